Source: an optimization exercise on an open RTL-to-GDS flow (aim: small area). Production flows keep margins and buffers that such runs may drop.
Function was checked by simulation only, so behaviour that the tests miss may differ from the original.
Runs are listed by start time; runs that overlapped did not see each other's results, and the first one shown may already differ from the original design.
The series may have gaps, and a smaller design here may also do less where the tests do not look.
Power figures rest on the tool's default switching activity, not on a simulated workload.

`config.mk`:
```
export PLATFORM = sky130hd
export DESIGN_NAME = pipeline_datapath_core
export DESIGN_NICKNAME = pipeline_datapath_core
export VERILOG_FILES = /design/flow/design.v
export SDC_FILE = /design/flow/constraint.sdc
export NUM_CORES = 4
export LEC_CHECK = 0
export CAP_MARGIN = 20
export CORE_MARGIN = 2
export CORE_UTILIZATION = 40
export SLEW_MARGIN = 20
```
`constraint.sdc`:
```
create_clock -name core_clock -period 8.0 [get_ports {clk}]
set_input_delay 1.6000 -clock core_clock [delete_from_list [all_inputs] [get_ports {clk}]]
set_output_delay 1.6000 -clock core_clock [all_outputs]
set_load 0.01 [all_outputs]
```
`design.v`:
```
`timescale 1ns / 1ps
module regfile #(
    parameter REGISTERED_OUTPUT = 1,
    parameter ADDRESS_WIDTH     = 5,
    parameter DATA_WIDTH        = 64
)(
    input                          clk,
    input  [ADDRESS_WIDTH-1:0]     r0addr, r1addr,
    input  [ADDRESS_WIDTH-1:0]     waddr,
    input  [DATA_WIDTH-1:0]        wdata,
    input                          wena,
    input                          rst,
    output [DATA_WIDTH-1:0]        r0data,
    output [DATA_WIDTH-1:0]        r1data
);
    reg [DATA_WIDTH-1:0] register [0:2**ADDRESS_WIDTH-1];
    integer i;
    always @(negedge clk) begin
        if(rst) begin
            for (i = 0; i < 2**ADDRESS_WIDTH; i = i + 1) begin
                register[i] <= {DATA_WIDTH{1'b0}};
            end
        end
        else if (wena && waddr != 0)
            register[waddr] <= wdata;
    end
    generate
        if (REGISTERED_OUTPUT) begin
            reg [DATA_WIDTH-1:0] data_reg0;
            reg [DATA_WIDTH-1:0] data_reg1;
            always @(posedge clk) begin
                data_reg0 <= (r0addr != 0) ? register[r0addr] : {DATA_WIDTH{1'b0}};
                data_reg1 <= (r1addr != 0) ? register[r1addr] : {DATA_WIDTH{1'b0}};
            end
            assign r0data = data_reg0;
            assign r1data = data_reg1;
        end
        else begin
            assign r0data = (r0addr != 0) ? register[r0addr] : {DATA_WIDTH{1'b0}};
            assign r1data = (r1addr != 0) ? register[r1addr] : {DATA_WIDTH{1'b0}};
        end
    endgenerate
endmodule
`timescale 1ns / 1ps
module pipeline_datapath_core #(
    parameter DATA_WIDTH              = 64,
    parameter INSTR_WIDTH             = 32,
    parameter IMEM_ADDR_WIDTH         = 9,    
    parameter DMEM_ADDR_WIDTH         = 8,    
    parameter REGFILE_ADDRESS_WIDTH   = 5
)(
    input  wire                         clk,
    input  wire                         reset,
    input  wire                         enable,
    output reg  [IMEM_ADDR_WIDTH-1:0]    imem_addr,
    input  wire [INSTR_WIDTH-1:0]        imem_dout,
    output wire                         dmem_wea,
    output wire [DMEM_ADDR_WIDTH-1:0]   dmem_addra,
    output wire [DMEM_ADDR_WIDTH-1:0]   dmem_addrb,
    output wire [DATA_WIDTH-1:0]        dmem_dina,
    input  wire [DATA_WIDTH-1:0]        dmem_doutb
);
    reg [IMEM_ADDR_WIDTH-1:0] PC;
    reg [INSTR_WIDTH-1:0]              if_id_instr;
    reg                               id_ex_wmem_en;
    reg                               id_ex_wreg_en;
    reg [DATA_WIDTH-1:0]              id_ex_r1out;
    reg [DATA_WIDTH-1:0]              id_ex_r2out;
    reg [REGFILE_ADDRESS_WIDTH-1:0]   id_ex_wreg;
    reg                               ex_mem_wmem_en;
    reg                               ex_mem_wreg_en;
    reg [DATA_WIDTH-1:0]              ex_mem_r1out;
    reg [DATA_WIDTH-1:0]              ex_mem_r2out;
    reg [REGFILE_ADDRESS_WIDTH-1:0]   ex_mem_wreg;
    reg                               mem_wb_wreg_en;
    reg [DATA_WIDTH-1:0]              mem_wb_wdata;
    reg [REGFILE_ADDRESS_WIDTH-1:0]   mem_wb_wreg;
    wire [DATA_WIDTH-1:0] r0data;
    wire [DATA_WIDTH-1:0] r1data;
    regfile #(
        .REGISTERED_OUTPUT(0),
        .ADDRESS_WIDTH(REGFILE_ADDRESS_WIDTH),
        .DATA_WIDTH(DATA_WIDTH)
    ) u_regfile (
        .clk   (clk),
        .r0addr(if_id_instr[29:25]),
        .r1addr(if_id_instr[24:20]),
        .wdata (mem_wb_wdata),
        .wena  (mem_wb_wreg_en),
        .waddr (mem_wb_wreg),
        .rst   (reset),
        .r0data(r0data),
        .r1data(r1data)
    );
    assign dmem_wea   = ex_mem_wmem_en;
    assign dmem_addra = ex_mem_r1out[DMEM_ADDR_WIDTH-1:0];
    assign dmem_addrb = ex_mem_r1out[DMEM_ADDR_WIDTH-1:0];
    assign dmem_dina  = ex_mem_r2out;
    always @(posedge clk) begin
        if (reset) begin
            PC         <= {IMEM_ADDR_WIDTH{1'b0}};
            imem_addr  <= {IMEM_ADDR_WIDTH{1'b0}};
            if_id_instr <= {INSTR_WIDTH{1'b0}};
            id_ex_wmem_en <= 1'b0;
            id_ex_wreg_en <= 1'b0;
            id_ex_r1out   <= {DATA_WIDTH{1'b0}};
            id_ex_r2out   <= {DATA_WIDTH{1'b0}};
            id_ex_wreg    <= {REGFILE_ADDRESS_WIDTH{1'b0}};
            ex_mem_wmem_en <= 1'b0;
            ex_mem_wreg_en <= 1'b0;
            ex_mem_r1out   <= {DATA_WIDTH{1'b0}};
            ex_mem_r2out   <= {DATA_WIDTH{1'b0}};
            ex_mem_wreg    <= {REGFILE_ADDRESS_WIDTH{1'b0}};
            mem_wb_wreg_en <= 1'b0;
            mem_wb_wdata   <= {DATA_WIDTH{1'b0}};
            mem_wb_wreg    <= {REGFILE_ADDRESS_WIDTH{1'b0}};
        end else if (enable) begin
            imem_addr <= PC;
            PC <= PC + 1'b1;
            if_id_instr <= imem_dout;
            id_ex_wmem_en <= if_id_instr[31];
            id_ex_wreg_en <= if_id_instr[30];
            id_ex_r1out   <= r0data;
            id_ex_r2out   <= r1data;
            id_ex_wreg    <= if_id_instr[19:15];
            ex_mem_wmem_en <= id_ex_wmem_en;
            ex_mem_wreg_en <= id_ex_wreg_en;
            ex_mem_r1out   <= id_ex_r1out;
            ex_mem_r2out   <= id_ex_r2out;
            ex_mem_wreg    <= id_ex_wreg;
            mem_wb_wdata   <= dmem_doutb;
            mem_wb_wreg_en <= ex_mem_wreg_en;
            mem_wb_wreg    <= ex_mem_wreg;
        end
    end
endmodule
```
`run.sh`:
```
#!/bin/bash
# synth_recipe.tcl (not shown) runs the flow's synth.tcl, then flattens the netlist and writes it again
# the make line also repeats each setting of config.mk as NAME=value (left out here)
make -C /OpenROAD-flow-scripts/flow DESIGN_CONFIG=/design/flow/config.mk WORK_HOME=/design/flow/orfs CLKGATE_MAP_FILE= SYNTH_SCRIPT=/design/flow/synth_recipe.tcl finish
```
==> results of run 1 <==
==> worst paths after layout <==
path                                              endpoint  cells after the start
worst min-delay path                       id_ex_r2out[51]                      1
worst max register to register  u_regfile.register[23][21]                      4
worst max-delay path            u_regfile.register[23][21]                      4
worst min register to register             id_ex_r2out[51]                      1
==> final cells by class <==
cell class	instances	area (um^2)
fill	22200	130000
multi-input combinational	3816	33600
clock inverter	2206	9280
sequential	2311	66800
tap	3384	4230
inverter	3	12.5
timing repair buffer	368	4320
clock buffer	326	7580
antenna	12	30.0
==> worst max-delay path: cells and delay by family (launching register included) <==
kind                   cells  cell delay (ns)
AND/OR/NAND/NOR            3             0.91
flip-flops                 1             0.69
buffers and inverters      1             0.84
==> state kept, by name (all words and copies together) (netlist names), 8 cells and up <==
| register | flops |
|---|---|
| imem_addr | 9 |
| mem_wb_wdata | 64 |
| if_id_instr | 17 |
| PC | 9 |
| ex_mem_r1out | 8 |
| u_regfile.register | 2048 |
| id_ex_r1out | 8 |
| id_ex_r2out | 64 |
| ex_mem_r2out | 64 |
==> routing by layer <==
metal / track usage / wire length (um) / share of wire / up-vias
li1: - / - / - / 29100
met1: 0.323 / 130000 / 0.39 / 34700
met2: 0.400 / 157000 / 0.47 / 3664
met3: 0.0686 / 34000 / 0.10 / 678
met4: 0.103 / 9960 / 0.030 / 16
met5: 0 / 95 / 0.00029 / -
==> logic make-up after synthesis <==
group	share of synthesized area
AO/OA/AOI/OAI	0.0343
multiplexers	0.146
other	0.0000365
adder cells (fa/ha/maj)	0.000122
flip-flops	0.650
buffers and inverters	0.0288
XOR/XNOR	0.000426
AND/OR/NAND/NOR	0.140
==> cell usage after synthesis (all sizes together) (32+ instances only) <==
| cell type | count |
|---|---|
| and2 | 1986 |
| mux2i | 406 |
| buf | 155 |
| o221ai | 57 |
| clkbuf | 546 |
| nor2 | 229 |
| a32o | 60 |
| mux4 | 470 |
| a211o | 53 |
| nand2 | 69 |
| dfxtp | 263 |
| a22o | 67 |
| a22oi | 89 |
| edfxtp | 2048 |
| mux2 | 32 |
| or2 | 32 |
| nand4 | 36 |
==> where the power goes <==
| part | total [mW] | switching [mW] | internal [mW] |
|---|---|---|---|
| clock | 16.8 | 7.63 | 9.13 |
| sequential | 14.0 | 0.327 | 13.6 |
| combinational | 1.85 | 1.12 | 0.726 |
| total | 32.5 | 9.07 | 23.5 |
==> stage by stage <==
stage | worst slack (ns) | std cells
2_1_floorplan | 0.219 | 6832
3_3_place_gp | 0.473 | 9883
3_5_place_dp | 0.472 | 9883
4_1_cts | 1.36 | 12400
5_1_grt | 1.21 | 12400
6_report | 1.26 | 12400
==> summary.md, run 1 <==
| Metric | Value |
|---|---|
| Post-synthesis cell type count | 56 |
| DRC violation count after routing | 0 |
| Synth Warn # | 2 |
| DP HPWL | 173,000 um |
| Syn Inst Count | 6,769 |
| Ranking of synthesized cells by area | edfxtp_1 (60%), and2_1 (12%), mux4_2 (10%), dfxtp_1 (5.1%), mux2i_1 (4.0%) |
| Sequential fraction of the synthesis area | 0.650 |
| Nets | approximately 8,900 |
| Hold_sp | id_ex_r2out[51] |
| Design area | about 130,000 um^2 |
| Root Buffer | clkbuf_16 |
| Grt ovf | 0 |
| Slowest cell on crit path | buf_4 |
| CP max FO | 64 |
| FF+latch count, synth | approximately 2,300 |
| Leakage | 52.9 nW |
| Post-CTS sizing | 0 |
| Cell area after synthesis | 103,000 um^2 |
| Cell taking the most area after synthesis | edfxtp_1 |
| Initial core utilization | 0.401 |
| Critical Path RT | 4.76 ns |
| CP cell instances | nand3b_1, nor2_4, buf_4, and2_1 |
| Number of buffers created by CTS | about 290 |
| Commonest non-fill, non-tap cell in the layout | inv_1 |
| GRT Total Usage | 0.251 |
| First-pass GRT wire length | around 470,000 um |
| Mapped Avg Cell Area | 15.2 um^2 |
| Most frequent cells in the layout | inv_1 (2,083), edfxtp_1 (2,048), and2_1 (1,985) |
| Drt total wl | 331,000 um |
| RSZ-0062 raised after global routing | no |
| Hold-fix buffers, CTS | 0 |
| Placement Cell Area | 109,000 um^2 |
| Maximum vdd ir drop | 0.275 mV |
| Commonest register cell after synthesis | edfxtp_1 |
| Antenna Violating Nets Remaining | 0 |
| Clk slew on worst S/H paths | 0.06 ns |
| Iteration count of the initial detailed-routing pass | 8 |
| Post-Route Skew | 0.0773 ns |
| Synth top area share | 0.599 |
| CP peak stage delay | 0.84 ns |
| Site row count | 186 |
| Pwr Density | 259 nW/um^2 |
| Antenna violations before repair | 34 |
| Chip Width | 511 um |
| Avg WL per Cell | 26.6 um |
| Design Power | 32.6 mW |
| CP startpoint kind | register |
| Area growth, synth to finish | 22.6% |
| Die area | approximately 260,000 um^2 |
| Slew HR | 0.239 |
| Critical path arrival | 3.50 ns |
| Post-synth EDFFs | 2,048 |
| Max Buffers Root-to-Sink | 4 |
| CTS tree | yes |
| Vias in the first global route | 71,600 |
| CP Launch Point | mem_wb_wreg[4] |
| Final core occ | 0.491 |
| Final hold slack | 0.471 ns |
| Endpoint class of the critical path | register |
| Post-CTS setup buffer count | 0 |
| Outcome | finished clean |
| Vias per std cell | between 5 and 6 |
| Hold Crit Class | reg -> reg |
| CORE AREA | 256,000 um^2 |
| Reg-to-reg slack, setup | ~1.3 ns |
| Measured slew at the worst slew-check pin | 1.14 ns |
| Final Max Tran Viols | 0 |
| Largest net degree at the start of global routing | 110 |
| Share of cells above drive strength 1 | 0.134 |
| Clock Sinks | 2,311 |
| GPL Wtd Cong | 0.800 |
| Setup TNS | 0 ns |
| Async SR Flop Fraction | 0 |
| Final setup vio count | 0 |
| Worst r2r src | mem_wb_wreg[4] |
| Clk Latency, worst-skew pair | 0.97 ns |
| IO Port Bufs | around 170 |
| Number of DRC markers in iteration 0 | 8,404 |
| Via Count | about 68,000 |
| # H-tree levels | 5 |
| I/O pins | 189 |
| Max-cap viol count | 0 |
| Final Hold Viols | 0 |
| Die Ht | 511 um |
| Critical path class | reg -> reg |
==> run 2: changes to the inputs <==
==> design.v (replaced) <==
`timescale 1ns / 1ps
module rf_aoi222 (
    input  a0, b0, a1, b1, a2, b2,
    output y
);
    assign y = ~((a0 & b0) | (a1 & b1) | (a2 & b2));
endmodule
module rf_read_bit (
    input  [30:0] sel,
    input  [30:0] data,
    output        y
);
    wire [10:0] g;
    genvar k;
    generate
        for (k = 0; k < 10; k = k + 1) begin : grp
            rf_aoi222 u_aoi (
                .a0(sel[3*k]),   .b0(data[3*k]),
                .a1(sel[3*k+1]), .b1(data[3*k+1]),
                .a2(sel[3*k+2]), .b2(data[3*k+2]),
                .y (g[k])
            );
        end
    endgenerate
    assign g[10] = ~(sel[30] & data[30]);
    assign y = ~&g;
endmodule
`timescale 1ns / 1ps
module pipeline_datapath_core #(
    parameter DATA_WIDTH              = 64,
    parameter INSTR_WIDTH             = 32,
    parameter IMEM_ADDR_WIDTH         = 9,
    parameter DMEM_ADDR_WIDTH         = 8,
    parameter REGFILE_ADDRESS_WIDTH   = 5
)(
    input  wire                         clk,
    input  wire                         reset,
    input  wire                         enable,
    output reg  [IMEM_ADDR_WIDTH-1:0]    imem_addr,
    input  wire [INSTR_WIDTH-1:0]        imem_dout,
    output wire                         dmem_wea,
    output wire [DMEM_ADDR_WIDTH-1:0]   dmem_addra,
    output wire [DMEM_ADDR_WIDTH-1:0]   dmem_addrb,
    output wire [DATA_WIDTH-1:0]        dmem_dina,
    input  wire [DATA_WIDTH-1:0]        dmem_doutb
);
    reg                               pc_started;
    reg                               if_id_wmem_en;
    reg                               if_id_wreg_en;
    reg [4:0]                         if_id_rs1;
    reg [4:0]                         if_id_rs2;
    reg [4:0]                         if_id_rd;
    reg                               id_ex_wmem_en;
    reg                               id_ex_wreg_en;
    reg [DMEM_ADDR_WIDTH-1:0]         id_ex_r1out;
    reg [DATA_WIDTH-1:0]              id_ex_r2out;
    reg [4:0]                         id_ex_wreg;
    reg                               ex_mem_wmem_en;
    reg                               ex_mem_wreg_en;
    reg [DMEM_ADDR_WIDTH-1:0]         ex_mem_r1out;
    reg [DATA_WIDTH-1:0]              ex_mem_r2out;
    reg [4:0]                         ex_mem_wreg;
    reg [DATA_WIDTH-1:0] register [1:31];
    reg [31:1]           valid;
    wire rf_we = enable && !reset && ex_mem_wreg_en;
    integer i;
    always @(posedge clk) begin
        for (i = 1; i < 32; i = i + 1)
            if (rf_we && ex_mem_wreg == i)
                register[i] <= dmem_doutb;
    end
    always @(posedge clk) begin
        if (reset)
            valid <= 31'd0;
        else
            for (i = 1; i < 32; i = i + 1)
                if (rf_we && ex_mem_wreg == i)
                    valid[i] <= 1'b1;
    end
    reg [30:0] sel1, sel2;
    always @(*) begin
        for (i = 1; i < 32; i = i + 1) begin
            sel1[i-1] = !reset && valid[i] && if_id_rs1 == i;
            sel2[i-1] = !reset && valid[i] && if_id_rs2 == i;
        end
    end
    wire [DMEM_ADDR_WIDTH-1:0] r0data;
    wire [DATA_WIDTH-1:0]      r1data;
    genvar b;
    generate
        for (b = 0; b < DATA_WIDTH; b = b + 1) begin : rd2
            wire [30:0] col;
            genvar r;
            for (r = 1; r < 32; r = r + 1) begin : c
                assign col[r-1] = register[r][b];
            end
            rf_read_bit u_rd (.sel(sel2), .data(col), .y(r1data[b]));
        end
        for (b = 0; b < DMEM_ADDR_WIDTH; b = b + 1) begin : rd1
            wire [30:0] col;
            genvar r;
            for (r = 1; r < 32; r = r + 1) begin : c
                assign col[r-1] = register[r][b];
            end
            rf_read_bit u_rd (.sel(sel1), .data(col), .y(r0data[b]));
        end
    endgenerate
    assign dmem_wea   = ex_mem_wmem_en;
    assign dmem_addra = ex_mem_r1out;
    assign dmem_addrb = ex_mem_r1out;
    assign dmem_dina  = ex_mem_r2out;
    always @(posedge clk) begin
        if (reset) begin
            imem_addr      <= {IMEM_ADDR_WIDTH{1'b0}};
            pc_started     <= 1'b0;
            if_id_wmem_en  <= 1'b0;
            if_id_wreg_en  <= 1'b0;
            id_ex_wmem_en  <= 1'b0;
            id_ex_wreg_en  <= 1'b0;
            ex_mem_wmem_en <= 1'b0;
            ex_mem_wreg_en <= 1'b0;
            ex_mem_r1out   <= {DMEM_ADDR_WIDTH{1'b0}};
            ex_mem_r2out   <= {DATA_WIDTH{1'b0}};
        end else if (enable) begin
            imem_addr      <= imem_addr + pc_started;
            pc_started     <= 1'b1;
            if_id_wmem_en  <= imem_dout[31];
            if_id_wreg_en  <= imem_dout[30];
            id_ex_wmem_en  <= if_id_wmem_en;
            id_ex_wreg_en  <= if_id_wreg_en;
            ex_mem_wmem_en <= id_ex_wmem_en;
            ex_mem_wreg_en <= id_ex_wreg_en;
            ex_mem_r1out   <= id_ex_r1out;
            ex_mem_r2out   <= id_ex_r2out;
        end
    end
    always @(posedge clk) begin
        if (reset || enable) begin
            id_ex_r1out <= r0data;
            id_ex_r2out <= r1data;
        end
    end
    always @(posedge clk) begin
        if (enable) begin
            if_id_rs1   <= imem_dout[29:25];
            if_id_rs2   <= imem_dout[24:20];
            if_id_rd    <= imem_dout[19:15];
            id_ex_wreg  <= if_id_rd;
            ex_mem_wreg <= id_ex_wreg;
        end
    end
endmodule
--- a/config.mk
+++ b/config.mk
@@ -7,5 +7,7 @@
 export LEC_CHECK = 0
 export CAP_MARGIN = 20
 export CORE_MARGIN = 2
-export CORE_UTILIZATION = 40
+export CORE_UTILIZATION = 60
+export CTS_BUF_LIST = sky130_fd_sc_hd__clkbuf_8
 export SLEW_MARGIN = 20
+export SYNTH_HIERARCHICAL = 1
==> run 2 against run 1 <==
Global-route usage increased by 11 points. Sequential share of layout area grew 20 points. Setup slack improved by 2.6 ns. Die area fell by 50%. Routed wire length is 29% lower. Cell count decreased by 50%. Cell area shrank 30%. Via count fell by 32%. Power down 33%. Clock power shrank 48%. Count of clock-buffer cells in the layout rose by 55. Sequential power is 9% lower. Critical path type is now in -> reg. Critical endpoint is now id_ex_r2out[54].
==> summary.md, run 2 <==
| Metric | Value |
|---|---|
| Iteration count of the initial detailed-routing pass | 13 |
| CP top delay family | buffers and inverters |
| Min Tclk post-route | 4.09 ns |
| Max-cap viol count | 0 |
| I/O pins | about 190 |
| Critical path class | in -> reg |
| Critical Path RT | 8.70 ns |
| CP startpoint kind | input pin |
| Design area | 88,300 um^2 |
| RSZ-0062 raised after global routing | no |
| Most frequent cells in the layout | edfxtp_1 (2,081), a222oi_1 (720), clkbuf_8 (381) |
| Top-count cell post-synth | edfxtp_1 |
| Hold_sp | id_ex_wreg[3] |
| Maximum vdd ir drop | 0.227 mV |
| Number of DRC markers in iteration 0 | 10,300 |
| Layout Cells excl Fill | 6,202 |
| Slew HR | 0.214 |
| Hold Path Cell Cnt | 0 |
| First-pass GRT wire length | 326,000 um |
| Mapped Avg Cell Area | around 21 um^2 |
| Leakage | 29.0 nW |
| Chip Width | roughly 360 um |
| Root Buffer | clkbuf_8 |
| DP HPWL | 118,000 um |
| Final hold slack | 0.418 ns |
| Max Buffers Root-to-Sink | 4 |
| Vias in the first global route | about 45,000 |
| Synth top area share | 0.814 |
| CTS tree | yes |
| Placed cell count | 5,586 |
| Grt ovf | 0 |
| Placement Cell Area | 81,900 um^2 |
| CORE AREA | about 130,000 um^2 |
| Hold-fix buffers, CTS | 0 |
| Max reg flops | 1,984 |
| Outcome | finished clean |
| Worst Hold End | ex_mem_wreg[3] |
| Ranking of synthesized cells by area | edfxtp_1 (81%), a222oi_1 (9.4%), dfxtp_1 (3.1%), nand4_1 (1.2%), a2111o_1 (1.1%) |
| Largest regs | register x1984, ex_mem_r2out x64, id_ex_r2out x64 |
| Worst Path Buf+Inv | 3 |
| Most frequent CP cell | buf_4 |
| Synth Warn # | 8 |
| Via Count | 46,200 |
| Clock Sinks | about 2,200 |
| Post-Route Skew | 0.0478 ns |
| Slowest cell on crit path | a222oi_1 |
| R2R Path End | id_ex_r2out[54] |
| Fill cells | 8,042 |
| Antenna Violating Nets Remaining | 0 |
| Worst reg-to-reg path cell count | 7 |
| Pwr Density | 247 nW/um^2 |
| FF+latch count, synth | between 2,000 and 2,500 |
| Synth top cells by count | edfxtp_1 (2,081), a222oi_1 (720), nand4_1 (146), dfxtp_1 (119), nor2_1 (119) |
| Post-synth EDFFs | 2,081 |
| Critical path arrival | around 4.8 ns |
| Die area | 131,000 um^2 |
| Largest net degree at the start of global routing | 70 |
| Endpoint class of the critical path | register |
| Vias per std cell | approximately 7.5 |
| Avg WL per Cell | 38.1 um |
| Share of cells above drive strength 1 | 0.149 |
| Period utilization | 0.511 |
| Commonest register cell after synthesis | edfxtp_1 |
| Post-CTS setup buffer count | 0 |
| Final Hold Viols | 0 |
| Hold Crit Class | reg -> reg |
| Post-synthesis cell type count | 35 |
| Post-CTS sizing | 0 |
| Cell area after synthesis | 76,700 um^2 |
| Setup TNS | 0 ns |
| Reg-to-reg slack, setup | 4.36 ns |
| Final Max Tran Viols | 0 |
| Final setup vio count | 0 |
| Measured slew at the worst slew-check pin | around 1.2 ns |
| Sequential fraction of the synthesis area | 0.845 |
| Worst r2r src | if_id_rs2[0] |
| Clk Latency, worst-skew pair | between 1 and 1.5 ns |
| Die Ht | 362 um |
| DRC violation count after routing | 0 |
| CP peak stage delay | approximately 0.68 ns |
| GPL Wtd Cong | 0.881 |
| Cell taking the most area after synthesis | edfxtp_1 |
| Clk slew on worst S/H paths | approximately 0.060 ns |
| IO Port Bufs | 173 |
| CP max FO | 69 |
| CP cell instances | buf_4, nand2b_1, nor3_2, buf_4, buf_4, a222oi_1, nand4_1, a2111o_1 |
| Initial core utilization | 0.603 |
| GRT Total Usage | 0.357 |
| Commonest non-fill, non-tap cell in the layout | edfxtp_1 |
| Drt total wl | between 200,000 and 250,000 um |
| Syn Inst Count | 3,644 |
| Area growth, synth to finish | 15.1% |
| Site row count | 131 |
| Antenna violations before repair | 11 |
| Fmax | about 240 MHz |
| Async SR Flop Fraction | 0 |
| Nets | 4,376 |
| # H-tree levels | 5 |
| Most flops, register | register |
| Number of buffers created by CTS | 348 |
## run 2: power breakdown
group	switching, mW	leakage, nW	internal, mW	total, mW
clock network	4.18	3.72	4.61	8.79
registers	0.0325	19.8	12.6	12.7
logic	0.231	5.45	0.0865	0.317
total	4.44	29.0	17.3	21.8
## run 2: cells by family after synthesis
family / after synthesis / share of synthesized area
simple gates: 485 / 0.0335
mux: 80 / 0.0104
fa+ha+maj: 2 / 0.000326
xor+xnor: 3 / 0.000342
flops: 2200 / 0.845
buf+inv: 43 / 0.00313
compound gates: 831 / 0.107
## run 2: metrics by stage
stage	utilization	power, mW	setup WS (ns)
4_1_cts	0.694	21.9	4.05
3_5_place_dp	0.644	13.2	2.99
3_3_place_gp	0.643	13.2	3.01
5_1_grt	0.694	22.4	3.97
2_1_floorplan	-	13.0	0.111
6_report	0.694	21.8	3.91
## run 2: metal layers
metal  up-vias  routed length (um)  track usage  part of all wire
li1      18200                   -            -                 -
met1     23500               82100        0.468              0.35
met2      3866              113000        0.576              0.48
met3       681               31300       0.0873              0.13
met4         6                9830        0.154             0.042
met5         -                  42            0           0.00018
## run 2: cell type report
class / count / area (um^2) / share of cell area
diodes: 7 / 17.5 / 0.000198
clock buffers: 381 / 5240 / 0.0594
clock inverters: 227 / 1110 / 0.0126
inverters: 1 / 3.75 / 0.0000425
multi-input cells: 1401 / 12100 / 0.137
flip-flops and latches: 2200 / 64900 / 0.735
well taps: 1662 / 2080 / 0.0236
repair buffers: 323 / 2890 / 0.0328
## run 2: Yosys stat by module, one instance, submodules excluded
module | area (um^2) | cells | copies in the design | flops+latches
rf_aoi222 | 10.0 | 1 | 720 | 0
rf_read_bit | 27.5 | 4 | 72 | 0
pipeline_datapath_core | 67600 | 2636 | 1 | 2200
## run 2: worst max path at each step
stage                     startpoint         endpoint  slack, ns  cells after the start
after detailed placement       reset  id_ex_r2out[54]       2.99                      8
final                          reset  id_ex_r2out[54]       3.91                      8
after floorplan                reset   id_ex_r2out[0]       0.11                      7
after CTS                      reset  id_ex_r2out[54]       4.05                      8
after global routing           reset  id_ex_r2out[54]       3.97                      8
after global placement         reset  id_ex_r2out[54]       3.01                      8
==> run 3: changes to the inputs <==
==> flow/run.sh (new file) <==
#!/bin/bash
# The standard layout with two changes:
#  - port buffers are the smallest buffer cell (buf_1) instead of buffer_ports' default;
#  - clock tree: clkbuf_8 only, larger sink clusters, and no dummy loads.
set -euo pipefail
export BUFFER_PORTS_ARGS="-buffer_cell sky130_fd_sc_hd__buf_1"
export CTS_ARGS="-sink_clustering_enable -repair_clock_nets -dont_use_dummy_load -buf_list sky130_fd_sc_hd__clkbuf_8 -sink_clustering_size 15 -sink_clustering_max_diameter 50"
bash standard.sh > flow_make.log 2>&1
==> standard.sh (new file) <==
#!/bin/bash
# synth_recipe.tcl (not shown) runs the flow's synth.tcl, then flattens the netlist and writes it again
# the make line also repeats each setting of config.mk as NAME=value (left out here)
make -C /OpenROAD-flow-scripts/flow DESIGN_CONFIG=/design/flow/config.mk WORK_HOME=/design/flow/orfs CLKGATE_MAP_FILE= SYNTH_SCRIPT=/design/flow/synth_recipe.tcl "${@:-finish}"
--- a/config.mk
+++ b/config.mk
@@ -8,6 +8,5 @@
 export CAP_MARGIN = 20
 export CORE_MARGIN = 2
 export CORE_UTILIZATION = 60
-export CTS_BUF_LIST = sky130_fd_sc_hd__clkbuf_8
 export SLEW_MARGIN = 20
 export SYNTH_HIERARCHICAL = 1
removed: run.sh
==> run 3 against run 2 <==
Routed wire length down 1.8%. Critical path type unchanged. Sequential cell count unchanged. Area after synthesis unchanged. Register-to-register slack lost 0.03 ns. Power is 16% lower. Cell count decreased by 7.0%. Synthesized cell count unchanged. Maximum frequency is 6.0% lower. Die area did not move. Count of clock-buffer cells in the layout down 200. Largest cell class unchanged.
==> summary.md, run 3 <==
| Metric | Value |
|---|---|
| Outcome | finished clean |
| Sequential fraction of the synthesis area | 0.845 |
| Hold-fix buffers, CTS | 0 |
| Ranking of synthesized cells by area | edfxtp_1 (81%), a222oi_1 (9.4%), dfxtp_1 (3.1%), nand4_1 (1.2%), a2111o_1 (1.1%) |
| Synth top cells by count | edfxtp_1 (2,081), a222oi_1 (720), nand4_1 (146), dfxtp_1 (119), nor2_1 (119) |
| CP startpoint kind | input pin |
| Die Ht | 362 um |
| Root Buffer | clkbuf_8 |
| Clk slew on worst S/H paths | 0.07 ns |
| Post-Route Skew | around 0.058 ns |
| Most frequent cells in the layout | edfxtp_1 (2,081), a222oi_1 (720), clkbuf_8 (181) |
| Iteration count of the initial detailed-routing pass | 12 |
| Final Max Tran Viols | 0 |
| Design Power | 18.3 mW |
| Critical Path RT | 8.49 ns |
| Number of buffers created by CTS | 181 |
| DP HPWL | 114,000 um |
| # H-tree levels | 4 |
| Via Count | 44,600 |
| DP Worst Slack | 2.81 ns |
| Number of DRC markers in iteration 0 | 10,000 |
| Final core occ | 0.657 |
| Leakage | 26.3 nW |
| Antenna violations before repair | 9 |
| Setup TNS | 0 ns |
| Async SR Flop Fraction | 0 |
| Post-synth EDFFs | 2,081 |
| CORE AREA | 127,000 um^2 |
| Critical path class | in -> reg |
| Share of cells above drive strength 1 | 0.115 |
| Cell area after synthesis | between 70,000 and 80,000 um^2 |
| Final Hold Viols | 0 |
| Chip Width | 362 um |
| Commonest non-fill, non-tap cell in the layout | edfxtp_1 |
| Syn Inst Count | between 3,000 and 4,000 |
| Vias per std cell | 7.74 |
| Max-cap viol count | 0 |
| Post-CTS setup buffer count | 0 |
| Pwr Density | 219 nW/um^2 |
| Site row count | 131 |
| GRT Total Usage | 0.350 |
| Final setup margin | 3.65 ns |
| Slew HR | 0.195 |
| Grt ovf | 0 |
| Vias in the first global route | 43,000 |
| GPL Wtd Cong | 0.845 |
| Measured slew at the worst slew-check pin | 1.20 ns |
| Max Buffers Root-to-Sink | 3 |
| Top-count cell post-synth | edfxtp_1 |
| Clock Sinks | between 2,000 and 2,500 |
| Synth Warn # | 8 |
| Mapped Avg Cell Area | 21.1 um^2 |
| Most flops, register | register |
| Die area | 131,000 um^2 |
| Cell taking the most area after synthesis | edfxtp_1 |
| CTS tree | yes |
| Area growth, synth to finish | 8.89% |
| Clk Latency, worst-skew pair | between 0.9 and 1 ns |
| FF+latch count, synth | 2,200 |
| Drt total wl | 232,000 um |
| Synth top area share | 0.814 |
| First-pass GRT wire length | between 300,000 and 400,000 um |
| DRC violation count after routing | 0 |
| Fmax | between 200 and 250 MHz |
| RSZ-0062 raised after global routing | no |
| Antenna Violating Nets Remaining | 0 |
| Endpoint class of the critical path | register |
| Critical path arrival | 4.84 ns |
| Post-synthesis cell type count | 35 |
| Final setup vio count | 0 |
| Min Tclk post-route | approximately 4.3 ns |
| Avg WL per Cell | 40.2 um |
| Commonest register cell after synthesis | edfxtp_1 |
| I/O pins | 189 |
| Max reg flops | 1,984 |
| Largest regs | register x1984, ex_mem_r2out x64, id_ex_r2out x64 |
| Initial core utilization | 0.603 |
| IO Port Bufs | 173 |
| Period utilization | 0.544 |
| Maximum vdd ir drop | ~0.18 mV |
| Nets | about 4,200 |
| Hold Crit Class | reg -> reg |
| Post-CTS sizing | 0 |
| Largest net degree at the start of global routing | 76 |
| CP max FO | 75 |
## run 3: cell types whose count changed in the layout (fill, tap and decap cells not counted), moves of 8 or more
cell,before,now
buf_1,0,117
buf_12,2,12
clkdlybuf4s50_1,164,0
inv_1,117,0
bufinv_16,8,0
clkbuf_2,0,52
clkbuf_8,381,181
buf_4,146,123
clkinv_1,64,0
clkinv_2,36,0
## run 3: cells by family after synthesis
kind of cell,Yosys count,synth area share
and+or+nand+nor,485,0.0335
muxes,80,0.0104
buffers and inverters,43,0.00313
xor gates and xnor gates,3,0.000342
adders and majority gates,2,0.000326
DFF,2200,0.845
AOI/OAI and AO/OA,831,0.107
## run 3: critical path: stages
cell	delay (ns)
clkbuf_4	0.54
nor3b_1	0.46
nand2_1	0.43
nor2_4	0.76
buf_4	0.90
## run 3: metal layers
| layer | routed length, um | global-route usage | vias up |
|---|---|---|---|
| li1 | - | - | 17600 |
| met1 | 82500 | 0.480 | 22700 |
| met2 | 109000 | 0.552 | 3719 |
| met3 | 30600 | 0.0757 | 627 |
| met4 | 9920 | 0.145 | 10 |
| met5 | 63 | 0 | - |
## run 3: final timing paths
check	from	endpoint	slack, ns	depth (start not counted)
hold / removal	if_id_rd[1]	id_ex_wreg[1]	0.40	0
setup / recovery	reset	register[13][47]	3.65	5
setup reg to reg	if_id_rs2[0]	id_ex_r2out[51]	4.33	7
hold reg to reg	if_id_rd[1]	id_ex_wreg[1]	0.40	0
## run 3: cell type report
type                    instances  area [um^2]
diodes                          5         12.5
inverters                       1         3.75
clock buffers                 181         2490
fillers                      8433        43600
repair buffers                315         2040
multi-input cells            1401        12100
well taps                    1662         2080
flip-flops and latches       2200        64900
## run 3: metrics by stage
step                      area, um^2  hold slack [ns]  instances
after global routing           83600            0.399       5764
after detailed placement       80900            0.405       5575
after floorplan                76700            0.400       3644
after CTS                      83400            0.385       5756
after global placement         80800            0.402       5571
final                          83600            0.396       5765
## run 3: report_power, final
group	total (mW)	internal, mW	switching [mW]
logic	0.285	0.0513	0.234
clock network	5.35	2.01	3.34
registers	12.6	12.6	0.0320
total	18.3	14.7	3.60
## run 3: modules after synthesis, one instance, submodules excluded
module / copies in the design / area (um^2)
pipeline_datapath_core: 1 / 67600
rf_read_bit: 72 / 27.5
rf_aoi222: 720 / 10.0
==> run 4: changes to the inputs <==
==> flow/run.sh (replaced) <==
#!/bin/bash
# The standard layout with two changes:
#  - port buffers are the smallest buffer cell (buf_1) instead of buffer_ports' default;
#  - clock tree: clkbuf_8 only, sink clusters of at most 16 flip-flops, and no dummy loads.
set -euo pipefail
export BUFFER_PORTS_ARGS="-buffer_cell sky130_fd_sc_hd__buf_1"
export CTS_ARGS="-sink_clustering_enable -repair_clock_nets -dont_use_dummy_load -buf_list sky130_fd_sc_hd__clkbuf_8 -sink_clustering_size 16 -sink_clustering_max_diameter 60"
bash standard.sh > flow_make.log 2>&1
--- a/config.mk
+++ b/config.mk
@@ -7,6 +7,6 @@
 export LEC_CHECK = 0
 export CAP_MARGIN = 20
 export CORE_MARGIN = 2
-export CORE_UTILIZATION = 60
+export CORE_UTILIZATION = 70
 export SLEW_MARGIN = 20
 export SYNTH_HIERARCHICAL = 1
==> run 4 against run 3 <==
Synthesized cell count stayed put. Sequential share of layout area is 0.74 points higher. Highest routed layer unchanged. Critical endpoint is now id_ex_r2out[36]. Combinational power is 1% lower. Still clean on timing, DRC and antenna. Largest power group unchanged. Cell count is 4.8% lower. Maximum frequency is 0.90% higher.
==> summary.md, run 4 <==
| Metric | Value |
|---|---|
| Number of DRC markers in iteration 0 | between 10,000 and 15,000 |
| Syn Inst Count | 3,644 |
| Slew HR | 0.185 |
| # H-tree levels | 4 |
| Antenna violations before repair | 9 |
| Critical Path RT | 8.64 ns |
| Cell taking the most area after synthesis | edfxtp_1 |
| CTS tree | yes |
| Clk slew on worst S/H paths | 0.09 ns |
| Avg WL per Cell | 39.1 um |
| Post-CTS setup buffer count | 0 |
| Clk Latency, worst-skew pair | 0.91 ns |
| IO Port Bufs | between 150 and 200 |
| Multi-input logic area | 12,100 um^2 |
| Die area | 112,000 um^2 |
| Drt total wl | 215,000 um |
| First-pass GRT wire length | 300,000 um |
| Antenna Violating Nets Remaining | 0 |
| Die Ht | between 300 and 400 um |
| Reg-to-reg slack, setup | 4.26 ns |
| Post-synth EDFFs | 2,081 |
| Vias in the first global route | around 43,000 |
| GR Layer Usage met2 | 0.594 |
| CORE AREA | around 110,000 um^2 |
| Gr busiest metal | met2 |
| Outcome | finished clean |
| CP startpoint kind | input pin |
| Setup TNS | 0 ns |
| Maximum vdd ir drop | between 0.2 and 0.25 mV |
| DRC violation count after routing | 0 |
| Pwr Density | about 220 nW/um^2 |
| DP HPWL | around 110,000 um |
| Most flops, register | register |
| Share of cells above drive strength 1 | 0.111 |
| Final setup vio count | 0 |
| Final hold slack | 0.429 ns |
| Synth top area share | 0.814 |
| Root Buffer | clkbuf_8 |
| Mapped Avg Cell Area | between 20 and 25 um^2 |
| Synth Warn # | 8 |
| I/O pins | between 150 and 200 |
| Grt ovf | 0 |
| Final Max Tran Viols | 0 |
| Register area | 64,900 um^2 |
| Max Buffers Root-to-Sink | 3 |
| FF+latch count, synth | 2,200 |
| Nets | 4,173 |
| Commonest non-fill, non-tap cell in the layout | edfxtp_1 |
| Chip Width | 335 um |
| Hold Crit Class | reg -> reg |
| Met3 usage | 0.0911 |
| Critical path class | in -> reg |
| Initial core utilization | 0.705 |
| Measured slew at the worst slew-check pin | between 1 and 1.5 ns |
| Hold-fix buffers, CTS | 0 |
| Post-CTS sizing | 0 |
| GRT Total Usage | 0.381 |
| Layout Cells excl Fill | 5,490 |
| Vias per std cell | 8.12 |
| Synth top cells by count | edfxtp_1 (2,081), a222oi_1 (720), nand4_1 (146), dfxtp_1 (119), nor2_1 (119) |
| RSZ-0062 raised after global routing | no |
| Via Count | about 45,000 |
| Worst reg-to-reg path cell count | 6 |
| Ranking of synthesized cells by area | edfxtp_1 (81%), a222oi_1 (9.4%), dfxtp_1 (3.1%), nand4_1 (1.2%), a2111o_1 (1.1%) |
| Cell area after synthesis | 76,700 um^2 |
| Commonest register cell after synthesis | edfxtp_1 |
| Placed cell count | between 5,000 and 6,000 |
| Top-count cell post-synth | edfxtp_1 |
| Fmax | 232 MHz |
| Endpoint class of the critical path | register |
| Critical path arrival | 4.95 ns |
| Site row count | 121 |
| Fill cells | 5,949 |
| Most frequent cells in the layout | edfxtp_1 (2,081), a222oi_1 (720), clkbuf_8 (160) |
| Min Tclk post-route | about 4.3 ns |
| Leakage | about 26 nW |
| Hold Path Cell Cnt | 0 |
| CP max FO | 65 |
| Final Hold Viols | 0 |
| Largest regs | register x1984, ex_mem_r2out x64, id_ex_r2out x64 |
| GPL Wtd Cong | 0.895 |
| Global Route met1 Usage | 0.526 |
| Post-synthesis cell type count | 35 |
| Design Power | 17.9 mW |
| Post-Route Skew | 0.0846 ns |
| Number of buffers created by CTS | 160 |
| Max reg flops | 1,984 |
| Period utilization | 0.539 |
| Async SR Flop Fraction | 0 |
| Area growth, synth to finish | 7.86% |
| Sequential fraction of the synthesis area | 0.845 |
| Max-cap viol count | 0 |
| Clock Sinks | 2,200 |
| Iteration count of the initial detailed-routing pass | 20 |
| Largest net degree at the start of global routing | 66 |
[run 4: cell counts after synthesis]
Identical to the previous run, type by type.
[run 4: cells by family after synthesis]
| logic type | synth area share |
|---|---|
| AOI/OAI and AO/OA | 0.107 |
| xor gates and xnor gates | 0.000342 |
| adders and majority gates | 0.000326 |
| buffers and inverters | 0.00313 |
| DFF | 0.845 |
| muxes | 0.0104 |
| and+or+nand+nor | 0.0335 |
[run 4: per-stage QoR]
step | worst slack, ns | util | instance area (um^2)
3_3_place_gp | 2.96 | 0.739 | 80400
2_1_floorplan | 0.111 | - | 76700
4_1_cts | 3.85 | 0.759 | 82600
5_1_grt | 3.62 | 0.760 | 82800
3_5_place_dp | 2.90 | 0.739 | 80400
6_report | 3.69 | 0.760 | 82800
[run 4: final timing paths]
check / startpoint / end
min: if_id_rd[0] / id_ex_wreg[0]
max: reset / id_ex_r2out[36]
min reg2reg: if_id_rd[0] / id_ex_wreg[0]
max reg2reg: if_id_rs2[0] / id_ex_r2out[55]
[run 4: critical path: stages]
cell and delay, ns:
clkbuf_4 0.67, buf_4 0.75, nand2b_1 0.32, nor4_2 0.09, buf_4 0.42, a222oi_1 0.38, nand2_1 0.18, a2111o_1 0.46
[run 4: routing by layer]
layer	vias to the layer above	wire [um]
met1	22300	72400
met3	599	32600
met5	-	114
met4	10	9180
li1	17500	-
met2	4183	100000
[run 4: cell type report]
cell class | count | area share
Sequential cell | 2200 | 0.784
Multi-Input combinational cell | 1401 | 0.146
Clock buffer | 160 | 0.0266
Timing Repair Buffer | 308 | 0.0221
Tap cell | 1414 | 0.0214
Antenna cell | 6 | 0.000181
Inverter | 1 | 0.0000453
[run 4: power breakdown]
group	internal, mW	switching, mW	total [mW]
sequential	12.6	0.0300	12.6
clock	1.79	3.22	5.01
combinational	0.0500	0.231	0.281
total	14.4	3.48	17.9
[run 4: modules after synthesis, one instance, submodules excluded]
module                  cells inside  flops+latches  times used  cell area (um^2)
rf_read_bit                        4              0          72              27.5
rf_aoi222                          1              0         720              10.0
pipeline_datapath_core          2636           2200           1             67600
==> run 5: changes to the inputs <==
--- a/config.mk
+++ b/config.mk
@@ -7,6 +7,6 @@
 export LEC_CHECK = 0
 export CAP_MARGIN = 20
 export CORE_MARGIN = 2
-export CORE_UTILIZATION = 70
+export CORE_UTILIZATION = 60
 export SLEW_MARGIN = 20
 export SYNTH_HIERARCHICAL = 1
==> run 5 against run 4 <==
Still clean. Combinational power about the same. Power is 0.30% higher. Clock power rose by 1%. Critical path depth unchanged. Maximum frequency is 1.4% lower. Routed wire length increased by 7.9%. Critical path type unchanged. Critical endpoint is now id_ex_r2out[20]. Largest power group unchanged.
==> summary.md, run 5 <==
| Metric | Value |
|---|---|
| Outcome | finished clean |
| Grt ovf | 0 |
| Drt total wl | 232,000 um |
| Min Tclk post-route | 4.37 ns |
| Mux share of post-synthesis cell area | 0.0104 |
| Largest family of logic cells by synthesized area | compound AO/OA/AOI/OAI gates |
| Cell area after synthesis | about 77,000 um^2 |
| Setup TNS | 0 ns |
| CP cell instances | clkbuf_4, nand2b_1, nor3_2, buf_4, buf_4, a222oi_1, nand4_1, a2111o_1 |
| Clk slew on worst S/H paths | about 0.09 ns |
| Vias in the first global route | 42,900 |
| Top-count cell post-synth | edfxtp_1 |
| Via Count | 44,400 |
| Critical path class | in -> reg |
| CP peak stage delay | 0.79 ns |
| CTS tree | yes |
| Clk Latency, worst-skew pair | 0.93 ns |
| Maximum vdd ir drop | 0.186 mV |
| Antenna violations before repair | 9 |
| Fraction of the mapped netlist area in adder cells | 0.000326 |
| Sequential fraction of the synthesis area | 0.845 |
| Post-synthesis cell type count | 35 |
| Syn Inst Count | 3,644 |
| Commonest register cell after synthesis | edfxtp_1 |
| Final setup margin | 3.63 ns |
| Endpoint class of the critical path | register |
| I/O pins | 189 |
| Xor/xnor cell area share of the yosys netlist | 0.000342 |
| Synth Area in Compound Gates | 0.107 |
| Post-CTS setup buffer count | 0 |
| Iteration count of the initial detailed-routing pass | 15 |
| DP HPWL | roughly 110,000 um |
| Slew HR | 0.197 |
| Most frequent cells in the layout | edfxtp_1 (2,081), a222oi_1 (720), clkbuf_8 (160) |
| Die area | 131,000 um^2 |
| Root Buffer | clkbuf_8 |
| Initial core utilization | 0.603 |
| Most frequent CP cell | buf_4 |
| Ranking of synthesized cells by area | edfxtp_1 (81%), a222oi_1 (9.4%), dfxtp_1 (3.1%), nand4_1 (1.2%), a2111o_1 (1.1%) |
| Hold Path Cell Cnt | 0 |
| Final Max Tran Viols | 0 |
| FF+latch count, synth | 2,200 |
| Vias per std cell | 7.72 |
| CP max FO | 75 |
| CP startpoint kind | input pin |
| GRT Total Usage | 0.350 |
| GPL Wtd Cong | 0.845 |
| Most flops, register | register |
| Design area | 83,300 um^2 |
| Chip Width | 362 um |
| Hold_sp | id_ex_wreg[0] |
| Leakage | 26.2 nW |
| Synth top cells by count | edfxtp_1 (2,081), a222oi_1 (720), nand4_1 (146), dfxtp_1 (119), nor2_1 (119) |
| Synth Area in Simple Gates | 0.0335 |
| Max-cap viol count | 0 |
| Critical Path RT | around 8.7 ns |
| Hold-fix buffers, CTS | 0 |
| Period utilization | 0.546 |
| Largest regs | register x1984, ex_mem_r2out x64, id_ex_r2out x64 |
| Synth Warn # | 8 |
| Critical path arrival | 5.04 ns |
| Antenna Violating Nets Remaining | 0 |
| Post-Route Skew | 0.0659 ns |
| Commonest non-fill, non-tap cell in the layout | edfxtp_1 |
| First-pass GRT wire length | 318,000 um |
| Reg-to-reg slack, setup | ~4.4 ns |
| Share of cells above drive strength 1 | 0.111 |
| Async SR Flop Fraction | 0 |
| IO Port Bufs | 173 |
| Hold Crit Class | reg -> reg |
| DP Worst Slack | 2.81 ns |
| Synth top area share | 0.814 |
| Area growth, synth to finish | 8.52% |
| RSZ-0062 raised after global routing | no |
| DRC violation count after routing | 0 |
| Avg WL per Cell | between 40 and 50 um |
| Die Ht | 362 um |
| Number of buffers created by CTS | 160 |
| Site row count | 131 |
| R2R Path End | id_ex_r2out[51] |
| Final setup vio count | 0 |
| Measured slew at the worst slew-check pin | 1.20 ns |
| Fmax | about 230 MHz |
| Post-synth EDFFs | around 2,100 |
| Nets | between 4,000 and 5,000 |
| Worst Hold End | ex_mem_wreg[0] |
| Mapped Avg Cell Area | around 21 um^2 |
| Worst reg-to-reg path cell count | 7 |
| Pwr Density | 216 nW/um^2 |
| Number of DRC markers in iteration 0 | 10,000 |
| Post-CTS sizing | 0 |
| Placement Cell Area | 80,900 um^2 |
| # H-tree levels | 4 |
| Cell taking the most area after synthesis | edfxtp_1 |
| Max reg flops | 1,984 |
| CORE AREA | 127,000 um^2 |
| Largest net degree at the start of global routing | 76 |
| Clock Sinks | around 2,200 |
| Max Buffers Root-to-Sink | 3 |
| Final Hold Viols | 0 |
| Worst r2r src | if_id_rs2[0] |
| Slowest cell on crit path | clkbuf_4 |
-- run 5: cell types whose count changed in the layout (fill, tap and decap cells not counted), sizes merged --
cell,before,now
buf,247,261
diode,6,8
clkbuf,221,214
-- run 5: Yosys stat by module (local to each module, per instance) --
module,flip-flops and latches,cells,times used
pipeline_datapath_core,2200,2636,1
rf_read_bit,0,4,72
rf_aoi222,0,1,720
-- run 5: how the worst max path moves through the flow --
stage                     startpoint          endpoint  slack [ns]
after floorplan                reset    id_ex_r2out[0]        0.11
after global placement         reset   id_ex_r2out[51]        2.87
after detailed placement       reset  register[14][42]        2.81
after CTS                      reset   id_ex_r2out[51]        3.78
after global routing           reset  register[13][43]        3.57
final                          reset   id_ex_r2out[20]        3.63
-- run 5: critical path: cells and delay by family --
family,cells,cell delay [ns]
AND/OR/NAND/NOR,3,0.62
buffers and inverters,3,1.57
AO/OA/AOI/OAI,2,1.07
-- run 5: report_power, final --
| part | switching [mW] | internal (mW) |
|---|---|---|
| sequential | 0.0321 | 12.6 |
| clock | 3.27 | 1.79 |
| combinational | 0.233 | 0.0512 |
| total | 3.54 | 14.5 |
-- run 5: kinds of logic after synthesis --
family | Yosys count
adder cells (fa/ha/maj) | 2
multiplexers | 80
AND/OR/NAND/NOR | 485
buffers and inverters | 43
XOR/XNOR | 3
AO/OA/AOI/OAI | 831
flip-flops | 2200
-- run 5: layout make-up --
type                            instances  area [um^2]
Inverter                                1         3.75
Multi-Input combinational cell       1401        12100
Antenna cell                            8         20.0
Fill cell                            8472        43900
Timing Repair Buffer                  315         2040
Clock buffer                          160         2200
Sequential cell                      2200        64900
Tap cell                             1662         2080
-- run 5: per-stage QoR --
step	util	power (mW)	cells	hold WS, ns
floorplan	-	13.0	3644	0.400
global placement	0.635	13.2	5571	0.402
detailed placement	0.636	13.2	5575	0.405
CTS	0.653	18.1	5735	0.431
global route	0.655	18.5	5745	0.443
finish	0.655	18.0	5747	0.423
-- run 5: layer usage --
layer | routed length, um | vias up | part of all wire | global-route usage
met5 | 50 | - | 0.00022 | 0
met4 | 9570 | 8 | 0.041 | 0.143
met3 | 30200 | 576 | 0.13 | 0.0784
met2 | 109000 | 3614 | 0.47 | 0.553
met1 | 83000 | 22600 | 0.36 | 0.479
li1 | - | 17500 | - | -
==> run 6: changes to the inputs <==
--- a/design.v
+++ b/design.v
@@ -24,6 +24,28 @@
     endgenerate
     assign g[10] = ~(sel[30] & data[30]);
     assign y = ~&g;
+endmodule
+module rf_next (
+    input  ld, d, hold, q,
+    output y
+);
+    assign y = (ld & d) | (hold & q);
+endmodule
+module rf_next_w #(
+    parameter W = 1
+) (
+    input          ld,
+    input  [W-1:0] d,
+    input          hold,
+    input  [W-1:0] q,
+    output [W-1:0] y
+);
+    genvar k;
+    generate
+        for (k = 0; k < W; k = k + 1) begin : b
+            rf_next u_n (.ld(ld), .d(d[k]), .hold(hold), .q(q[k]), .y(y[k]));
+        end
+    endgenerate
 endmodule
 `timescale 1ns / 1ps
 module pipeline_datapath_core #(
@@ -63,19 +85,28 @@
     reg [DATA_WIDTH-1:0] register [1:31];
     reg [31:1]           valid;
     wire rf_we = enable && !reset && ex_mem_wreg_en;
+    reg [31:1] row_we;
     integer i;
-    always @(posedge clk) begin
+    always @(*)
         for (i = 1; i < 32; i = i + 1)
-            if (rf_we && ex_mem_wreg == i)
-                register[i] <= dmem_doutb;
-    end
+            row_we[i] = rf_we && ex_mem_wreg == i;
+    wire [31:1] row_hold = ~row_we;
+    genvar b, r;
+    generate
+        for (r = 1; r < 32; r = r + 1) begin : row
+            wire [DATA_WIDTH-1:0] next;
+            rf_next_w #(.W(DATA_WIDTH)) u_next (
+                .ld(row_we[r]), .d(dmem_doutb),
+                .hold(row_hold[r]), .q(register[r]), .y(next));
+            always @(posedge clk)
+                register[r] <= next;
+        end
+    endgenerate
     always @(posedge clk) begin
         if (reset)
             valid <= 31'd0;
         else
-            for (i = 1; i < 32; i = i + 1)
-                if (rf_we && ex_mem_wreg == i)
-                    valid[i] <= 1'b1;
+            valid <= valid | row_we;
     end
     reg [30:0] sel1, sel2;
     always @(*) begin
@@ -86,11 +117,9 @@
     end
     wire [DMEM_ADDR_WIDTH-1:0] r0data;
     wire [DATA_WIDTH-1:0]      r1data;
-    genvar b;
     generate
         for (b = 0; b < DATA_WIDTH; b = b + 1) begin : rd2
             wire [30:0] col;
-            genvar r;
             for (r = 1; r < 32; r = r + 1) begin : c
                 assign col[r-1] = register[r][b];
             end
@@ -98,7 +127,6 @@
         end
         for (b = 0; b < DMEM_ADDR_WIDTH; b = b + 1) begin : rd1
             wire [30:0] col;
-            genvar r;
             for (r = 1; r < 32; r = r + 1) begin : c
                 assign col[r-1] = register[r][b];
             end
@@ -119,8 +147,6 @@
             id_ex_wreg_en  <= 1'b0;
             ex_mem_wmem_en <= 1'b0;
             ex_mem_wreg_en <= 1'b0;
-            ex_mem_r1out   <= {DMEM_ADDR_WIDTH{1'b0}};
-            ex_mem_r2out   <= {DATA_WIDTH{1'b0}};
         end else if (enable) begin
             imem_addr      <= imem_addr + pc_started;
             pc_started     <= 1'b1;
@@ -130,23 +156,37 @@
             id_ex_wreg_en  <= if_id_wreg_en;
             ex_mem_wmem_en <= id_ex_wmem_en;
             ex_mem_wreg_en <= id_ex_wreg_en;
-            ex_mem_r1out   <= id_ex_r1out;
-            ex_mem_r2out   <= id_ex_r2out;
         end
     end
+    wire exm_ld   = enable && !reset;
+    wire exm_hold = !enable && !reset;
+    wire [DMEM_ADDR_WIDTH-1:0] ex_mem_r1_next;
+    wire [DATA_WIDTH-1:0]      ex_mem_r2_next;
+    rf_next_w #(.W(DMEM_ADDR_WIDTH)) u_exm1 (
+        .ld(exm_ld), .d(id_ex_r1out), .hold(exm_hold), .q(ex_mem_r1out), .y(ex_mem_r1_next));
+    rf_next_w #(.W(DATA_WIDTH)) u_exm2 (
+        .ld(exm_ld), .d(id_ex_r2out), .hold(exm_hold), .q(ex_mem_r2out), .y(ex_mem_r2_next));
     always @(posedge clk) begin
-        if (reset || enable) begin
-            id_ex_r1out <= r0data;
-            id_ex_r2out <= r1data;
-        end
+        ex_mem_r1out <= ex_mem_r1_next;
+        ex_mem_r2out <= ex_mem_r2_next;
     end
+    wire idx_ld   = reset || enable;
+    wire idx_hold = !idx_ld;
+    wire [DMEM_ADDR_WIDTH-1:0] id_ex_r1_next;
+    wire [DATA_WIDTH-1:0]      id_ex_r2_next;
+    rf_next_w #(.W(DMEM_ADDR_WIDTH)) u_idx1 (
+        .ld(idx_ld), .d(r0data), .hold(idx_hold), .q(id_ex_r1out), .y(id_ex_r1_next));
+    rf_next_w #(.W(DATA_WIDTH)) u_idx2 (
+        .ld(idx_ld), .d(r1data), .hold(idx_hold), .q(id_ex_r2out), .y(id_ex_r2_next));
     always @(posedge clk) begin
-        if (enable) begin
-            if_id_rs1   <= imem_dout[29:25];
-            if_id_rs2   <= imem_dout[24:20];
-            if_id_rd    <= imem_dout[19:15];
-            id_ex_wreg  <= if_id_rd;
-            ex_mem_wreg <= id_ex_wreg;
-        end
+        id_ex_r1out <= id_ex_r1_next;
+        id_ex_r2out <= id_ex_r2_next;
     end
+    wire [24:0] regnum_q = {if_id_rs1, if_id_rs2, if_id_rd, id_ex_wreg, ex_mem_wreg};
+    wire [24:0] regnum_next;
+    rf_next_w #(.W(25)) u_regnum (
+        .ld(enable), .d({imem_dout[29:15], if_id_rd, id_ex_wreg}),
+        .hold(!enable), .q(regnum_q), .y(regnum_next));
+    always @(posedge clk)
+        {if_id_rs1, if_id_rs2, if_id_rd, id_ex_wreg, ex_mem_wreg} <= regnum_next;
 endmodule
--- a/config.mk
+++ b/config.mk
@@ -7,6 +7,6 @@
 export LEC_CHECK = 0
 export CAP_MARGIN = 20
 export CORE_MARGIN = 2
-export CORE_UTILIZATION = 60
+export CORE_UTILIZATION = 70
 export SLEW_MARGIN = 20
 export SYNTH_HIERARCHICAL = 1
==> run 6 against run 5 <==
Still clean on timing, DRC and antenna. Clock skew is 0.0080 ns lower. Utilization is 11 points higher. Hold slack improved by 0.053 ns. Clock power grew 2%. Sequential share of layout area shrank 23 points. Non-clock buffer count is 61 higher. Register-to-register slack lost 0.40 ns. Count of clock-buffer cells in the layout decreased by 3. Die area shrank 17%. Sequential power decreased by 12%. Area after synthesis is 3.8% lower. Critical path depth fell by 1. Critical endpoint is now register[16][35]. Largest cell class unchanged. Largest power group unchanged.
==> summary.md, run 6 <==
| Metric | Value |
|---|---|
| Outcome | finished clean |
| Vias in the first global route | 62,200 |
| Final setup vio count | 0 |
| Post-Route Skew | ~0.058 ns |
| Critical Path RT | around 8.8 ns |
| Sw Share | 0.226 |
| Antenna Violating Nets Remaining | 0 |
| Placed cell count | between 7,000 and 8,000 |
| DRC violation count after routing | 0 |
| Mapped Avg Cell Area | 13.0 um^2 |
| Antenna violations before repair | 5 |
| R2R Path End | register[13][35] |
| Die Ht | approximately 330 um |
| I/O pins | roughly 190 |
| Fmax | 216 MHz |
| Max Buffers Root-to-Sink | 3 |
| Iteration count of the initial detailed-routing pass | 13 |
| Synth Area in Simple Gates | 0.0332 |
| Final Max Tran Viols | 0 |
| Hold_sp | ex_mem_r2out[43] |
| Slew HR | 0.135 |
| Commonest non-fill, non-tap cell in the layout | dfxtp_1 |
| Flop pwr share | 0.665 |
| # H-tree levels | 4 |
| CP startpoint kind | input pin |
| IO Port Bufs | 173 |
| First-pass GRT wire length | roughly 400,000 um |
| Max-cap viol count | 0 |
| Synth top area share | 0.596 |
| RSZ-0062 raised after global routing | no |
| Vias per std cell | 8.68 |
| Critical path class | in -> reg |
| Period utilization | 0.579 |
| Worst r2r src | ex_mem_wreg[3] |
| CP Launch Point | reset |
| Chip Width | 329 um |
| Endpoint class of the critical path | register |
| Ranking of synthesized cells by area | dfxtp_1 (60%), a22o_1 (26%), a222oi_1 (9.8%), nand4_1 (1.3%), a2111o_1 (1.1%) |
| Mux share of post-synthesis cell area | 0.00108 |
| Nets | 6,274 |
| Setup TNS | 0 ns |
| Syn Inst Count | 5,668 |
| Hold Path Cell Cnt | 1 |
| Post-CTS sizing | 0 |
| Synth top cells by count | dfxtp_1 (2,200), a22o_1 (2,153), a222oi_1 (720), nand4_1 (148), nand2_1 (112) |
| Grt ovf | 0 |
| Drt total wl | about 280,000 um |
| Via Count | 65,700 |
| Commonest register cell after synthesis | dfxtp_1 |
| Hold-fix buffers, CTS | 0 |
| Largest regs | register x1984, ex_mem_r2out x64, id_ex_r2out x64 |
| Site row count | 119 |
| Pwr Density | 207 nW/um^2 |
| Max reg flops | a little under 2,000 |
| Area growth, synth to finish | 8.94% |
| Reg-to-reg slack, setup | 3.98 ns |
| Clock share of power | 0.310 |
| Clk Latency, worst-skew pair | between 0.9 and 1 ns |
| Synth Area in Compound Gates | 0.364 |
| Root Buffer | clkbuf_8 |
| Min Tclk post-route | between 4 and 5 ns |
| Critical path arrival | 5.41 ns |
| Largest net degree at the start of global routing | 86 |
| Comb power frac | 0.025 |
| Fraction of the mapped netlist area in adder cells | 0.000339 |
| Worst reg-to-reg path cell count | 5 |
| Async SR Flop Fraction | 0 |
| Avg WL per Cell | 36.6 um |
| CORE AREA | 105,000 um^2 |
| Post-synthesis cell type count | 41 |
| Cell taking the most area after synthesis | dfxtp_1 |
| Top-count cell post-synth | dfxtp_1 |
| Leakage | 30.5 nW |
| Post-CTS setup buffer count | 0 |
| Synth Warn # | 9 |
| Final Hold Viols | 0 |
| Cell area after synthesis | 73,800 um^2 |
| Initial core utilization | 0.704 |
| CP max FO | 44 |
| Most frequent cells in the layout | dfxtp_1 (2,200), a22o_1 (2,153), a222oi_1 (720) |
| Number of DRC markers in iteration 0 | 15,600 |
| Largest family of logic cells by synthesized area | compound AO/OA/AOI/OAI gates |
| Clock Sinks | 2,200 |
| Worst Hold End | ex_mem_r2out[43] |
| NetSw | ~3.8 mW |
| Xor/xnor cell area share of the yosys netlist | 0.000356 |
| P_int | 12.9 mW |
| Number of buffers created by CTS | about 160 |
| Die area | 108,000 um^2 |
| Hold Crit Class | reg -> reg |
| FF+latch count, synth | 2,200 |
| Most flops, register | register |
| DP HPWL | 146,000 um |
| Post-synth EDFFs | 0 |
| Measured slew at the worst slew-check pin | 1.30 ns |
| GRT Total Usage | 0.487 |
| Layout Cells excl Fill | 7,572 |
| GPL Wtd Cong | 0.927 |
| Maximum vdd ir drop | between 0.15 and 0.2 mV |
| Sequential fraction of the synthesis area | 0.596 |
| CTS tree | yes |
| Clk slew on worst S/H paths | approximately 0.1 ns |
| Share of cells above drive strength 1 | 0.0783 |
[run 6: worst max path at each step]
stage,end,slack [ns]
after floorplan,id_ex_r2out[0],0.38
after global placement,register[16][35],2.95
after detailed placement,register[16][39],2.90
after CTS,register[16][39],3.85
after global routing,register[16][35],3.65
final,register[16][35],3.37
[run 6: modules after synthesis (local to each module, per instance), excerpt]
| module | flip-flops and latches | cell area, um^2 |
|---|---|---|
| rf_read_bit | 0 | 27.5 |
| rf_aoi222 | 0 | 10.0 |
| rf_next | 0 | 8.76 |
| pipeline_datapath_core | 2200 | 45800 |
[run 6: power groups by stage]
stage	registers (mW)	logic [mW]	clock network [mW]
global placement	11.3	0.389	0
floorplan	11.3	0.141	0
finish	11.1	0.416	5.17
CTS	11.1	0.403	5.12
global route	11.1	0.437	5.50
detailed placement	11.3	0.402	0
[run 6: critical path: stages]
cell and delay [ns]:
buf_1 0.42, and4b_1 0.26, buf_4 0.27, nand3_4 0.55
clkinv_2 1.20, buf_4 0.67, a22o_1 0.29
[run 6: metal layers]
metal | vias up | track usage | part of all wire
li1 | 26000 | - | -
met1 | 31800 | 0.644 | 0.36
met2 | 6570 | 0.680 | 0.40
met3 | 1370 | 0.187 | 0.17
met4 | 13 | 0.268 | 0.062
met5 | - | 0.0226 | 0.0015
[run 6: cell families (layout without fill, tap and decap cells)]
logic type / after synthesis / count (layout)
flops: 2200 / 2200
fa+ha+maj: 2 / 2
simple gates: 438 / 438
other cells: 0 / 10
compound gates: 2953 / 2953
xor+xnor: 3 / 3
mux: 8 / 8
buf+inv: 64 / 567
[run 6: layout make-up]
cell class | count | area, um^2
Antenna cell | 10 | 25.0
Clock buffer | 157 | 2160
Fill cell | 6988 | 24500
Inverter | 34 | 171
Multi-Input combinational cell | 3404 | 30100
Sequential cell | 2200 | 44000
Tap cell | 1391 | 1740
Timing Repair Buffer | 376 | 2240
[run 6: stage by stage]
| step | utilization | total power [mW] | area, um^2 | hold slack [ns] | worst slack (ns) |
|---|---|---|---|---|---|
| finish | 0.766 | 16.7 | 80400 | 0.475 | 3.37 |
| CTS | 0.765 | 16.6 | 80300 | 0.479 | 3.85 |
| detailed placement | 0.745 | 11.7 | 78200 | 0.451 | 2.90 |
| global placement | 0.745 | 11.7 | 78200 | 0.450 | 2.95 |
| floorplan | - | 11.5 | 73800 | 0.434 | 0.383 |
| global route | 0.766 | 17.0 | 80400 | 0.484 | 3.65 |
==> run 7: changes to the inputs <==
--- a/config.mk
+++ b/config.mk
@@ -7,6 +7,6 @@
 export LEC_CHECK = 0
 export CAP_MARGIN = 20
 export CORE_MARGIN = 2
-export CORE_UTILIZATION = 70
+export CORE_UTILIZATION = 60
 export SLEW_MARGIN = 20
 export SYNTH_HIERARCHICAL = 1
==> run 7 against run 6 <==
Still clean on timing, DRC and antenna. Largest cell class unchanged. Hold slack worse by 0.0092 ns. Combinational power about the same. Clock power increased by 2%. Sequential share of layout area down 0.25 points.
==> summary.md, run 7 <==
| Metric | Value |
|---|---|
| Outcome | finished clean |
| Sequential fraction of the synthesis area | 0.596 |
| Most frequent cells in the layout | dfxtp_1 (2,200), a22o_1 (2,153), a222oi_1 (720) |
| Cell area after synthesis | approximately 74,000 um^2 |
| Commonest non-fill, non-tap cell in the layout | dfxtp_1 |
| Initial core utilization | 0.605 |
| Hold Crit Class | reg -> reg |
| Fmax | between 150 and 200 MHz |
| Ranking of synthesized cells by area | dfxtp_1 (60%), a22o_1 (26%), a222oi_1 (9.8%), nand4_1 (1.3%), a2111o_1 (1.1%) |
| Vias per std cell | 8.26 |
| First-pass GRT wire length | between 400,000 and 500,000 um |
| Final Max Tran Viols | 0 |
| Async SR Flop Fraction | 0 |
| Critical Path RT | 8.88 ns |
| Site row count | 128 |
| Period utilization | 0.672 |
| Synth top area share | 0.596 |
| # H-tree levels | 4 |
| Leakage | 30.6 nW |
| Post-synth EDFFs | 0 |
| Min Tclk post-route | ~5.4 ns |
| RSZ-0062 raised after global routing | no |
| CP top delay family | buffers and inverters |
| Most flops, register | register |
| CTS tree | yes |
| Antenna Violating Nets Remaining | 0 |
| Die area | 126,000 um^2 |
| Critical path arrival | 6.25 ns |
| Grt ovf | 0 |
| Post-CTS setup buffer count | 0 |
| Max-cap viol count | 0 |
| Max reg flops | 1,984 |
| Design area | a little over 80,000 um^2 |
| Final Hold Viols | 0 |
| Number of DRC markers in iteration 0 | 14,500 |
| Clock Sinks | 2,200 |
| Max Buffers Root-to-Sink | 3 |
| Pwr Density | 208 nW/um^2 |
| CP cell instances | clkbuf_2, and4b_1, buf_4, nand3_4, inv_4, buf_4, a22o_1 |
| Hold-fix buffers, CTS | 0 |
| DP HPWL | 151,000 um |
| CORE AREA | roughly 120,000 um^2 |
| Most frequent CP cell | buf_4 |
| Commonest register cell after synthesis | dfxtp_1 |
| Worst r2r src | ex_mem_wreg_en |
| Mapped Avg Cell Area | 13.0 um^2 |
| Nets | 6,286 |
| Synth top cells by count | dfxtp_1 (2,200), a22o_1 (2,153), a222oi_1 (720), nand4_1 (148), nand2_1 (112) |
| Drt total wl | slightly below 300,000 um |
| Top-count cell post-synth | dfxtp_1 |
| Clk slew on worst S/H paths | 0.10 ns |
| Via Count | 64,600 |
| Vias in the first global route | 60,300 |
| Iteration count of the initial detailed-routing pass | 14 |
| Cell taking the most area after synthesis | dfxtp_1 |
| Share of cells above drive strength 1 | 0.0802 |
| Antenna violations before repair | 6 |
| CP startpoint kind | input pin |
| CP peak stage delay | 1.20 ns |
| R2R Path End | register[18][46] |
| Number of buffers created by CTS | 160 |
| Post-CTS sizing | 0 |
| Hold Path Cell Cnt | 1 |
| Largest regs | register x1984, ex_mem_r2out x64, id_ex_r2out x64 |
| IO Port Bufs | 173 |
| Final setup vio count | 0 |
| Post-synthesis cell type count | 41 |
| Endpoint class of the critical path | register |
| Critical path class | in -> reg |
| Chip Width | 355 um |
| GPL Wtd Cong | between 0.8 and 0.9 |
| Placement Cell Area | 78,500 um^2 |
| Area growth, synth to finish | 9.44% |
| Syn Inst Count | about 5,700 |
| DRC violation count after routing | 0 |
| Root Buffer | clkbuf_8 |
| Reg-to-reg slack, setup | 3.72 ns |
| Avg WL per Cell | 37.2 um |
| Clk Latency, worst-skew pair | 0.96 ns |
| I/O pins | 189 |
| Setup TNS | 0 ns |
| Worst reg-to-reg path cell count | 6 |
| Slew HR | 0.151 |
| GRT Total Usage | 0.438 |
| Post-Route Skew | between 0.06 and 0.07 ns |
| CP max FO | 51 |
| FF+latch count, synth | 2,200 |
| Worst Path Buf+Inv | 4 |
| Hold_sp | id_ex_r2out[33] |
| Measured slew at the worst slew-check pin | 1.27 ns |
| Maximum vdd ir drop | approximately 0.20 mV |
| Synth Warn # | 9 |
| Worst Hold End | ex_mem_r2out[33] |
| Die Ht | ~350 um |
| Largest net degree at the start of global routing | 93 |
| Slowest cell on crit path | and4b_1 |
run 7: report_power, final:
part	internal (mW)	switching (mW)	leakage [nW]
clock network	1.80	3.47	1.15
registers	11.0	0.0716	17.7
logic	0.119	0.297	11.7
run 7: worst register-to-register path, stage by stage (launching register included):
cell and delay [ns]:
dfxtp_1 0.38, and4b_1 0.96, buf_4 0.41, nand3_4 0.56
inv_4 0.91, buf_4 0.71, a22o_1 0.29
run 7: per-layer routing:
layer  share of wire  routed length [um]  vias to the layer above  track usage
li1                -                   -                    26000            -
met1            0.38              110000                    31800        0.590
met2            0.42              121000                     5675        0.634
met3            0.15               43200                     1080        0.135
met4           0.056               16400                        4        0.225
met5        0.000093                  27                        -            0
run 7: cells by family after synthesis:
kind of cell | after synthesis | share of synthesized area
compound gates | 2953 | 0.364
flops | 2200 | 0.596
simple gates | 438 | 0.0332
buf+inv | 64 | 0.00415
mux | 8 | 0.00108
xor+xnor | 3 | 0.000356
fa+ha+maj | 2 | 0.000339
run 7: worst max-delay path by stage:
stage / cells past startpoint / endpoint / startpoint / slack, ns
5_1_grt: 7 / register[18][19] / reset / 2.76
6_report: 7 / register[18][46] / reset / 2.63
3_5_place_dp: 7 / register[18][12] / reset / 1.93
4_1_cts: 7 / register[18][12] / reset / 2.94
2_1_floorplan: 7 / id_ex_r2out[0] / reset / 0.38
3_3_place_gp: 7 / register[18][24] / reset / 1.96
run 7: per-module statistics from Yosys (local to each module, per instance), a selection:
module / copies in the design / area (um^2) / flip-flops and latches / cells inside
pipeline_datapath_core: 1 / 45800 / 2200 / 2507
rf_aoi222: 720 / 10.0 / 0 / 1
rf_next: 2153 / 8.76 / 0 / 1
rf_read_bit: 72 / 27.5 / 0 / 4
run 7: cell type report:
cell class	instances	area, um^2
diodes	7	17.5
repair buffers	385	2280
multi-input cells	3404	30100
clock buffers	160	2200
flip-flops and latches	2200	44000
well taps	1625	2030
inverters	34	180
fillers	9350	41200
run 7: through the flow:
step | hold slack [ns] | setup WS [ns] | power (mW) | cells | util
floorplan | 0.434 | 0.383 | 11.5 | 5668 | -
global placement | 0.450 | 1.96 | 11.7 | 7646 | 0.644
detailed placement | 0.451 | 1.93 | 11.8 | 7646 | 0.644
CTS | 0.469 | 2.94 | 16.7 | 7806 | 0.662
global route | 0.486 | 2.76 | 17.2 | 7811 | 0.662
finish | 0.466 | 2.63 | 16.8 | 7815 | 0.662

-- re-timing with driven ports --
How much do the figures lean on ideal ports? The routed layouts below were timed once more, with nothing changed but the port constraints. Step 1 assumes that a clkbuf_16 drives the clock port and a buf_2 every other input. Step 2 also shifts input and output timing later by t, the mid clock arrival at the registers, as if the neighbouring blocks saw the same clock. a / b / c = no drivers / after step 1 / after step 2; a / b = the first two.
run | shift t [ns] | slack for setup (ns) | hold slack, ns | worst setup path at the end
run 2 | 1.063 | 3.911 / 3.954 / 2.891 | 0.418 / 0.418 / 0.418 | input to register
run 3 | 0.972 | 3.650 / 3.698 / 2.726 | 0.396 / 0.396 / 0.396 | input to register
run 4 | 0.941 | 3.689 / 3.721 / 2.780 | 0.429 / 0.429 / 0.429 | input to register
run 5 | 0.974 | 3.628 / 3.675 / 2.701 | 0.423 / 0.423 / 0.423 | input to register
run 6 | 0.959 | 3.368 / 3.416 / 2.457 | 0.475 / 0.475 / 0.475 | input to register
run 7 | 1.004 | 2.625 / 2.678 / 1.674 | 0.466 / 0.466 / 0.466 | input to register
After both steps setup and hold are still met in every run listed. For run 2, which loses most, drivers alone change the setup slack by +0.043 ns; drivers and shift together by -1.020 ns.
